This design comes from an exercise in tuning for a short achievable clock period and few clock cycles on the open sky130 flow, not from production work.
In this exercise RTL edits were held to simulation tests only and were not proved equivalent to the original.
The runs stand in the order in which they began. Some may have run side by side, so a run need not build on the results above it, and the first need not be the original design.
The series may have gaps, and a smaller design here may also do less where the tests do not look.
Power figures rest on the tool's default switching activity, not on a simulated workload.

==> design/flow/design.v <==
module add64 (
    input  wire [63:0] a,
    input  wire [63:0] b,
    input  wire        ci,
    output wire [63:0] s,
    output wire [63:0] c    
);
  wire [63:0] p0 = a ^ b;
  wire [63:0] g0 = a & b;
  wire [63:0] g [0:6];
  wire [63:0] p [0:6];
  assign g[0] = {g0[63:1], g0[0] | (p0[0] & ci)};
  assign p[0] = p0;
  genvar l, i;
  generate
    for (l = 0; l < 6; l = l + 1) begin : lv
      for (i = 0; i < 64; i = i + 1) begin : bt
        if (i >= (1 << l)) begin : c
          assign g[l+1][i] = g[l][i] | (p[l][i] & g[l][i - (1 << l)]);
          assign p[l+1][i] = p[l][i] & p[l][i - (1 << l)];
        end else begin : w
          assign g[l+1][i] = g[l][i];
          assign p[l+1][i] = p[l][i];
        end
      end
    end
  endgenerate
  assign c = {g[6][62:0], ci};
  assign s = p0 ^ c;
endmodule
module y86_pipe (
    input  wire             clk,
    input  wire             rst,
    output wire [63:0] imem_addr,
    input  wire [79:0] imem_data,
    output wire [63:0] dmem_addr,
    output wire [63:0] dmem_wdata,
    output wire             dmem_wen,
    input  wire [63:0] dmem_rdata,
    output wire [2:0] stat
);
  function cond;
    input [3:0] fn;
    input zf, sf, of;
    begin
      case (fn)
        4'H0: cond = 1'b1;
        4'H1:  cond = (sf ^ of) | zf;
        4'H2:   cond = sf ^ of;
        4'H3:   cond = zf;
        4'H4:  cond = ~zf;
        4'H5:  cond = ~(sf ^ of);
        4'H6:   cond = ~(sf ^ of) & ~zf;
        default: cond = 1'b0;
      endcase
    end
  endfunction
  reg  [63:0] pc;
  reg  [63:0] ras;
  reg  [63:0] rf [0:14];
  reg  [14:0] rfv;
  reg  [2:0]  cc;               
  reg  [3:0]  E_ifun;
  reg  [2:0]  E_stat;
  reg  [3:0]  E_dstE, E_dstM;
  reg  [63:0] E_aluA, E_aluB, E_valA, E_pred;
  reg         E_sub, E_and, E_xor, E_ofen, E_op, E_rr, E_popret, E_store, E_memop, E_ret;
  reg  [63:0] M_addr, M_wdata, M_valE, M_pred;
  reg         M_wen, M_ret;
  reg  [3:0]  M_dstE, M_dstM;
  reg  [2:0]  M_stat;
  assign imem_addr  = pc;
  assign dmem_addr  = M_addr;
  assign dmem_wdata = M_wdata;
  assign dmem_wen   = M_wen;
  assign stat       = M_stat;
  wire stop_now = M_stat[2] | M_stat[1];    
  wire retmis = M_ret & (dmem_rdata != M_pred);
  integer k;
  always @(posedge clk) begin
    for (k = 0; k < 15; k = k + 1) begin
      if (M_dstM == k) rf[k] <= dmem_rdata;
      else if (M_dstE == k) rf[k] <= M_valE;
    end
  end
  always @(posedge clk) begin
    if (rst) rfv <= 15'b0;
    else begin
      for (k = 0; k < 15; k = k + 1)
        if (M_dstM == k || M_dstE == k) rfv[k] <= 1'b1;
    end
  end
  wire [63:0] aA = E_aluA ^ {64{E_sub}};
  wire [63:0] aB = E_aluB;
  wire [63:0] sum, carry;
  add64 alu_add (.a(aA), .b(aB), .ci(E_sub), .s(sum), .c(carry));
  wire [63:0] e_valE = E_and ? (aA & aB) : E_xor ? (aA ^ aB) : sum;
  wire [63:0] axb = aA ^ aB;
  wire [63:0] aob = aA | aB;
  wire        z_add = &(~(axb ^ {aob[62:0], E_sub}));
  wire        z_and = ~|(aA & aB);
  wire        z_xor = ~|axb;
  wire        new_zf = E_and ? z_and : E_xor ? z_xor : z_add;
  wire        new_sf = e_valE[63];
  wire        new_of = E_ofen & (aA[63] == aB[63]) & (aA[63] != sum[63]);
  wire        c10 = carry[10];
  wire        hz0 = &(~(axb[63:10] ^ {aob[62:10], 1'b0}));
  wire        hz1 = &(~(axb[63:10] ^ {aob[62:10], 1'b1}));
  wire        sum_hi_zero = c10 ? hz1 : hz0;
  wire        adr_err = E_popret ? (|E_aluB[63:10]) : ~sum_hi_zero;
  wire        e_cnd = cond(E_ifun, cc[2], cc[1], cc[0]);
  wire [3:0]  e_dstE = (E_rr & ~e_cnd) ? 4'HF : E_dstE;
  wire        e_exc_f = (E_stat == 4'H2) | (E_stat == 4'H3) | (E_stat == 4'H4);
  wire        e_exc = e_exc_f | (E_memop & adr_err);
  wire [2:0]  e_code = e_exc_f ? E_stat : 4'H2;
  always @(posedge clk) begin
    if (rst) cc <= 3'b100;
    else if (E_op & ~retmis) cc <= {new_zf, new_sf, new_of};
  end
  always @(posedge clk) begin
    M_addr  <= E_popret ? E_aluB : sum;
    M_wdata <= E_valA;
    M_valE  <= e_valE;
    M_pred  <= E_pred;
    if (rst || retmis) begin
      M_wen  <= 1'b0;
      M_ret  <= 1'b0;
      M_dstE <= 4'HF;
      M_dstM <= 4'HF;
    end else begin
      M_wen  <= E_store & ~adr_err & ~stop_now;
      M_ret  <= E_ret;
      M_dstE <= e_dstE;
      M_dstM <= E_dstM;
    end
    if (rst) M_stat <= 3'd0;
    else if (stop_now) M_stat <= M_stat;
    else if (e_exc & ~retmis) M_stat <= e_code;
    else M_stat <= 4'H1;
  end
  wire        imem_err = |pc[63:10];
  wire [3:0]  f_icode = imem_err ? 4'H1 : imem_data[7:4];
  wire [3:0]  f_ifun  = imem_err ? 4'H0 : imem_data[3:0];
  wire [3:0]  f_rA = imem_data[15:12];
  wire [3:0]  f_rB = imem_data[11:8];
  wire [2:0]  f_stat = imem_err ? 4'H2 : (imem_data[7:4] > 4'hB) ? 4'H3 :
                       (imem_data[7:4] == 4'H0) ? 4'H4 : 4'H1;
  wire f_rr   = f_icode == 4'H2;
  wire f_ir   = f_icode == 4'H3;
  wire f_rm   = f_icode == 4'H4;
  wire f_mr   = f_icode == 4'H5;
  wire f_op   = f_icode == 4'H6;
  wire f_j    = f_icode == 4'H7;
  wire f_call = f_icode == 4'H8;
  wire f_ret  = f_icode == 4'H9;
  wire f_push = f_icode == 4'HA;
  wire f_pop  = f_icode == 4'HB;
  wire [3:0] f_srcA = (f_rr | f_rm | f_op | f_push) ? f_rA : (f_pop | f_ret) ? 4'H4 : 4'HF;
  wire [3:0] f_srcB = (f_op | f_rm | f_mr) ? f_rB : (f_push | f_pop | f_call | f_ret) ? 4'H4 : 4'HF;
  wire [3:0] f_dstE = (f_rr | f_ir | f_op) ? f_rB : (f_push | f_pop | f_call | f_ret) ? 4'H4 : 4'HF;
  wire [3:0] f_dstM = (f_mr | f_pop) ? f_rA : 4'HF;
  wire [63:0] valC_r = imem_data[79:16];    
  wire [63:0] valC_j = imem_data[71:8];     
  wire [63:0] pc1, pc2, pc9, pc10, unused1, unused2, unused9, unused10;
  add64 inc1  (.a(pc), .b(64'd1),  .ci(1'b0), .s(pc1),  .c(unused1));
  add64 inc2  (.a(pc), .b(64'd2),  .ci(1'b0), .s(pc2),  .c(unused2));
  add64 inc9  (.a(pc), .b(64'd9),  .ci(1'b0), .s(pc9),  .c(unused9));
  add64 inc10 (.a(pc), .b(64'd10), .ci(1'b0), .s(pc10), .c(unused10));
  wire [63:0] f_valP = (f_rr | f_op | f_push | f_pop) ? pc2 :
                       (f_ir | f_rm | f_mr) ? pc10 :
                       (f_j | f_call) ? pc9 : pc1;
  wire [63:0] rf_m [0:15];
  genvar g;
  generate
    for (g = 0; g < 15; g = g + 1) begin : rdm
      assign rf_m[g] = rf[g] & {64{rfv[g]}};
    end
  endgenerate
  assign rf_m[15] = 64'b0;
  wire [63:0] rvA = (f_pop | f_ret) ? rf_m[4'H4] : rf_m[f_rA];
  wire [63:0] rvB = (f_push | f_pop | f_call | f_ret) ? rf_m[4'H4] : rf_m[f_rB];
  wire [63:0] valA = (f_srcA == e_dstE) ? e_valE :
                     (f_srcA == M_dstM) ? dmem_rdata :
                     (f_srcA == M_dstE) ? M_valE : rvA;
  wire [63:0] valB = (f_srcB == e_dstE) ? e_valE :
                     (f_srcB == M_dstM) ? dmem_rdata :
                     (f_srcB == M_dstE) ? M_valE : rvB;
  wire stall = (E_dstM != 4'HF) & ((E_dstM == f_srcA) | (E_dstM == f_srcB));
  wire [2:0] flags = E_op ? {new_zf, new_sf, new_of} : cc;
  wire       taken = cond(f_ifun, flags[2], flags[1], flags[0]);
  always @(posedge clk) begin
    if (rst) pc <= 64'b0;
    else if (retmis) pc <= dmem_rdata;
    else if (stall) pc <= pc;
    else if (f_ret) pc <= ras;
    else if (f_call | (f_j & taken)) pc <= valC_j;
    else pc <= f_valP;
    if (rst) ras <= 64'b0;
    else if (~retmis & ~stall & f_call) ras <= f_valP;
  end
  always @(posedge clk) begin
    E_aluA <= (f_rr | f_op) ? valA : (f_ir | f_rm | f_mr) ? valC_r :
              (f_call | f_push) ? 64'hfffffffffffffff8 : (f_ret | f_pop) ? 64'd8 : 64'd0;
    E_aluB <= (f_rm | f_mr | f_op | f_call | f_push | f_ret | f_pop) ? valB : 64'd0;
    E_valA <= f_call ? f_valP : valA;
    E_pred <= ras;
    E_ifun <= f_ifun;
    if (rst || retmis || stall) begin
      E_stat   <= 3'd0;
      E_dstE   <= 4'HF;
      E_dstM   <= 4'HF;
      E_sub    <= 1'b0;
      E_and    <= 1'b0;
      E_xor    <= 1'b0;
      E_ofen   <= 1'b0;
      E_op     <= 1'b0;
      E_rr     <= 1'b0;
      E_popret <= 1'b0;
      E_store  <= 1'b0;
      E_memop  <= 1'b0;
      E_ret    <= 1'b0;
    end else begin
      E_stat   <= f_stat;
      E_dstE   <= f_dstE;
      E_dstM   <= f_dstM;
      E_sub    <= f_op & (f_ifun == 4'H1);
      E_and    <= f_op & (f_ifun == 4'H2);
      E_xor    <= f_op & (f_ifun == 4'H3);
      E_ofen   <= f_op & ((f_ifun == 4'H0) | (f_ifun == 4'H1));
      E_op     <= f_op;
      E_rr     <= f_rr;
      E_popret <= f_pop | f_ret;
      E_store  <= f_rm | f_push | f_call;
      E_memop  <= f_rm | f_mr | f_push | f_pop | f_call | f_ret;
      E_ret    <= f_ret;
    end
  end
endmodule
==> design/flow/run.sh <==
#!/bin/bash
# synth_recipe.tcl (not shown) runs the flow's synth.tcl, then flattens the netlist and writes it again
# the make line also repeats each setting of config.mk as NAME=value (left out here)
make -C /OpenROAD-flow-scripts/flow DESIGN_CONFIG=/design/flow/config.mk WORK_HOME=/design/flow/orfs CLKGATE_MAP_FILE= SYNTH_SCRIPT=/design/flow/synth_recipe.tcl finish
==> design/flow/config.mk <==
export PLATFORM = sky130hd
export DESIGN_NAME = y86_pipe
export DESIGN_NICKNAME = y86_pipe
export VERILOG_FILES = /design/flow/design.v
export SDC_FILE = /design/flow/constraint.sdc
export NUM_CORES = 4
export LEC_CHECK = 0
export CAP_MARGIN = 20
export CORE_MARGIN = 2
export CORE_UTILIZATION = 30
export SETUP_SLACK_MARGIN = 5
export SLEW_MARGIN = 20
==> design/flow/constraint.sdc <==
create_clock -name core_clock -period 9.0 [get_ports {clk}]
set_input_delay 1.8000 -clock core_clock [delete_from_list [all_inputs] [get_ports {clk}]]
set_output_delay 1.8000 -clock core_clock [all_outputs]
set_load 0.01 [all_outputs]
==> flow_metrics.tcl, run 1 <==
set metrics [dict create \
    drt-total-wl_um 623000 \
    rsz0062_at_grt "true" \
    so_faults "antenna violations" \
    grt_pass1_wl_um 798000 \
    layout.nets 10300 \
    synthDistinctLibCells 94 \
    slowest_stage "o41ai_2" \
    criticalPathCategory "reg -> reg" \
    skew_ps 111 \
    max-slew-margin-rel_pct 5.72 \
    yosys.area.top_type_share_pct 31.4 \
    clk_pin_slew_ps 70 \
    synthAdderAreaFrac_pct 1.78 \
    cts_made_buffers 188 \
    gp_congestion 1.06 \
    die_area_um2 310000 \
    max_freq_mhz 204 \
    synthSimpleGateAreaFrac_pct 15.4 \
    hold_viol 0 \
    portBuffers 341 \
    grt_util_all_layers_pct 37.5 \
    path_buf_inv 8 \
    setup_viol 0 \
    maxCapViolCount 0 \
    synthTopCellsByArea "edfxtp_1 (31%), dfxtp_1 (15%), mux2_2 (12%)" \
    wire_per_inst_um 43.2 \
    core-area_um2 305000 \
    ys_seq_area_share_pct 46.6 \
    drv_slew 0 \
    synthXorXnorAreaFrac_pct 3.63 \
    path_max_fanout 7 \
    worstHoldPathType "reg -> reg" \
    drive_above_1_share_pct 32.8 \
    dp_hpwl_um 363000 \
    m1WireLength_um 208000 \
    fin_tns_setup_ps 0 \
    end_kind "register" \
    synth-compound-area-share_pct 14.9 \
    crit_family "compound AO/OA/AOI/OAI gates" \
    ant_nets 1 \
    dr.pass1.iters 17 \
    dr_wl_met2_um 227000 \
    areaGrowthSynthToFinish_pct 33.6 \
    grt-ovfl-total 0 \
    synth_area_um2 91700 \
    dr_total_vias 102000 \
    nFillCells 29300 \
    cts_htree_levels 4 \
    yosysWarnings 3 \
    critPathArrivalTime_ps 5730 \
    fp.dieW_um 557 \
    crit_path_cell_trace "buf_12, buf_16, buf_12, xor2_4, inv_2, ha_4, a21o_1, a21o_1, o41ai_2, a21oi_2, o2111a_2, buf_6, buf_6, o21ai_4, nand3_4, and3_4, o31ai_4, a41oi_4, buf_12, buf_12, and2_4, a221o_1" \
    top_layer "met5" \
    antenna_found_initial 94 \
    ios 342 \
    clockBufferDepth 4 \
    status "finished with violations" \
    synth_cells 9480 \
    cpPeakStageDelay_ps 400 \
    die_y_um 557 \
    fin_crit_sh_pct 54.4 \
    synth.largest_area_cell "edfxtp_1" \
    drtIter0Drc 23800 \
    path_common_cell "buf_12" \
    synthMuxAreaShare_pct 12.9 \
    grt_pass1_vias 90500 \
    synthArstFlopShare_pct 0 \
    ys.flop_type "edfxtp_1" \
    crit_required_ps 9830 \
    cts_hold_buf 0 \
    fin_crit_ps 4890 \
    cts-root-buf "clkbuf_16" \
    grt_max_degree 78 \
    start_kind "register" \
    rows 203 \
    initial_core_util_pct 30.1 \
    drt-vias-per-instance 7.09 \
    cts_tree "done" \
    synth_top_family_by_area "simple AND/OR/NAND/NOR gates" \
    cts_sinks 1656 \
    synth_edf_count 960 \
    route.met3.wl_um 116000 \
    worstMarginPinSlew_ps 1400 \
    clk_latency_ps 950 \
    drc 0 \
    avgSynthCellArea_um2 9.67 \
    ys_ff_latch 1656 \
]
[cells in the final DEF, fill, tap and decap left out, types with 67 or more instances in the layout]
cell	synthesis	layout
a311oi_1	113	109
xnor2_1	175	126
nand2_1	937	878
o211ai_1	111	111
mux2_2	1005	980
o22ai_1	296	282
clkbuf_16	0	209
nor2_1	578	474
a211oi_1	137	74
nand4_1	172	172
buf_12	0	139
and3_1	94	89
nor4_1	133	97
dfxtp_1	696	649
o21ai_0	449	246
buf_4	6	564
a21oi_1	359	273
clkdlybuf4s50_1	0	288
o21ai_1	15	95
o21ai_2	2	67
nor3_1	134	97
buf_6	2	182
nand3_1	747	721
nor2_4	0	73
inv_1	177	167
xor2_1	205	134
diode_2	0	154
edfxtp_1	960	960
a31oi_1	198	177
and2_1	78	73
[worst paths after layout]
kind,start,endpoint,slack [ps],cells after the start
max,E_sub$_SDFF_PP0_,pc[0]$_SDFFE_PP0P_,4110,22
min,E_pred[17]$_DFF_P_,M_pred[17]$_DFF_P_,320,0
max reg2reg,E_sub$_SDFF_PP0_,pc[0]$_SDFFE_PP0P_,4110,22
min reg2reg,E_pred[17]$_DFF_P_,M_pred[17]$_DFF_P_,320,0
[area by class of cell]
type	instances	area, um^2	share of cell area (%)
clock buffer	248	5230	4.26
multi-input combinational	6693	52600	42.9
clock inverter	91	983	0.802
timing repair buffer	1311	14700	12.0
tap	4100	5130	4.19
inverter	177	668	0.545
antenna	154	385	0.314
sequential	1656	42900	35.0
timing repair inverter	1	7.51	0.00613
[synth_stat cells, types with 175 or more instances]
| master | instances |
|---|---|
| edfxtp_1 | 960 |
| dfxtp_1 | 696 |
| xnor2_1 | 175 |
| nor2_1 | 578 |
| o21ai_0 | 449 |
| o22ai_1 | 296 |
| a21oi_1 | 359 |
| clkbuf_1 | 836 |
| inv_1 | 177 |
| mux2_2 | 1005 |
| a31oi_1 | 198 |
| nand3_1 | 747 |
| xor2_1 | 205 |
| nand2_1 | 937 |
[metal layers]
metal	up-vias	track usage (%)
li1	36500	-
met1	49100	43.9
met2	12400	48.0
met3	4160	22.4
met4	79	30.7
met5	-	2.62
[cell families after synthesis]
| family | count (synthesis) |
|---|---|
| AND/OR/NAND/NOR | 3015 |
| XOR/XNOR | 380 |
| buffers and inverters | 1147 |
| adder cells (fa/ha/maj) | 130 |
| AO/OA/AOI/OAI | 2096 |
| multiplexers | 1056 |
| flip-flops | 1656 |
[sequential cells by signal (all words and copies together) (netlist names), 3 cells and up]
register / flops
rf: 960
E_aluA: 64
E_aluB: 64
E_pred: 64
E_valA: 64
M_addr: 64
M_pred: 64
M_valE: 64
M_wdata: 64
pc: 64
ras: 64
rfv: 15
E_dstE: 4
E_dstM: 4
E_ifun: 4
M_dstE: 4
M_dstM: 4
E_stat: 3
M_stat: 3
cc: 3
[repair_timing]
| action | CTS | global route |
|---|---|---|
| endpoints found under the setup margin | 614 | 620 |
| pin swaps | 292 | 292 |
| cloned | 50 | 22 |
| resized for setup | 1190 | 656 |
| setup buffers | 360 | 239 |
[stage by stage]
stage               hold WS [ps]  instance area, um^2  util [%]  instances  setup WS (ps)
detailed placement           312               101000      33.0      13300           2050
finish                       321               123000      40.2      14400           4110
floorplan                    310                93000         -       9480           4590
global route                 327               122000      40.1      14300           4040
CTS                          323               117000      38.2      14000           4190
global placement             310               101000      33.0      13300           2060
[worst register-to-register path: stages (launching register included)]
cell and delay [ps]:
dfxtp_4 370, buf_12 160, buf_16 180, buf_12 160
xor2_4 180, inv_2 70, ha_4 260, a21o_1 150
a21o_1 190, o41ai_2 400, a21oi_2 180, o2111a_2 400
buf_6 170, buf_6 110, o21ai_4 160, nand3_4 130
and3_4 220, o31ai_4 310, a41oi_4 190, buf_12 200
buf_12 120, and2_4 180, a221o_1 330
Testbench counts, summed over its fixed seeds: cycles 190,104.
Power of run 1 is left out: the tool's default activity adds up to more than one toggle a clock period on the data nets, which glitch-free logic cannot reach.
==> run 2: changes to the inputs <==
==> design/flow/design.v (replaced) <==
module pc_sel (
    input  wire        E_op,
    input  wire        new_zf,
    input  wire        u1,
    input  wire        u0,
    input  wire        ucc,
    input  wire [15:0] valC,
    input  wire [15:0] other,
    output wire [15:0] pc_next
);
  wire jsel = E_op ? (new_zf ? u1 : u0) : ucc;
  assign pc_next = jsel ? valC : other;
endmodule
module pc_inc (
    input  wire [63:0] pc,
    output wire [63:0] pc1,
    output wire [63:0] pc2,
    output wire [63:0] pc9,
    output wire [63:0] pc10
);
  assign pc1  = pc + 64'd1;
  assign pc2  = pc + 64'd2;
  assign pc9  = pc + 64'd9;
  assign pc10 = pc + 64'd10;
endmodule
module late_sel (
    input  wire        s_e,
    input  wire        s_en,
    input  wire [15:0] e,
    input  wire [15:0] en,
    input  wire [15:0] rest,
    output wire [15:0] out
);
  assign out = s_e ? e : s_en ? en : rest;
endmodule
module alu (
    input  wire [63:0] a,
    input  wire [63:0] b,
    input  wire        ci,
    input  wire        f_and,
    input  wire        f_xor,
    input  wire        ofen,       
    output wire [63:0] r,          
    output wire [63:0] rn,         
    output wire [63:0] sum,        
    output wire        zf,
    output wire        lt,         
    output wire        hi_zero     
);
  wire [64:0] s65 = {1'b0, a} + {1'b0, b} + {64'b0, ci};
  assign sum = s65[63:0];
  wire cout = s65[64];
  wire [63:0] axb = a ^ b;
  wire [63:0] aob = a | b;
  assign r  = f_and ? (a & b) : f_xor ? axb : sum;
  assign rn = ~r;
  wire z_add = &(~(axb ^ {aob[62:0], ci}));
  wire z_and = ~|(a & b);
  wire z_xor = ~|axb;
  assign zf = f_and ? z_and : f_xor ? z_xor : z_add;
  assign lt = ofen ? (a[63] ^ b[63] ^ cout) : r[63];
  wire [10:0] lo = {1'b0, a[9:0]} + {1'b0, b[9:0]} + {10'b0, ci};
  wire hz0 = &(~(axb[63:10] ^ {aob[62:10], 1'b0}));
  wire hz1 = &(~(axb[63:10] ^ {aob[62:10], 1'b1}));
  assign hi_zero = lo[10] ? hz1 : hz0;
endmodule
module y86_pipe (
    input  wire             clk,
    input  wire             rst,
    output wire [63:0] imem_addr,
    input  wire [79:0] imem_data,
    output wire [63:0] dmem_addr,
    output wire [63:0] dmem_wdata,
    output wire             dmem_wen,
    input  wire [63:0] dmem_rdata,
    output wire [2:0] stat
);
  function cond;
    input [3:0] fn;
    input zf, lt;
    begin
      case (fn)
        4'H0: cond = 1'b1;
        4'H1:  cond = lt | zf;
        4'H2:   cond = lt;
        4'H3:   cond = zf;
        4'H4:  cond = ~zf;
        4'H5:  cond = ~lt;
        4'H6:   cond = ~lt & ~zf;
        default: cond = 1'b0;
      endcase
    end
  endfunction
  reg  [63:0] pc;
  reg  [63:0] ras;
  reg  [63:0] rf [0:14];
  reg  [14:0] rfv;
  reg  [1:0]  cc;               
  reg  [3:0]  E_ifun;
  reg  [2:0]  E_stat;
  reg  [3:0]  E_dstE, E_dstM;
  reg  [63:0] E_aluA, E_aluB, E_valA, E_pred;
  reg  [63:0] E_alt;            
  reg         E_sub, E_and, E_xor, E_ofen, E_op, E_rr, E_popret, E_store, E_memop, E_ret;
  reg         E_jpred;          
  reg         E_ld;             
  reg  [63:0] M_addr, M_wdata, M_valE, M_pred;
  reg         M_wen, M_ret;
  reg  [3:0]  M_dstE, M_dstM;
  reg         R_mis;
  reg  [63:0] R_tgt;
  reg  [2:0]  M_stat;
  assign imem_addr  = pc;
  assign dmem_addr  = M_addr;
  assign dmem_wdata = M_wdata;
  assign dmem_wen   = M_wen;
  assign stat       = M_stat;
  wire stop_now = M_stat[2] | M_stat[1];    
  wire retmis = M_ret & (dmem_rdata != M_pred);
  always @(posedge clk) begin
    R_tgt <= dmem_rdata;
    if (rst) R_mis <= 1'b0;
    else R_mis <= retmis & ~R_mis;
  end
  wire drop_E = retmis | R_mis;
  integer k;
  always @(posedge clk) begin
    for (k = 0; k < 15; k = k + 1) begin
      if (M_dstM == k) rf[k] <= dmem_rdata;
      else if (M_dstE == k) rf[k] <= M_valE;
    end
  end
  always @(posedge clk) begin
    if (rst) rfv <= 15'b0;
    else begin
      for (k = 0; k < 15; k = k + 1)
        if (M_dstM == k || M_dstE == k) rfv[k] <= 1'b1;
    end
  end
  wire [63:0] e_valE, e_valEn, sum;
  wire        new_zf, new_lt, sum_hi_zero;
  alu alu (
      .a(E_aluA), .b(E_aluB), .ci(E_sub), .f_and(E_and), .f_xor(E_xor), .ofen(E_ofen),
      .r(e_valE), .rn(e_valEn), .sum(sum), .zf(new_zf), .lt(new_lt), .hi_zero(sum_hi_zero)
  );
  wire        adr_err = E_popret ? (|E_aluB[63:10]) : ~sum_hi_zero;
  wire        e_cnd = cond(E_ifun, cc[1], cc[0]);
  wire [3:0]  e_dstE = (E_rr & ~e_cnd) ? 4'HF : E_dstE;
  wire        e_exc_f = (E_stat == 4'H2) | (E_stat == 4'H3) | (E_stat == 4'H4);
  wire        e_exc = e_exc_f | (E_memop & adr_err);
  wire [2:0]  e_code = e_exc_f ? E_stat : 4'H2;
  always @(posedge clk) begin
    if (rst) cc <= 2'b10;
    else if (E_op & ~drop_E) cc <= {new_zf, new_lt};
  end
  wire misE = E_jpred & ~e_cnd & ~R_mis;
  always @(posedge clk) begin
    M_addr  <= E_popret ? E_aluB : sum;
    M_wdata <= E_valA;
    M_valE  <= e_valE;
    M_pred  <= E_pred;
    if (rst || drop_E) begin
      M_wen  <= 1'b0;
      M_ret  <= 1'b0;
      M_dstE <= 4'HF;
      M_dstM <= 4'HF;
    end else begin
      M_wen  <= E_store & ~adr_err & ~e_exc_f & ~stop_now;
      M_ret  <= E_ret;
      M_dstE <= e_dstE;
      M_dstM <= E_dstM;
    end
    if (rst) M_stat <= 3'd0;
    else if (stop_now) M_stat <= M_stat;
    else if (e_exc & ~drop_E) M_stat <= e_code;
    else M_stat <= 4'H1;
  end
  wire        imem_err = |pc[63:10];
  wire [3:0]  f_icode = imem_data[7:4];
  wire [3:0]  f_ifun  = imem_data[3:0];
  wire [3:0]  f_rA = imem_data[15:12];
  wire [3:0]  f_rB = imem_data[11:8];
  wire [2:0]  f_stat = imem_err ? 4'H2 : (f_icode > 4'hB) ? 4'H3 :
                       (f_icode == 4'H0) ? 4'H4 : 4'H1;
  wire f_rr   = f_icode == 4'H2;
  wire f_ir   = f_icode == 4'H3;
  wire f_rm   = f_icode == 4'H4;
  wire f_mr   = f_icode == 4'H5;
  wire f_op   = f_icode == 4'H6;
  wire f_j    = f_icode == 4'H7;
  wire f_call = f_icode == 4'H8;
  wire f_ret  = f_icode == 4'H9;
  wire f_push = f_icode == 4'HA;
  wire f_pop  = f_icode == 4'HB;
  wire f_sub  = f_op & (f_ifun == 4'H1);
  wire [3:0] f_srcA = (f_rr | f_rm | f_op | f_push) ? f_rA : (f_pop | f_ret) ? 4'H4 : 4'HF;
  wire [3:0] f_srcB = (f_op | f_rm | f_mr) ? f_rB : (f_push | f_pop | f_call | f_ret) ? 4'H4 : 4'HF;
  wire [3:0] f_dstE = (f_rr | f_ir | f_op) ? f_rB : (f_push | f_pop | f_call | f_ret) ? 4'H4 : 4'HF;
  wire [3:0] f_dstM = (f_mr | f_pop) ? f_rA : 4'HF;
  wire [63:0] valC_r = imem_data[79:16];    
  wire [63:0] valC_j = imem_data[71:8];     
  wire [63:0] pc1, pc2, pc9, pc10;
  pc_inc pc_inc (.pc(pc), .pc1(pc1), .pc2(pc2), .pc9(pc9), .pc10(pc10));
  wire [63:0] f_valP = (f_rr | f_op | f_push | f_pop) ? pc2 :
                       (f_ir | f_rm | f_mr) ? pc10 :
                       (f_j | f_call) ? pc9 : pc1;
  wire [63:0] rf_m [0:15];
  genvar g;
  generate
    for (g = 0; g < 15; g = g + 1) begin : rdm
      assign rf_m[g] = (M_dstM == g) ? dmem_rdata : (M_dstE == g) ? M_valE :
                       (rf[g] & {64{rfv[g]}});
    end
  endgenerate
  assign rf_m[15] = 64'b0;
  wire        hitEA  = (f_rA == e_dstE);
  wire        hitEB  = (f_rB == e_dstE);
  wire        hitESP = (e_dstE == 4'H4);
  wire [63:0] vA_m  = rf_m[f_rA];
  wire [63:0] vB_m  = rf_m[f_rB];
  wire [63:0] vSP_m = rf_m[4'H4];
  wire        f_useSP = f_push | f_pop | f_call | f_ret;
  wire        f_useRB = f_rm | f_mr | f_op;
  wire        f_useRA = f_rr | f_op;
  wire [63:0] restA = f_useRA ? (vA_m ^ {64{f_sub}}) :
                      (f_ir | f_rm | f_mr) ? valC_r :
                      (f_call | f_push) ? 64'hfffffffffffffff8 : (f_ret | f_pop) ? 64'd8 : 64'd0;
  wire        eA    = f_useRA & hitEA;
  wire [63:0] nextA, nextB, nextV;
  wire        sAe = eA & ~f_sub;
  wire        sAn = eA & f_sub;
  wire [63:0] restB = f_useSP ? vSP_m : f_useRB ? vB_m : 64'd0;
  wire        eB    = f_useSP ? hitESP : (f_useRB & hitEB);
  wire [63:0] restV = f_call ? f_valP : vA_m;
  wire        sV = ~f_call & hitEA;
  generate
    for (g = 0; g < 4; g = g + 1) begin : ls
      late_sel selA (.s_e(sAe), .s_en(sAn), .e(e_valE[16*g +: 16]), .en(e_valEn[16*g +: 16]),
                     .rest(restA[16*g +: 16]), .out(nextA[16*g +: 16]));
      late_sel selB (.s_e(eB), .s_en(1'b0), .e(e_valE[16*g +: 16]), .en(e_valEn[16*g +: 16]),
                     .rest(restB[16*g +: 16]), .out(nextB[16*g +: 16]));
      late_sel selV (.s_e(sV), .s_en(1'b0), .e(e_valE[16*g +: 16]), .en(e_valEn[16*g +: 16]),
                     .rest(restV[16*g +: 16]), .out(nextV[16*g +: 16]));
    end
  endgenerate
  wire hA = E_ld & (E_dstM == f_rA);
  wire hB = E_ld & (E_dstM == f_rB);
  wire hS = E_ld & (E_dstM == 4'H4);
  wire stall = (hA & (f_rr | f_rm | f_op | f_push)) | (hB & (f_op | f_rm | f_mr)) |
               (hS & (f_push | f_pop | f_call | f_ret));
  wire drop_F = R_mis | misE;
  wire        f_ltdep = (f_ifun == 4'H1) | (f_ifun == 4'H2) | (f_ifun == 4'H5) | (f_ifun == 4'H6);
  wire        f_pred  = f_j & E_op & f_ltdep;
  wire        go  = ~rst & ~drop_F;
  wire        ucc = go & (f_call | (f_j & cond(f_ifun, cc[1], cc[0])));
  wire        u0  = go & (f_call | (f_j & (f_ltdep | cond(f_ifun, 1'b0, 1'b0))));
  wire        u1  = go & (f_call | (f_j & (f_ltdep | cond(f_ifun, 1'b1, 1'b0))));
  wire [63:0] pc_oth = rst ? 64'b0 : R_mis ? R_tgt : misE ? E_alt :
                       f_ret ? ras : f_valP;
  wire [63:0] pc_next;
  generate
    for (g = 0; g < 4; g = g + 1) begin : ps
      pc_sel pc_sel (.E_op(E_op), .new_zf(new_zf), .u1(u1), .u0(u0), .ucc(ucc),
                     .valC(valC_j[16*g +: 16]), .other(pc_oth[16*g +: 16]),
                     .pc_next(pc_next[16*g +: 16]));
    end
  endgenerate
  always @(posedge clk) begin
    if (rst | drop_F | ~stall) pc <= pc_next;
    if (rst) ras <= 64'b0;
    else if (~drop_F & ~stall & f_call) ras <= f_valP;
  end
  always @(posedge clk) begin
    E_aluA <= nextA;
    E_aluB <= nextB;
    E_valA <= nextV;
    E_pred <= ras;
    E_alt  <= f_valP;
    E_ifun <= f_ifun;
    if (rst || drop_F || stall) begin
      E_stat   <= 3'd0;
      E_dstE   <= 4'HF;
      E_dstM   <= 4'HF;
      E_sub    <= 1'b0;
      E_and    <= 1'b0;
      E_xor    <= 1'b0;
      E_ofen   <= 1'b0;
      E_op     <= 1'b0;
      E_rr     <= 1'b0;
      E_popret <= 1'b0;
      E_store  <= 1'b0;
      E_memop  <= 1'b0;
      E_ret    <= 1'b0;
      E_jpred  <= 1'b0;
      E_ld     <= 1'b0;
    end else begin
      E_stat   <= f_stat;
      E_dstE   <= f_dstE;
      E_dstM   <= f_dstM;
      E_sub    <= f_sub;
      E_and    <= f_op & (f_ifun == 4'H2);
      E_xor    <= f_op & (f_ifun == 4'H3);
      E_ofen   <= f_op & ((f_ifun == 4'H0) | (f_ifun == 4'H1));
      E_op     <= f_op;
      E_rr     <= f_rr;
      E_popret <= f_pop | f_ret;
      E_store  <= f_rm | f_push | f_call;
      E_memop  <= f_rm | f_mr | f_push | f_pop | f_call | f_ret;
      E_ret    <= f_ret;
      E_jpred  <= f_pred;
      E_ld     <= f_mr | f_pop;
    end
  end
endmodule
==> design/flow/flow/run.sh (new file) <==
#!/bin/bash
set -euo pipefail
bash standard.sh \
  "BUFFER_PORTS_ARGS=-buffer_cell sky130_fd_sc_hd__buf_4" \
  "MATCH_CELL_FOOTPRINT=0" \
  "SETUP_SLACK_MARGIN=6" \
  finish > flow_make.log 2>&1
==> design/flow/standard.sh (new file) <==
#!/bin/bash
# synth_recipe.tcl (not shown) runs the flow's synth.tcl, then flattens the netlist and writes it again
# the make line also repeats each setting of config.mk as NAME=value (left out here)
make -C /OpenROAD-flow-scripts/flow DESIGN_CONFIG=/design/flow/config.mk WORK_HOME=/design/flow/orfs CLKGATE_MAP_FILE= SYNTH_SCRIPT=/design/flow/synth_recipe.tcl "${@:-finish}"
--- a/design/flow/config.mk
+++ b/design/flow/config.mk
@@ -10,3 +10,3 @@
 export CORE_UTILIZATION = 30
-export SETUP_SLACK_MARGIN = 5
 export SLEW_MARGIN = 20
+export SYNTH_HIERARCHICAL = 1
removed: design/flow/run.sh
==> flow_metrics.tcl, run 2 <==
set metrics [dict create \
    synth_commonest_cells "nand2_1 (3,618), clkbuf_1 (1,301), nor2_1 (1,066), edfxtp_1 (1,024), o21ai_0 (879)" \
    cts_made_buffers 209 \
    dp_cells 20200 \
    rows 235 \
    synth.largest_area_cell "edfxtp_1" \
    error "[ERROR GRT-0232] Routing congestion too high. Check the congestion heatmap in the GUI." \
    synth_edf_count 1024 \
    fp.dieW_um 646 \
    synthDistinctLibCells 124 \
    cts-root-buf "clkbuf_16" \
    placed_area_um2 131000 \
    grt_max_degree 101 \
    initial_core_util_pct 30.1 \
    cts_htree_levels 4 \
    status "stopped before the end" \
    gp_congestion 1.07 \
    dp_hpwl_um 505000 \
    grt-ovfl-total 6 \
    synthArstFlopShare_pct 0 \
    clockBufferDepth 4 \
    yosysMostFrequentCell "nand2_1" \
    cts_sinks 1786 \
    haltStage "global routing" \
    grt_util_all_layers_pct 46.7 \
    ios 342 \
    ys.flop_type "edfxtp_1" \
    cts_hold_buf 0 \
    synth_area_um2 123000 \
    ys_ff_latch 1786 \
    avgSynthCellArea_um2 7.81 \
    yosys.area.top_type_share_pct 24.9 \
    portBuffers 341 \
    ys_seq_area_share_pct 37.3 \
    synthTopCellsByArea "edfxtp_1 (25%), dfxtp_1 (12%), nand2_1 (11%)" \
    synth_cells 15800 \
    yosysWarnings 8 \
    die_y_um 646 \
]
-- run 2: repair_timing --
action | in CTS
setup endpoints to repair | 1822
pin swaps | 460
cloned | 159
setup buffers | 967
gates resized for setup | 2515
-- run 2: how the worst min path moves through the flow --
stage                       start  slack, ps  depth (start not counted)                 end
2_1_floorplan   E_pred[0]$_DFF_P_        310                          0   M_pred[0]$_DFF_P_
3_3_place_gp   E_pred[55]$_DFF_P_        310                          0  M_pred[55]$_DFF_P_
3_5_place_dp    E_pred[2]$_DFF_P_        310                          0   M_pred[2]$_DFF_P_
4_1_cts        E_pred[58]$_DFF_P_        320                          0  M_pred[58]$_DFF_P_
-- run 2: metrics by stage --
stage	utilization [%]	hold WS [ps]	setup WS (ps)
CTS	39.3	320	5050
detailed placement	32.0	312	2730
global placement	32.0	310	2540
floorplan	-	310	4940
-- run 2: logic make-up after synthesis --
kind of cell / count (synthesis) / synth area share, %
AO/OA/AOI/OAI: 3749 / 19.2
XOR/XNOR: 494 / 3.50
adder cells (fa/ha/maj): 131 / 1.34
buffers and inverters: 2067 / 6.95
flip-flops: 1786 / 37.3
multiplexers: 876 / 7.68
other: 1 / 0.00304
AND/OR/NAND/NOR: 6700 / 24.1
-- run 2: modules after synthesis (local to each module, per instance) --
module    times used  cells  flops+latches  area (um^2)
late_sel          12     53              0          345
y86_pipe           1  13100           1786       105000
pc_inc             1    763              0         4890
alu                1   1273              0         8810
pc_sel             4     19              0          275
-- run 2: routing by layer --
metal	overflow	track usage [%]
met4	0	45.5
met3	0	36.5
met1	0	46.7
met5	6	26.5
met2	0	56.9
Testbench counts for the RTL of run 2, summed over its fixed seeds: cycles 190,999.
==> run 3: changes to the inputs <==
--- a/design/flow/design.v
+++ b/design/flow/design.v
@@ -1,7 +1,5 @@
 module pc_sel (
-    input  wire        E_op,
     input  wire        new_zf,
-    input  wire        u1,
-    input  wire        u0,
-    input  wire        ucc,
+    input  wire        v1,
+    input  wire        v0,
     input  wire [15:0] valC,
@@ -10,5 +8,24 @@
 );
-  wire jsel = E_op ? (new_zf ? u1 : u0) : ucc;
+  wire jsel = new_zf ? v1 : v0;
   assign pc_next = jsel ? valC : other;
 endmodule
+module pc_other (
+    input  wire        ovr,
+    input  wire [63:0] ovr_pc,
+    input  wire        s_ret,
+    input  wire        s1,
+    input  wire        s2,
+    input  wire        s9,
+    input  wire        s10,
+    input  wire [63:0] ras,
+    input  wire [63:0] pc1,
+    input  wire [63:0] pc2,
+    input  wire [63:0] pc9,
+    input  wire [63:0] pc10,
+    output wire [63:0] other
+);
+  wire [63:0] seq = ({64{s_ret}} & ras) | ({64{s1}} & pc1) | ({64{s2}} & pc2) |
+                    ({64{s9}} & pc9) | ({64{s10}} & pc10);
+  assign other = ovr ? ovr_pc : seq;
+endmodule
 module pc_inc (
@@ -96,3 +113,2 @@
   reg  [63:0] rf [0:14];
-  reg  [14:0] rfv;
   reg  [1:0]  cc;               
@@ -128,3 +144,4 @@
     for (k = 0; k < 15; k = k + 1) begin
-      if (M_dstM == k) rf[k] <= dmem_rdata;
+      if (rst) rf[k] <= 64'b0;
+      else if (M_dstM == k) rf[k] <= dmem_rdata;
       else if (M_dstE == k) rf[k] <= M_valE;
@@ -132,9 +149,2 @@
   end
-  always @(posedge clk) begin
-    if (rst) rfv <= 15'b0;
-    else begin
-      for (k = 0; k < 15; k = k + 1)
-        if (M_dstM == k || M_dstE == k) rfv[k] <= 1'b1;
-    end
-  end
   wire [63:0] e_valE, e_valEn, sum;
@@ -210,4 +220,3 @@
     for (g = 0; g < 15; g = g + 1) begin : rdm
-      assign rf_m[g] = (M_dstM == g) ? dmem_rdata : (M_dstE == g) ? M_valE :
-                       (rf[g] & {64{rfv[g]}});
+      assign rf_m[g] = rf[g];
     end
@@ -218,5 +227,5 @@
   wire        hitESP = (e_dstE == 4'H4);
-  wire [63:0] vA_m  = rf_m[f_rA];
-  wire [63:0] vB_m  = rf_m[f_rB];
-  wire [63:0] vSP_m = rf_m[4'H4];
+  wire [63:0] vA_m  = (f_rA == M_dstM) ? dmem_rdata : (f_rA == M_dstE) ? M_valE : rf_m[f_rA];
+  wire [63:0] vB_m  = (f_rB == M_dstM) ? dmem_rdata : (f_rB == M_dstE) ? M_valE : rf_m[f_rB];
+  wire [63:0] vSP_m = (M_dstM == 4'H4) ? dmem_rdata : (M_dstE == 4'H4) ? M_valE : rf_m[4'H4];
   wire        f_useSP = f_push | f_pop | f_call | f_ret;
@@ -257,4 +266,14 @@
   wire        u1  = go & (f_call | (f_j & (f_ltdep | cond(f_ifun, 1'b1, 1'b0))));
-  wire [63:0] pc_oth = rst ? 64'b0 : R_mis ? R_tgt : misE ? E_alt :
-                       f_ret ? ras : f_valP;
+  wire        v0  = E_op ? u0 : ucc;
+  wire        v1  = E_op ? u1 : ucc;
+  wire        ovr = rst | R_mis | misE;
+  wire [63:0] ovr_pc = rst ? 64'b0 : R_mis ? R_tgt : E_alt;
+  wire        s2  = f_rr | f_op | f_push | f_pop;
+  wire        s10 = f_ir | f_rm | f_mr;
+  wire        s9  = f_j | f_call;
+  wire        s1  = ~(s2 | s10 | s9 | f_ret);
+  wire [63:0] pc_oth;
+  pc_other pc_other (.ovr(ovr), .ovr_pc(ovr_pc), .s_ret(f_ret), .s1(s1), .s2(s2), .s9(s9),
+                     .s10(s10), .ras(ras), .pc1(pc1), .pc2(pc2), .pc9(pc9), .pc10(pc10),
+                     .other(pc_oth));
   wire [63:0] pc_next;
@@ -262,3 +281,3 @@
     for (g = 0; g < 4; g = g + 1) begin : ps
-      pc_sel pc_sel (.E_op(E_op), .new_zf(new_zf), .u1(u1), .u0(u0), .ucc(ucc),
+      pc_sel pc_sel (.new_zf(new_zf), .v1(v1), .v0(v0),
                      .valC(valC_j[16*g +: 16]), .other(pc_oth[16*g +: 16]),
==> design/flow/flow/run.sh (replaced) <==
#!/bin/bash
# The standard layout (standard.sh: standard synthesis, ORFS from
# floorplan to finish) with these changes to how it is made:
#  - the port buffers are buf_4 instead of the delay cell buffer_ports picks
#    by default (every port still gets its own buffer);
#  - the resizer may swap a cell for one of another footprint;
#  - timing repair aims for 6.5 ns of setup slack at the design's 9 ns clock;
set -euo pipefail
bash standard.sh \
  "BUFFER_PORTS_ARGS=-buffer_cell sky130_fd_sc_hd__buf_4" \
  "MATCH_CELL_FOOTPRINT=0" \
  "SETUP_SLACK_MARGIN=6.5" \
  "MAX_REPAIR_ANTENNAS_ITER_GRT=10" \
  "MAX_REPAIR_ANTENNAS_ITER_DRT=20" \
  finish > flow_make.log 2>&1
--- a/design/flow/config.mk
+++ b/design/flow/config.mk
@@ -10,2 +10,3 @@
 export CORE_UTILIZATION = 30
+export PLACE_DENSITY = 0.4
 export SLEW_MARGIN = 20
==> flow_metrics.tcl, run 3 <==
set metrics [dict create \
    yosys.area.top_type_share_pct 32.5 \
    worstMarginPinSlew_ps 1360 \
    synthDistinctLibCells 121 \
    status "no timing/DRC/antenna violations" \
    r2r_start "E_aluA[0]$_DFF_P_" \
    ff_latch_area_um2 36400 \
    clk_latency_ps 1010 \
    antenna_found_initial 138 \
    power.share.clock_pct 27.9 \
    drc 0 \
    fin_crit_ps 3920 \
    portBuffers 341 \
    avgSynthCellArea_um2 8.67 \
    fin_crit_sh_pct 43.5 \
    power.total_mw 35.4 \
    fin_cells 17900 \
    ys.flop_type "dfxtp_1" \
    placed_area_um2 111000 \
    cts_sinks 1771 \
    synth_edf_count 64 \
    grt_pass1_wl_um 1090000 \
    synthArstFlopShare_pct 0 \
    cts_htree_levels 4 \
    yosysMostFrequentCell "dfxtp_1" \
    dp_cells 15800 \
    dr_total_vias 125000 \
    largest-register "rf" \
    dp_slack_ps 3110 \
    layout.nets 13300 \
    worstHoldPathType "reg -> reg" \
    synth_area_um2 105000 \
    wire_per_inst_um 48.3 \
    max_freq_mhz 255 \
    grt-ovfl-total 0 \
    hold_viol 0 \
    criticalPathCategory "reg -> reg" \
    cts_made_buffers 217 \
    final_cell_area_um2 151000 \
    ios 342 \
    gp_congestion 0.977 \
    hold_depth 0 \
    comb_power_share_pct 41.2 \
    rows 217 \
    final_util_pct 43.4 \
    rsz0062_at_grt "true" \
    ys_seq_area_share_pct 34.4 \
    initial_core_util_pct 30.1 \
    r2r_setup_slack_ps 5080 \
    synth.largest_area_cell "dfxtp_1" \
    maxCapViolCount 0 \
    end_kind "register" \
    clk_pin_slew_ps 60 \
    r2r-end "E_aluA[60]$_DFF_P_" \
    power_switching_mw 14.4 \
    synthTopCellsByArea "dfxtp_1 (33%), mux2i_1 (12%), a211oi_1 (7.0%)" \
    die_y_um 596 \
    power.share.sequential_pct 30.9 \
    holdWs_ps 287 \
    yosysWarnings 8 \
    core-area_um2 349000 \
    cts-root-buf "clkbuf_16" \
    ys_ff_latch 1771 \
    min_to "M_wdata[10]$_DFF_P_" \
    min_from "E_valA[10]$_DFF_P_" \
    multi_input_area_um2 73300 \
    final_cell_mix "dfxtp_1 (1,508), nor2_1 (1,356), mux2i_1 (1,220)" \
    p_int_mw 21.0 \
    max-slew-margin-rel_pct 9.63 \
    grt_pass1_vias 111000 \
    fin_ws_ps 5080 \
    setup_viol 0 \
    clockBufferDepth 4 \
    synth_commonest_cells "dfxtp_1 (1,707), nor2_1 (1,424), mux2i_1 (1,265), a211oi_1 (973), clkbuf_1 (907)" \
    ant_nets 0 \
    path_max_fanout 5 \
    largest_register_ffs 960 \
    areaGrowthSynthToFinish_pct 44.2 \
    grt_util_all_layers_pct 45.2 \
    leakage_nw 54.7 \
    drive_above_1_share_pct 32.6 \
    fin_tns_setup_ps 0 \
    fp.dieW_um 596 \
    drtIter0Drc 24600 \
    r2r_cells 14 \
    start_kind "register" \
    drt-total-wl_um 865000 \
    drv_slew 0 \
    final_common_cell "dfxtp_1" \
    grt_max_degree 129 \
    nFillCells 33100 \
    synth_cells 12100 \
    pwr_density_cell_nw_per_um2 234 \
    cts_tree "done" \
    skew_ps 76.1 \
    crit_required_ps 9770 \
    drt-vias-per-instance 6.98 \
    critPathArrivalTime_ps 4690 \
    switching_share_pct 40.7 \
    vdd_drop_max_v 0.000172 \
    dp_hpwl_um 422000 \
    cts_hold_buf 0 \
    die_area_um2 355000 \
    dr.pass1.iters 14 \
]
-- run 3: changes by cell type after synthesis, sizes merged, moves of 648 or more --
cell	before	now
a211oi	340	1038
dfxtp	762	1707
edfxtp	1024	64
mux2i	477	1269
nand2	3619	528
o21ai	1043	395
-- run 3: area by class of cell --
class,instances,share of cell area (%)
Clock buffer,313,4.31
Inverter,191,0.509
Timing Repair Buffer,2061,17.9
Timing Repair inverter,3,0.0339
Antenna cell,141,0.233
Multi-Input combinational cell,8732,48.4
Clock inverter,89,0.767
Sequential cell,1771,24.0
Tap cell,4599,3.80
-- run 3: kinds of logic (layout without fill, tap and decap cells) --
logic type,count (synthesis),count (layout),synth area share (%)
fa+ha+maj,131,131,1.57
simple gates,3233,3249,14.6
flops,1771,1771,34.4
xor+xnor,510,510,4.25
buf+inv,1647,2657,7.01
mux,1445,1445,14.2
other cells,1,149,0.00357
compound gates,3384,3389,24.0
-- run 3: per-module statistics from Yosys (local to each module, per instance) --
module	cells inside	copies in the design	flip-flops and latches	area, um^2
pc_sel	18	4	0	251
alu	1273	1	0	8810
late_sel	53	12	0	345
y86_pipe	9073	1	1771	83900
pc_other	305	1	0	2260
pc_inc	763	1	0	4890
-- run 3: routing by layer --
metal | global-route usage (%) | share of wire (%)
met1 | 51.9 | 35
met2 | 63.0 | 39
met3 | 19.1 | 14
met4 | 41.9 | 12
met5 | 1.15 | 0.058
-- run 3: power by group through the flow --
stage,clock [mW],sequential [mW],combinational [mW]
4_1_cts,9.80,10.8,12.9
2_1_floorplan,0,9.56,6.24
5_1_grt,10.1,10.9,14.8
3_3_place_gp,0,10.9,9.45
3_5_place_dp,0,10.9,9.48
6_report,9.87,10.9,14.6
-- run 3: worst max-delay path, stage by stage, from the launching register on --
cell      delay [ps]
dfxtp_4          370
fa_2             230
inv_2             50
fa_2             360
nand2b_4         160
a21o_4           250
a2111o_1         440
a21bo_4          290
a211oi_4         360
o211ai_4         150
and2_4           220
o211ai_1         290
o211ai_1         230
mux2i_1          200
o21ai_1           80
-- run 3: worst max-delay path by stage --
| stage | startpoint | slack, ps | depth (start not counted) | endpoint |
|---|---|---|---|---|
| 4_1_cts | E_aluA[13]$_DFF_P_ | 5180 | 15 | pc[4]$_DFFE_PP_ |
| 5_1_grt | E_aluA[0]$_DFF_P_ | 5070 | 14 | E_aluA[60]$_DFF_P_ |
| 3_3_place_gp | imem_data[14] | 2990 | 10 | E_aluA[15]$_DFF_P_ |
| 2_1_floorplan | imem_data[8] | 5150 | 9 | pc[0]$_DFFE_PP_ |
| 6_report | E_aluA[0]$_DFF_P_ | 5080 | 14 | E_aluA[60]$_DFF_P_ |
| 3_5_place_dp | E_aluB[45]$_DFF_P_ | 3110 | 12 | pc[31]$_DFFE_PP_ |
-- run 3: what timing repair did --
action / 4_1_cts / 5_1_grt
buffers inserted: 924 / 329
endpoints found under the setup margin: 1748 / 1313
pin swaps: 652 / 573
cloned: 225 / 29
hold endpoints to repair: 0 / 0
resized for setup: 2486 / 744
Testbench counts for the RTL of run 3, summed over its fixed seeds: cycles 190,999.
==> run 4: changes to the inputs <==
--- a/design/flow/config.mk
+++ b/design/flow/config.mk
@@ -9,4 +9,4 @@
 export CORE_MARGIN = 2
-export CORE_UTILIZATION = 30
-export PLACE_DENSITY = 0.4
+export CORE_UTILIZATION = 22
+export PLACE_DENSITY = 0.35
 export SLEW_MARGIN = 20
==> flow_metrics.tcl, run 4 <==
set metrics [dict create \
    layout.nets 13500 \
    portBuffers 341 \
    worstHoldPathType "reg -> reg" \
    die_y_um 695 \
    cts-root-buf "clkbuf_16" \
    yosysMostFrequentCell "dfxtp_1" \
    grt_pass1_wl_um 1150000 \
    avgSynthCellArea_um2 8.67 \
    synth_commonest_cells "dfxtp_1 (1,707), nor2_1 (1,424), mux2i_1 (1,265), a211oi_1 (973), clkbuf_1 (907)" \
    dr_total_vias 127000 \
    drt-vias-per-instance 6.35 \
    maxCapViolCount 0 \
    ios 342 \
    ff_latch_area_um2 36500 \
    hold_viol 0 \
    cts_sinks 1771 \
    drc 0 \
    grt_pass1_vias 113000 \
    clk_pin_slew_ps 60 \
    vdd_drop_max_v 0.000165 \
    fp.dieW_um 695 \
    initial_core_util_pct 22.1 \
    pwr_density_cell_nw_per_um2 228 \
    path_max_fanout 4 \
    drt-total-wl_um 933000 \
    rows 253 \
    core-area_um2 475000 \
    synthArstFlopShare_pct 0 \
    synth.largest_area_cell "dfxtp_1" \
    drv_slew 0 \
    worstMarginPinSlew_ps 1310 \
    crit_required_ps 9850 \
    grt_max_degree 129 \
    synth_cells 12100 \
    yosysWarnings 8 \
    yosys.area.top_type_share_pct 32.5 \
    largest-register "rf" \
    largest_register_ffs 960 \
    clockBufferDepth 4 \
    rsz0062_at_grt "true" \
    fin_crit_ps 3790 \
    synthDistinctLibCells 121 \
    antenna_found_initial 138 \
    criticalPathCategory "reg -> reg" \
    skew_ps 103 \
    fin_tns_setup_ps 0 \
    cts_tree "done" \
    nFillCells 48200 \
    areaGrowthSynthToFinish_pct 50.1 \
    status "no timing/DRC/antenna violations" \
    fin_cells 19900 \
    dp_cells 17600 \
    wire_per_inst_um 46.8 \
    critPathArrivalTime_ps 4640 \
    cts_hold_buf 0 \
    drive_above_1_share_pct 34.2 \
    final_common_cell "dfxtp_1" \
    end_kind "register" \
    dr.pass1.iters 13 \
    cts_htree_levels 4 \
    drtIter0Drc 21800 \
    ys_ff_latch 1771 \
    fin_crit_sh_pct 42.1 \
    multi_input_area_um2 74400 \
    max_freq_mhz 264 \
    ys.flop_type "dfxtp_1" \
    dp_hpwl_um 450000 \
    grt_util_all_layers_pct 35.5 \
    synth_edf_count 64 \
    leakage_nw 56.8 \
    die_area_um2 483000 \
    setup_viol 0 \
    ant_nets 0 \
    synthTopCellsByArea "dfxtp_1 (33%), mux2i_1 (12%), a211oi_1 (7.0%)" \
    grt-ovfl-total 0 \
    start_kind "register" \
    synth_area_um2 105000 \
    final_cell_mix "dfxtp_1 (1,495), nor2_1 (1,343), mux2i_1 (1,226)" \
    max-slew-margin-rel_pct 12.4 \
    ys_seq_area_share_pct 34.4 \
    gp_congestion 0.946 \
    cts_made_buffers 222 \
    clk_latency_ps 1030 \
]
run 4: cell counts after synthesis:
Identical to the previous run, type by type.
run 4: worst paths after layout:
| kind | start | slack (ps) | to | cells after the start |
|---|---|---|---|---|
| max | E_aluB[12]$_DFF_P_ | 5210 | E_aluA[61]$_DFF_P_ | 17 |
| min | E_pred[63]$_DFF_P_ | 280 | M_pred[63]$_DFF_P_ | 0 |
| max reg2reg | E_aluB[12]$_DFF_P_ | 5210 | E_aluA[61]$_DFF_P_ | 17 |
| min reg2reg | E_pred[63]$_DFF_P_ | 280 | M_pred[63]$_DFF_P_ | 0 |
run 4: timing repair:
item | 4_1_cts | 5_1_grt
cloned | 248 | 34
endpoints found under the setup margin | 1719 | 1201
pin swaps | 709 | 587
endpoints found under the hold margin | 0 | 0
resized for setup | 2741 | 815
setup buffers | 1070 | 370
run 4: final cells by class:
cell class	instances	area share, %
inverters	191	0.501
repair inverters	3	0.0214
repair buffers	2270	18.9
clock inverters	90	0.837
diodes	158	0.251
multi-input cells	8738	47.2
flip-flops and latches	1771	23.1
clock buffers	316	4.06
well taps	6375	5.06
run 4: per-layer routing:
layer / GRT usage (%) / up-vias / share of wire [%]
li1: - / 47700 / -
met1: 41.1 / 63400 / 36
met2: 50.0 / 11600 / 40
met3: 13.8 / 3834 / 13
met4: 32.5 / 61 / 12
met5: 1.65 / - / 0.15
run 4: worst max-delay path, cell delays in order, from the launching register on:
cell,delay (ps)
dfxtp_4,430
inv_2,60
ha_4,290
nand4_1,200
nor4b_4,360
buf_4,170
nand4_1,140
buf_4,180
a311o_2,480
a31oi_1,230
o31ai_2,70
buf_4,170
a31oi_4,130
xor2_1,90
buf_4,170
mux2_4,300
nand2_2,60
o21ai_1,90
run 4: metrics by stage:
step                hold slack [ps]  power (mW)  setup slack (ps)  instance area, um^2  util [%]
global route                    301        36.5              5150               157000      33.1
detailed placement              312        20.6              3330               114000      23.9
global placement                312        20.6              3150               114000      23.9
finish                          284        36.0              5210               158000      33.2
floorplan                       310        15.8              5150               108000         -
CTS                             286        34.1              5250               149000      31.4
run 4: logic make-up (layout without fill, tap and decap cells):
| logic type | Yosys count | in the layout | share of synthesized area (%) |
|---|---|---|---|
| adder cells (fa/ha/maj) | 131 | 131 | 1.57 |
| buffers and inverters | 1647 | 2870 | 7.01 |
| XOR/XNOR | 510 | 510 | 4.25 |
| other | 1 | 166 | 0.00357 |
| AND/OR/NAND/NOR | 3233 | 3258 | 14.6 |
| AO/OA/AOI/OAI | 3384 | 3386 | 24.0 |
| multiplexers | 1445 | 1445 | 14.2 |
| flip-flops | 1771 | 1771 | 34.4 |
run 4: report_power, final:
part	switching, mW	internal (mW)	leakage (nW)
clock network	4.24	5.75	3.81
logic	8.49	6.53	38.2
registers	1.99	9.01	14.7
run 4: modules after synthesis (local to each module, per instance):
module	area, um^2	cells	copies in the design	flops+latches
alu	8810	1273	1	0
y86_pipe	83900	9073	1	1771
pc_inc	4890	763	1	0
pc_sel	251	18	4	0
late_sel	345	53	12	0
pc_other	2260	305	1	0
==> run 5: changes to the inputs <==
--- a/design/flow/design.v
+++ b/design/flow/design.v
@@ -66,5 +66,18 @@
 );
-  wire [64:0] s65 = {1'b0, a} + {1'b0, b} + {64'b0, ci};
-  assign sum = s65[63:0];
-  wire cout = s65[64];
+  wire [15:0] s0 [0:3];
+  wire [15:0] s1 [0:3];
+  wire [3:0]  bg, bp;
+  genvar i;
+  generate
+    for (i = 0; i < 4; i = i + 1) begin : blk
+      add16cs add (.a(a[16*i +: 16]), .b(b[16*i +: 16]), .s0(s0[i]), .s1(s1[i]),
+                   .g(bg[i]), .p(bp[i]));
+    end
+  endgenerate
+  wire c16  = bg[0] | (bp[0] & ci);
+  wire c32  = bg[1] | (bp[1] & bg[0]) | (bp[1] & bp[0] & ci);
+  wire c48  = bg[2] | (bp[2] & bg[1]) | (bp[2] & bp[1] & bg[0]) | (bp[2] & bp[1] & bp[0] & ci);
+  wire cout = bg[3] | (bp[3] & bg[2]) | (bp[3] & bp[2] & bg[1]) | (bp[3] & bp[2] & bp[1] & bg[0]) |
+              (bp[3] & bp[2] & bp[1] & bp[0] & ci);
+  assign sum = {c48 ? s1[3] : s0[3], c32 ? s1[2] : s0[2], c16 ? s1[1] : s0[1], ci ? s1[0] : s0[0]};
   wire [63:0] axb = a ^ b;
@@ -83,2 +96,16 @@
 endmodule
+module add16cs (
+    input  wire [15:0] a,
+    input  wire [15:0] b,
+    output wire [15:0] s0,
+    output wire [15:0] s1,
+    output wire        g,
+    output wire        p
+);
+  wire [16:0] t0 = {1'b0, a} + {1'b0, b};
+  assign s0 = t0[15:0];
+  assign s1 = a + b + 16'd1;
+  assign g  = t0[16];
+  assign p  = &(a ^ b);
+endmodule
 module y86_pipe (
--- a/design/flow/config.mk
+++ b/design/flow/config.mk
@@ -9,4 +9,4 @@
 export CORE_MARGIN = 2
-export CORE_UTILIZATION = 22
-export PLACE_DENSITY = 0.35
+export CORE_UTILIZATION = 30
+export PLACE_DENSITY = 0.4
 export SLEW_MARGIN = 20
==> flow_metrics.tcl, run 5 <==
set metrics [dict create \
    fin_crit_ps 3950 \
    cts_htree_levels 4 \
    leakage_nw 53.8 \
    synth_area_um2 107000 \
    ys_ff_latch 1771 \
    grt_pass1_wl_um 1090000 \
    cts_made_buffers 214 \
    ys.flop_type "dfxtp_1" \
    grt_pass1_vias 111000 \
    drt-total-wl_um 858000 \
    grt_util_all_layers_pct 44.5 \
    ios 342 \
    ant_nets 0 \
    synthArstFlopShare_pct 0 \
    layout.nets 13200 \
    yosysWarnings 9 \
    avgSynthCellArea_um2 8.75 \
    synth.largest_area_cell "dfxtp_1" \
    maxCapViolCount 0 \
    antenna_found_initial 91 \
    setup_viol 0 \
    path_max_fanout 8 \
    drv_slew 0 \
    yosys.area.top_type_share_pct 31.9 \
    synth_edf_count 64 \
    largest-register "rf" \
    grt_max_degree 129 \
    drtIter0Drc 24300 \
    synthTopCellsByArea "dfxtp_1 (32%), mux2i_1 (12%), a211oi_1 (6.8%)" \
    ys_seq_area_share_pct 33.7 \
    crit_required_ps 9690 \
    grt-ovfl-total 0 \
    die_y_um 601 \
    cts_sinks 1771 \
    fin_crit_sh_pct 43.9 \
    core-area_um2 355000 \
    final_util_pct 42.0 \
    final_cell_mix "dfxtp_1 (1,452), nor2_1 (1,342), mux2i_1 (1,241)" \
    fin_tns_setup_ps 0 \
    initial_core_util_pct 30.1 \
    worstMarginPinSlew_ps 1440 \
    cts_hold_buf 0 \
    wire_per_inst_um 47.8 \
    dp_hpwl_um 434000 \
    criticalPathCategory "reg -> reg" \
    rsz0062_at_grt "true" \
    worstHoldPathType "reg -> reg" \
    gp_congestion 0.993 \
    drc 0 \
    hold_viol 0 \
    synth-compound-area-share_pct 23.8 \
    synthDistinctLibCells 106 \
    synthXorXnorAreaFrac_pct 4.19 \
    max-slew-margin-rel_pct 3.93 \
    synthMuxAreaShare_pct 14.6 \
    synthSimpleGateAreaFrac_pct 14.1 \
    cts_tree "done" \
    drive_above_1_share_pct 30.6 \
    skew_ps 61.1 \
    start_kind "register" \
    clk_latency_ps 990 \
    end_kind "register" \
    fp.dieW_um 601 \
    dr_total_vias 124000 \
    die_area_um2 361000 \
    drt-vias-per-instance 6.92 \
    yosysMostFrequentCell "dfxtp_1" \
    cts-root-buf "clkbuf_16" \
    synth_top_family_by_area "compound AO/OA/AOI/OAI gates" \
    pwr_density_cell_nw_per_um2 247 \
    portBuffers 341 \
    synth_commonest_cells "dfxtp_1 (1,707), nor2_1 (1,399), mux2i_1 (1,281), a211oi_1 (970), clkbuf_1 (898)" \
    synth_cells 12200 \
    status "no timing/DRC/antenna violations" \
    clk_pin_slew_ps 60 \
    final_common_cell "dfxtp_1" \
    critPathArrivalTime_ps 4640 \
    clockBufferDepth 4 \
    vdd_drop_max_v 0.000202 \
    dr.pass1.iters 14 \
    synthAdderAreaFrac_pct 2.52 \
    areaGrowthSynthToFinish_pct 39.5 \
    largest_register_ffs 960 \
    rows 219 \
    max_freq_mhz 253 \
]
==> run 5: Yosys stat by module, one instance, submodules excluded <==
| module | flops+latches | cells inside | area [um^2] |
|---|---|---|---|
| y86_pipe | 1771 | 9073 | 83900 |
| alu | 0 | 744 | 5940 |
| pc_inc | 0 | 763 | 4890 |
| pc_other | 0 | 305 | 2260 |
| add16cs | 0 | 158 | 1190 |
| late_sel | 0 | 53 | 345 |
| pc_sel | 0 | 18 | 251 |
==> run 5: per-layer routing <==
layer	vias up	wire length, um	track usage [%]	part of all wire (%)
li1	47200	-	-	-
met1	61500	307000	51.8	36
met2	11600	331000	60.3	39
met3	3871	120000	20.3	14
met4	46	98600	40.8	11
met5	-	993	0.291	0.12
==> run 5: logic make-up after synthesis <==
group / count (synthesis)
adder cells (fa/ha/maj): 210
buffers and inverters: 1660
flip-flops: 1771
XOR/XNOR: 512
AND/OR/NAND/NOR: 3162
multiplexers: 1508
other: 1
AO/OA/AOI/OAI: 3401
==> run 5: worst paths after layout <==
path / slack [ps] / startpoint / endpoint / depth (start not counted)
max reg2reg: 5050 / E_aluB[40]$_DFF_P_ / pc[51]$_DFFE_PP_ / 12
min reg2reg: 320 / E_pred[26]$_DFF_P_ / M_pred[26]$_DFF_P_ / 0
max: 5050 / E_aluB[40]$_DFF_P_ / pc[51]$_DFFE_PP_ / 12
min: 320 / E_pred[26]$_DFF_P_ / M_pred[26]$_DFF_P_ / 0
==> run 5: stage by stage <==
stage	area [um^2]	hold WS [ps]	setup WS [ps]	power (mW)	cells
after CTS	142000	325	5210	34.7	17400
after global routing	149000	331	5170	37.3	17900
after floorplan	110000	310	5150	16.7	12200
after global placement	113000	310	3230	22.1	16100
final	149000	323	5050	36.9	17900
after detailed placement	113000	312	3260	22.2	16100
==> run 5: timing repair <==
item,in CTS,in global routing
pin swaps,312,359
cloned,204,15
endpoints found under the setup margin,1750,1145
endpoints found under the hold margin,0,0
gates resized for setup,2386,761
buffers inserted,745,329
==> run 5: area by class of cell <==
cell class              count  area (um^2)
inverters                 208          862
repair inverters            7          106
clock buffers             301         6180
repair buffers           1818        23900
diodes                    168          420
fillers                 34300       206000
multi-input cells        8830        74200
well taps                4751         5940
clock inverters            88         1010
flip-flops and latches   1771        36600
==> run 5: critical path, stage by stage, from the launching register on <==
cell	delay, ps
dfxtp_4	500
inv_1	80
ha_1	360
nor4_2	260
nand4_1	320
nor4_4	360
nand4_1	340
o311ai_4	220
buf_12	230
mux2i_4	260
buf_12	160
buf_16	160
mux2_4	320
==> run 5: power breakdown <==
part	switching (mW)	total [mW]	internal [mW]	leakage [nW]
Clock	4.11	9.37	5.25	3.54
Combinational	9.26	16.1	6.81	35.5
Sequential	2.39	11.4	9.04	14.7
Testbench counts for the RTL of run 5, summed over its fixed seeds: cycles 190,999.
==> run 6: changes to the inputs <==
--- a/design/flow/config.mk
+++ b/design/flow/config.mk
@@ -9,4 +9,4 @@
 export CORE_MARGIN = 2
-export CORE_UTILIZATION = 30
-export PLACE_DENSITY = 0.4
+export CORE_UTILIZATION = 22
+export PLACE_DENSITY = 0.35
 export SLEW_MARGIN = 20
==> flow_metrics.tcl, run 6 <==
set metrics [dict create \
    ys.flop_type "dfxtp_1" \
    cts-root-buf "clkbuf_16" \
    placed_area_um2 115000 \
    fin_crit_sh_pct 42.3 \
    maxCapViolCount 0 \
    largest_register_ffs 960 \
    yosysMostFrequentCell "dfxtp_1" \
    clk_pin_slew_ps 60 \
    worstHoldPathType "reg -> reg" \
    synth_edf_count 64 \
    cts_tree "done" \
    hold_depth 0 \
    power.share.clock_pct 26.7 \
    leakage_nw 55.3 \
    drc 0 \
    fin_ws_ps 5190 \
    worstMarginPinSlew_ps 1260 \
    dp_hpwl_um 456000 \
    p_int_mw 21.6 \
    start_kind "register" \
    final_cell_area_um2 155000 \
    synthDistinctLibCells 106 \
    synthArstFlopShare_pct 0 \
    max_freq_mhz 263 \
    path_max_fanout 8 \
    initial_core_util_pct 22.0 \
    gp_congestion 0.948 \
    die_y_um 701 \
    rsz0062_at_grt "true" \
    dr.pass1.iters 13 \
    dr_total_vias 121000 \
    comb_power_share_pct 42.7 \
    fp.dieW_um 701 \
    portBuffers 341 \
    cts_htree_levels 4 \
    synth_commonest_cells "dfxtp_1 (1,707), nor2_1 (1,399), mux2i_1 (1,281), a211oi_1 (970), clkbuf_1 (898)" \
    clockBufferDepth 4 \
    critPathArrivalTime_ps 4530 \
    switching_share_pct 41.4 \
    grt_util_all_layers_pct 33.3 \
    crit_start "E_aluB[9]$_DFF_P_" \
    fin_tns_setup_ps 0 \
    max-slew-margin-rel_pct 16.0 \
    largest-register "rf" \
    grt_pass1_vias 109000 \
    rows 256 \
    die_area_um2 492000 \
    ys_seq_area_share_pct 33.7 \
    synth_area_um2 107000 \
    r2r_start "E_aluB[9]$_DFF_P_" \
    fin_crit_ps 3810 \
    criticalPathCategory "reg -> reg" \
    avgSynthCellArea_um2 8.75 \
    pwr_density_cell_nw_per_um2 239 \
    ant_nets 0 \
    final_cell_mix "dfxtp_1 (1,437), nor2_1 (1,305), mux2i_1 (1,239)" \
    ys_ff_latch 1771 \
    power_switching_mw 15.3 \
    setup_viol 0 \
    power.share.sequential_pct 30.6 \
    yosysWarnings 9 \
    end_kind "register" \
    cts_made_buffers 221 \
    r2r_cells 13 \
    core-area_um2 485000 \
    synth.largest_area_cell "dfxtp_1" \
    min_from "E_pred[4]$_DFF_P_" \
    drtIter0Drc 20700 \
    areaGrowthSynthToFinish_pct 44.5 \
    grt_max_degree 129 \
    drive_above_1_share_pct 32.6 \
    antenna_found_initial 125 \
    cts_sinks 1771 \
    clk_latency_ps 1010 \
    synthTopCellsByArea "dfxtp_1 (32%), mux2i_1 (12%), a211oi_1 (6.8%)" \
    final_common_cell "dfxtp_1" \
    hold_viol 0 \
    skew_ps 47.9 \
    yosys.area.top_type_share_pct 31.9 \
    drt-vias-per-instance 6.13 \
    synth_cells 12200 \
    grt-ovfl-total 0 \
    vdd_drop_max_v 0.000204 \
    grt_pass1_wl_um 1110000 \
    ios 342 \
    drt-total-wl_um 890000 \
    drv_slew 0 \
    status "no timing/DRC/antenna violations" \
    layout.nets 13400 \
    crit_required_ps 9720 \
    wire_per_inst_um 45.1 \
    dp_slack_ps 3230 \
]
## run 6: cell counts after synthesis
Identical to the previous run, type by type.
## run 6: repair_timing
action / CTS / global route
setup endpoints to repair: 1690 / 1351
hold buffers: 0 / 0
gates resized for setup: 2472 / 920
gates cloned: 214 / 53
setup buffers: 826 / 339
pin swaps: 443 / 478
## run 6: per-layer routing
| layer | global-route usage, % | part of all wire (%) | wire [um] | up-vias |
|---|---|---|---|---|
| li1 | - | - | - | 47500 |
| met1 | 40.1 | 37 | 331000 | 60600 |
| met2 | 47.8 | 41 | 361000 | 9688 |
| met3 | 9.56 | 11 | 98000 | 3208 |
| met4 | 30.0 | 11 | 100000 | 50 |
| met5 | 0 | 0.037 | 325 | - |
## run 6: worst max-delay path: stages (launching register included)
cell	delay [ps]
dfxtp_4	440
inv_2	70
ha_4	270
nor4_4	280
nand4_1	330
nor4_4	380
nand4_1	330
o311ai_4	180
buf_12	190
buf_8	130
mux2i_4	250
buf_12	160
buf_16	170
mux2_4	340
## run 6: Yosys stat by module, one instance, submodules excluded
| module | cells inside | flip-flops and latches | area, um^2 |
|---|---|---|---|
| pc_sel | 18 | 0 | 251 |
| y86_pipe | 9073 | 1771 | 83900 |
| add16cs | 158 | 0 | 1190 |
| pc_other | 305 | 0 | 2260 |
| late_sel | 53 | 0 | 345 |
| pc_inc | 763 | 0 | 4890 |
| alu | 744 | 0 | 5940 |
## run 6: cell type report
type / count / area, um^2
timing repair inverter: 2 / 22.5
fill: 49900 / 331000
clock inverter: 92 / 1220
tap: 6450 / 8070
inverter: 208 / 860
timing repair buffer: 1961 / 25900
clock buffer: 312 / 6400
antenna: 96 / 240
multi-input combinational: 8838 / 75100
sequential: 1771 / 36700
## run 6: cell families (layout without fill, tap and decap cells)
group                    Yosys count  in the layout  synth area share (%)
AO/OA/AOI/OAI                   3401           3407                  23.8
AND/OR/NAND/NOR                 3162           3193                  14.1
flip-flops                      1771           1771                  33.7
buffers and inverters           1660           2575                  7.07
multiplexers                    1508           1508                  14.6
XOR/XNOR                         512            512                  4.19
adder cells (fa/ha/maj)          210            210                  2.52
other                              1            104               0.00351
## run 6: path summary, 6_finish.rpt
path	slack (ps)	end
setup reg to reg	5190	pc[0]$_DFFE_PP_
setup / recovery	5190	pc[0]$_DFFE_PP_
hold / removal	320	M_pred[4]$_DFF_P_
hold reg to reg	320	M_pred[4]$_DFF_P_
## run 6: power by group through the flow
stage | Clock, mW | Combinational [mW] | Sequential [mW]
CTS | 9.91 | 14.0 | 11.2
detailed placement | 0 | 10.4 | 11.4
floorplan | 0 | 7.04 | 9.62
global route | 10.2 | 16.2 | 11.3
global placement | 0 | 10.5 | 11.4
finish | 9.86 | 15.7 | 11.3
## run 6: stage by stage
stage | cells | power [mW] | hold slack (ps) | utilization [%]
4_1_cts | 19200 | 35.1 | 323 | 30.1
2_1_floorplan | 12200 | 16.7 | 310 | -
6_report | 19700 | 36.9 | 323 | 31.8
5_1_grt | 19700 | 37.6 | 323 | 31.8
3_3_place_gp | 17800 | 21.9 | 310 | 23.8
3_5_place_dp | 17800 | 21.8 | 312 | 23.8
==> run 7: changes to the inputs <==
--- a/design/flow/design.v
+++ b/design/flow/design.v
@@ -1,5 +1,9 @@
 module pc_sel (
+    input  wire [3:0]  icode,
+    input  wire [3:0]  ifun,
+    input  wire        go,
+    input  wire        E_op,
+    input  wire        cc_zf,
+    input  wire        cc_lt,
     input  wire        new_zf,
-    input  wire        v1,
-    input  wire        v0,
     input  wire [15:0] valC,
@@ -8,2 +12,26 @@
 );
+  function cond;
+    input [3:0] fn;
+    input zf, lt;
+    begin
+      case (fn)
+        4'H0: cond = 1'b1;
+        4'H1:  cond = lt | zf;
+        4'H2:   cond = lt;
+        4'H3:   cond = zf;
+        4'H4:  cond = ~zf;
+        4'H5:  cond = ~lt;
+        4'H6:   cond = ~lt & ~zf;
+        default: cond = 1'b0;
+      endcase
+    end
+  endfunction
+  wire j     = icode == 4'H7;
+  wire call  = icode == 4'H8;
+  wire ltdep = (ifun == 4'H1) | (ifun == 4'H2) | (ifun == 4'H5) | (ifun == 4'H6);
+  wire ucc = go & (call | (j & cond(ifun, cc_zf, cc_lt)));
+  wire u0  = go & (call | (j & (ltdep | cond(ifun, 1'b0, 1'b0))));
+  wire u1  = go & (call | (j & (ltdep | cond(ifun, 1'b1, 1'b0))));
+  wire v0  = E_op ? u0 : ucc;
+  wire v1  = E_op ? u1 : ucc;
   wire jsel = new_zf ? v1 : v0;
@@ -13,17 +41,18 @@
     input  wire        ovr,
-    input  wire [63:0] ovr_pc,
-    input  wire        s_ret,
-    input  wire        s1,
-    input  wire        s2,
-    input  wire        s9,
-    input  wire        s10,
-    input  wire [63:0] ras,
-    input  wire [63:0] pc1,
-    input  wire [63:0] pc2,
-    input  wire [63:0] pc9,
-    input  wire [63:0] pc10,
-    output wire [63:0] other
+    input  wire [15:0] ovr_pc,
+    input  wire [3:0]  icode,
+    input  wire [15:0] ras,
+    input  wire [15:0] pc1,
+    input  wire [15:0] pc2,
+    input  wire [15:0] pc9,
+    input  wire [15:0] pc10,
+    output wire [15:0] other
 );
-  wire [63:0] seq = ({64{s_ret}} & ras) | ({64{s1}} & pc1) | ({64{s2}} & pc2) |
-                    ({64{s9}} & pc9) | ({64{s10}} & pc10);
+  wire s_ret = icode == 4'H9;
+  wire s2    = (icode == 4'H2) | (icode == 4'H6) | (icode == 4'HA) | (icode == 4'HB);
+  wire s10   = (icode == 4'H3) | (icode == 4'H4) | (icode == 4'H5);
+  wire s9    = (icode == 4'H7) | (icode == 4'H8);
+  wire s1    = ~(s2 | s10 | s9 | s_ret);
+  wire [15:0] seq = ({16{s_ret}} & ras) | ({16{s1}} & pc1) | ({16{s2}} & pc2) |
+                    ({16{s9}} & pc9) | ({16{s10}} & pc10);
   assign other = ovr ? ovr_pc : seq;
@@ -290,17 +319,5 @@
   wire        go  = ~rst & ~drop_F;
-  wire        ucc = go & (f_call | (f_j & cond(f_ifun, cc[1], cc[0])));
-  wire        u0  = go & (f_call | (f_j & (f_ltdep | cond(f_ifun, 1'b0, 1'b0))));
-  wire        u1  = go & (f_call | (f_j & (f_ltdep | cond(f_ifun, 1'b1, 1'b0))));
-  wire        v0  = E_op ? u0 : ucc;
-  wire        v1  = E_op ? u1 : ucc;
   wire        ovr = rst | R_mis | misE;
   wire [63:0] ovr_pc = rst ? 64'b0 : R_mis ? R_tgt : E_alt;
-  wire        s2  = f_rr | f_op | f_push | f_pop;
-  wire        s10 = f_ir | f_rm | f_mr;
-  wire        s9  = f_j | f_call;
-  wire        s1  = ~(s2 | s10 | s9 | f_ret);
   wire [63:0] pc_oth;
-  pc_other pc_other (.ovr(ovr), .ovr_pc(ovr_pc), .s_ret(f_ret), .s1(s1), .s2(s2), .s9(s9),
-                     .s10(s10), .ras(ras), .pc1(pc1), .pc2(pc2), .pc9(pc9), .pc10(pc10),
-                     .other(pc_oth));
   wire [63:0] pc_next;
@@ -308,3 +325,8 @@
     for (g = 0; g < 4; g = g + 1) begin : ps
-      pc_sel pc_sel (.new_zf(new_zf), .v1(v1), .v0(v0),
+      pc_other pc_other (.ovr(ovr), .ovr_pc(ovr_pc[16*g +: 16]), .icode(f_icode),
+                         .ras(ras[16*g +: 16]), .pc1(pc1[16*g +: 16]), .pc2(pc2[16*g +: 16]),
+                         .pc9(pc9[16*g +: 16]), .pc10(pc10[16*g +: 16]),
+                         .other(pc_oth[16*g +: 16]));
+      pc_sel pc_sel (.icode(f_icode), .ifun(f_ifun), .go(go), .E_op(E_op), .cc_zf(cc[1]),
+                     .cc_lt(cc[0]), .new_zf(new_zf),
                      .valC(valC_j[16*g +: 16]), .other(pc_oth[16*g +: 16]),
==> flow_metrics.tcl, run 7 <==
set metrics [dict create \
    cts_made_buffers 222 \
    dr_total_vias 124000 \
    synth-compound-area-share_pct 22.1 \
    cts_sinks 1771 \
    largest_register_ffs 960 \
    dp_hpwl_um 473000 \
    ys_ff_latch 1771 \
    placed_area_um2 119000 \
    r2r-end "pc[61]$_DFFE_PP_" \
    core-area_um2 498000 \
    skew_ps 107 \
    yosys.area.top_type_share_pct 31.1 \
    areaGrowthSynthToFinish_pct 43.8 \
    fin_ws_ps 4750 \
    fin_cells 20600 \
    dr.pass1.iters 9 \
    synth_edf_count 64 \
    synthSimpleGateAreaFrac_pct 14.0 \
    cts-root-buf "clkbuf_16" \
    worstHoldPathType "reg -> reg" \
    synthAdderAreaFrac_pct 2.45 \
    ys.flop_type "dfxtp_1" \
    min_from "E_pred[8]$_DFF_P_" \
    leakage_nw 57.9 \
    power.total_mw 38.0 \
    ant_nets 0 \
    antenna_found_initial 134 \
    dp_cells 18600 \
    crit_family "simple AND/OR/NAND/NOR gates" \
    clockBufferDepth 4 \
    dp_slack_ps 2980 \
    worstMarginPinSlew_ps 1160 \
    wire_per_inst_um 42.9 \
    synth_area_um2 110000 \
    vdd_drop_max_v 0.000204 \
    path_max_fanout 8 \
    die_area_um2 505000 \
    hold_viol 0 \
    criticalPathCategory "reg -> reg" \
    synthDistinctLibCells 107 \
    drc 0 \
    max-slew-margin-rel_pct 22.4 \
    drt-total-wl_um 885000 \
    end_kind "register" \
    grt-ovfl-total 0 \
    maxCapViolCount 0 \
    fin_tns_setup_ps 0 \
    ios 342 \
    ys_seq_area_share_pct 32.8 \
    yosysMostFrequentCell "dfxtp_1" \
    layout.nets 14100 \
    drive_above_1_share_pct 33.5 \
    yosysWarnings 10 \
    rsz0062_at_grt "true" \
    grt_max_degree 141 \
    grt_util_all_layers_pct 32.9 \
    grt_pass1_wl_um 1130000 \
    drt-vias-per-instance 6.02 \
    clk_latency_ps 1030 \
    initial_core_util_pct 22.1 \
    rows 259 \
    final_cell_mix "nor2_1 (1,540), dfxtp_1 (1,457), mux2i_1 (1,303)" \
    slowest_stage "nor4b_4" \
    final_util_pct 31.8 \
    setup_viol 0 \
    crit_required_ps 9720 \
    path_buf_inv 3 \
    synthMuxAreaShare_pct 17.4 \
    holdWs_ps 289 \
    gp_congestion 0.944 \
    avgSynthCellArea_um2 8.59 \
    critPathArrivalTime_ps 4970 \
    final_common_cell "nor2_1" \
    synthArstFlopShare_pct 0 \
    r2r_setup_slack_ps 4750 \
    r2r_cells 14 \
    cts_hold_buf 0 \
    max_freq_mhz 235 \
    cpPeakStageDelay_ps 540 \
    drtIter0Drc 21100 \
    min_to "M_pred[8]$_DFF_P_" \
    synth.largest_area_cell "dfxtp_1" \
    r2r_start "E_aluA[0]$_DFF_P_" \
    drv_slew 0 \
    fin_crit_sh_pct 47.2 \
    cts_htree_levels 4 \
    final_cell_area_um2 158000 \
    synth_cells 12800 \
    clk_pin_slew_ps 60 \
    crit_path_cell_trace "ha_4, nor4b_4, nand4_1, nor4_2, nand4_1, o311ai_4, buf_12, nand2_2, a311o_1, nor4b_4, o21ai_4, buf_12, clkbuf_16, mux2_4" \
    die_y_um 711 \
    portBuffers 341 \
    synthXorXnorAreaFrac_pct 4.09 \
    hold_depth 0 \
    largest-register "rf" \
    pwr_density_cell_nw_per_um2 240 \
    fp.dieW_um 711 \
    synth_top_family_by_area "compound AO/OA/AOI/OAI gates" \
    synth_commonest_cells "dfxtp_1 (1,707), nor2_1 (1,660), mux2i_1 (1,382), a211oi_1 (1,037), clkbuf_1 (974)" \
    status "no timing/DRC/antenna violations" \
    start_kind "register" \
    grt_pass1_vias 113000 \
    synthTopCellsByArea "dfxtp_1 (31%), mux2i_1 (13%), a211oi_1 (7.1%)" \
    fin_crit_ps 4250 \
    cts_tree "done" \
]
==> run 7: how the worst max path moves through the flow <==
stage | start | end | slack (ps) | depth (start not counted)
6_report | E_aluA[0]$_DFF_P_ | pc[61]$_DFFE_PP_ | 4750 | 14
5_1_grt | E_aluA[14]$_DFF_P_ | pc[12]$_DFFE_PP_ | 4730 | 16
4_1_cts | E_aluB[48]$_DFF_P_ | pc[56]$_DFFE_PP_ | 4830 | 15
3_5_place_dp | imem_data[14] | E_aluA[53]$_DFF_P_ | 2980 | 11
3_3_place_gp | imem_data[14] | E_aluA[53]$_DFF_P_ | 3020 | 11
2_1_floorplan | rst | pc[29]$_DFFE_PP_ | 5230 | 10
==> run 7: cells by family after synthesis <==
family | count (synthesis)
muxes | 1824
other | 1
and+or+nand+nor | 3328
AOI/OAI and AO/OA | 3374
buffers and inverters | 1779
DFF | 1771
adders and majority gates | 210
xor gates and xnor gates | 513
==> run 7: area by class of cell <==
type / instances / area, um^2
fill: 51400 / 340000
multi-input combinational: 9273 / 77400
sequential: 1771 / 36600
timing repair buffer: 2104 / 26500
tap: 6655 / 8330
clock buffer: 316 / 6430
inverter: 324 / 1530
clock inverter: 85 / 1080
antenna: 112 / 280
==> run 7: routing by layer <==
metal	track usage (%)	share of wire, %	wire length (um)
met1	41.5	39	344000
met5	0	0.046	405
met4	23.8	9.2	80900
met2	45.8	39	347000
met3	11.8	13	113000
==> run 7: per-module statistics from Yosys, one instance, submodules excluded <==
module / flops+latches / times used / cell area, um^2 / cells inside
y86_pipe: 1771 / 1 / 83200 / 9125
pc_sel: 0 / 4 / 365 / 34
alu: 0 / 1 / 5940 / 744
late_sel: 0 / 12 / 345 / 53
pc_other: 0 / 4 / 1390 / 191
pc_inc: 0 / 1 / 4890 / 763
add16cs: 0 / 4 / 1190 / 158
==> run 7: power by group <==
group / internal (mW) / total (mW) / switching, mW
combinational: 7.54 / 17.1 / 9.57
clock: 5.54 / 9.80 / 4.26
sequential: 9.06 / 11.1 / 2.04
==> run 7: timing repair <==
action,4_1_cts,5_1_grt
pin swaps,450,365
endpoints found under the setup margin,1716,1267
resized for setup,2975,659
gates cloned,185,14
setup buffers,1009,293
Testbench counts for the RTL of run 7, summed over its fixed seeds: cycles 190,999.

afterwards: timing with drivers on the ports:
How much do the figures lean on ideal ports? The routed layouts below were timed once more, with nothing changed but the port constraints. Step 1, drivers: a clkbuf_16 drives clk and a buf_2 each remaining input, both assumed. Step 2, shift: input delay + t, output delay - t, t = (earliest + latest rising clock arrival at the registers) / 2. This alone moves slack from input paths to output paths. Three values: ideal ports, drivers, drivers and shift; two values: the first two.
| run | shift t [ns] | setup slack, ns | worst data-port slew with drivers (ns) |
|---|---|---|---|
| run 1 | 1.002 | 4.108 / 4.108 / 3.418 | 0.67 |
| run 3 | 1.082 | 5.084 / 5.081 / 4.038 | 0.57 |
| run 4 | 1.108 | 5.207 / 5.170 / 4.077 | 0.70 |
| run 5 | 1.083 | 5.051 / 5.051 / 4.057 | 0.32 |
| run 6 | 1.109 | 5.194 / 5.172 / 4.064 | 0.67 |
| run 7 | 1.111 | 4.751 / 4.751 / 3.919 | 0.42 |
